This design comes from an exercise in tuning for small area on the open sky130 flow, not from production work. At most, simulation tests tie the RTL to the original design; equivalence was not proved. The runs stand in the order in which they began. Some may have run side by side, so a run need not build on the results above it, and the first need not be the original design. The series may have gaps, and a smaller design here may also do less where the tests do not look. Function not checked in run 1: the RTL went through the layout flow alone.

<file path="flow/run.sh">
#!/bin/bash
# synth_recipe.tcl (not shown) runs the flow's synth.tcl, then flattens the netlist and writes it again
# the make line also repeats each setting of config.mk as NAME=value (left out here)
make -C /OpenROAD-flow-scripts/flow DESIGN_CONFIG=/design/flow/config.mk WORK_HOME=/design/flow/orfs CLKGATE_MAP_FILE= SYNTH_SCRIPT=/design/flow/synth_recipe.tcl finish
</file>
<file path="flow/design.v">
module input_port(clk,rst,Data_Request_Switching,Data_Request_Routing,input_flit,Credit_out,output_flit);
	input clk,rst,Data_Request_Switching,Data_Request_Routing;
	input [31:0] input_flit;
	output reg Credit_out;
	output reg[31:0] output_flit;
	wire Data_Request;
	reg[191:0] Virtual_buffer;
	reg[191:0] vb;
	always @(negedge clk)
	begin
		vb = Virtual_buffer;
		if(rst) begin
			vb = 192'h000000000000000000000000000000000000000000000000;
			Credit_out <= 1'b0;
		end
		else begin
		if(Data_Request==1'b1) begin
			vb = vb >> 32;
			Credit_out <= 1'b1;
		end
		if(vb[31:30]==2'b00)
			vb[31:0] = input_flit;
		else if(vb[63:62]==2'b00)
			vb[63:32] = input_flit;
		else if(vb[95:94]==2'b00)
			vb[95:64] = input_flit;
		else if(vb[127:126]==2'b00)
			vb[127:96] = input_flit;
		else if(vb[159:158]==2'b00)
			vb[159:128] = input_flit;
		else if(vb[191:190]==2'b00)
			vb[191:160] = input_flit;
		end
		Virtual_buffer <= vb;
		output_flit <= vb[31:0];
	end	
	assign Data_Request = Data_Request_Switching & Data_Request_Routing;
endmodule
module routing_logic(clk,rst,Type_headerL,Type_headerN,Type_headerS,Type_headerE,Type_headerW,XDestinationL,YDestinationL,XDestinationN,YDestinationN,XDestinationS,YDestinationS,XDestinationE,YDestinationE,XDestinationW,YDestinationW,MoveUpL,MoveDownL,MoveRightL,MoveLeftL,MoveDownN,MoveRightN,MoveLeftN,MoveCoreN,MoveUpS,MoveRightS,MoveLeftS,MoveCoreS,MoveUpE,MoveDownE,MoveLeftE,MoveCoreE,MoveUpW,MoveDownW,MoveRightW,MoveCoreW,Data_requestL,Data_requestN,Data_requestS,Data_requestE,Data_requestW);
        input clk,rst;
		input[1:0] Type_headerL,Type_headerN,Type_headerS,Type_headerE,Type_headerW;
		input[1:0] XDestinationL,YDestinationL;
		input[1:0] XDestinationN,YDestinationN;
		input[1:0] XDestinationS,YDestinationS;
		input[1:0] XDestinationE,YDestinationE;
		input[1:0] XDestinationW,YDestinationW;
		output reg MoveUpL,MoveDownL,MoveRightL,MoveLeftL;
		output reg MoveDownN,MoveRightN,MoveLeftN,MoveCoreN;
		output reg MoveUpS,MoveRightS,MoveLeftS,MoveCoreS;
		output reg MoveUpE,MoveDownE,MoveLeftE,MoveCoreE;
		output reg MoveUpW,MoveDownW,MoveRightW,MoveCoreW;
        output reg Data_requestL,Data_requestN,Data_requestS,Data_requestE,Data_requestW;
		reg[2:0] XdiffL,YdiffL,XdiffN,YdiffN,XdiffS,YdiffS,XdiffE,YdiffE,XdiffW,YdiffW;
		wire[1:0] XPresent=2'b01,YPresent=2'b01;
		parameter IDLEL = 0, MoveNorthL = 1, MoveSouthL = 2, MoveEastL = 3, MoveWestL =4;
		parameter IDLEN = 5, MoveSouthN = 6, MoveEastN = 7, MoveWestN =8, MoveLocalN =9;
		parameter IDLES = 10, MoveNorthS = 11,  MoveEastS = 12, MoveWestS =13, MoveLocalS =14;
		parameter IDLEE = 15, MoveNorthE = 16, MoveSouthE = 17, MoveWestE =18, MoveLocalE =19;
		parameter IDLEW = 20, MoveNorthW = 21, MoveSouthW = 22, MoveEastW = 23, MoveLocalW =24;
		reg[2:0] state_signalL,next_stateL;  
		reg[3:0] state_signalN,next_stateN;  
		reg[3:0] state_signalS,next_stateS;  
		reg[4:0] state_signalE,next_stateE;  
		reg[4:0] state_signalW,next_stateW;  
		always @(state_signalL,Type_headerL,XdiffL,YdiffL)
		begin
		next_stateL = IDLEL;
		case(state_signalL)
		IDLEL: begin
			if(Type_headerL== 2'b01) begin
				if($signed(XdiffL) < 0)
					next_stateL = MoveWestL;
				else if($signed(XdiffL) > 0)
					next_stateL = MoveEastL;
				else begin
					if($signed(YdiffL) < 0)
						next_stateL = MoveNorthL;
					else if($signed(YdiffL) >0)
						next_stateL = MoveSouthL;
					else
						next_stateL = IDLEL;
				end
			end
			else
				next_stateL = IDLEL;			
		end
		MoveNorthL: begin
			if(Type_headerL== 2'b01) begin
				if($signed(XdiffL) < 0)
					next_stateL = MoveWestL;
				else if($signed(XdiffL) > 0)
					next_stateL = MoveEastL;
				else begin
					if($signed(YdiffL) < 0)
						next_stateL = MoveNorthL;
					else if($signed(YdiffL) >0)
						next_stateL = MoveSouthL;
					else
						next_stateL = IDLEL;
				end
			end
			else if(Type_headerL== 2'b10||Type_headerL== 2'b11)
				next_stateL = MoveNorthL;
			else
				next_stateL = IDLEL;
		end
		MoveSouthL: begin
			if(Type_headerL== 2'b01) begin
				if($signed(XdiffL) < 0)
					next_stateL = MoveWestL;
				else if($signed(XdiffL) > 0)
					next_stateL = MoveEastL;
				else begin
					if($signed(YdiffL) < 0)
						next_stateL = MoveNorthL;
					else if($signed(YdiffL) >0)
						next_stateL = MoveSouthL;
					else
						next_stateL = IDLEL;
				end
			end
			else if(Type_headerL== 2'b10 || Type_headerL== 2'b11)
				next_stateL = MoveSouthL;
			else
				next_stateL = IDLEL;
		end
		MoveEastL: begin
			if(Type_headerL== 2'b01) begin
				if($signed(XdiffL) < 0)
					next_stateL = MoveWestL;
				else if($signed(XdiffL) > 0)
					next_stateL = MoveEastL;
				else begin
					if($signed(YdiffL) < 0)
						next_stateL = MoveNorthL;
					else if($signed(YdiffL) >0)
						next_stateL = MoveSouthL;
					else
						next_stateL = IDLEL;
				end
			end
			else if(Type_headerL== 2'b10 || Type_headerL== 2'b11)
				next_stateL = MoveEastL;
			else
				next_stateL = IDLEL;
		end
		MoveWestL: begin
			if(Type_headerL== 2'b01) begin
				if($signed(XdiffL) < 0)
					next_stateL = MoveWestL;
				else if($signed(XdiffL) > 0)
					next_stateL = MoveEastL;
				else begin
					if($signed(YdiffL) < 0)
						next_stateL = MoveNorthL;
					else if($signed(YdiffL) >0)
						next_stateL = MoveSouthL;
					else
						next_stateL = IDLEL;
				end
			end
			else if(Type_headerL== 2'b10 || Type_headerL== 2'b11)
				next_stateL = MoveWestL;
			else
				next_stateL = IDLEL;
		end
		endcase
		end
		always @(state_signalN,Type_headerN,XdiffN,YdiffN)
		begin
		next_stateN = IDLEN;
		case(state_signalN)
		IDLEN :begin
			if(Type_headerN== 2'b01) begin
				if($signed(XdiffN) < 0)
					next_stateN = MoveWestN;
				else if($signed(XdiffN) > 0)
					next_stateN = MoveEastN;
				else begin
					if($signed(YdiffN) < 0)
						next_stateN = IDLEN;  
					else if($signed(YdiffN) > 0)
						next_stateN = MoveSouthN;
					else
						next_stateN = MoveLocalN;
				end
			end
			else
				next_stateN = IDLEN;			
		end
		MoveSouthN: begin
			if(Type_headerN== 2'b01) begin
				if($signed(XdiffN) < 0)
					next_stateN = MoveWestN;
				else if($signed(XdiffN) > 0)
					next_stateN = MoveEastN;
				else begin
					if($signed(YdiffN) < 0)
						next_stateN = IDLEN;  
					else if($signed(YdiffN) > 0)
						next_stateN = MoveSouthN;
					else
						next_stateN = MoveLocalN;
				end
			end
			else if(Type_headerN== 2'b10 || Type_headerN== 2'b11)
				next_stateN = MoveSouthN;
			else
				next_stateN = IDLEN;
		end
		MoveEastN: begin
			if(Type_headerN== 2'b01) begin
				if($signed(XdiffN) < 0)
					next_stateN = MoveWestN;
				else if($signed(XdiffN) > 0)
					next_stateN = MoveEastN;
				else begin
					if($signed(YdiffN) < 0)
						next_stateN = IDLEN;  
					else if($signed(YdiffN) > 0)
						next_stateN = MoveSouthN;
					else
						next_stateN = MoveLocalN;
				end
			end
			else if(Type_headerN== 2'b10 || Type_headerN== 2'b11)
				next_stateN = MoveEastN;
			else
				next_stateN = IDLEN;
		end
		MoveWestN: begin
			if(Type_headerN== 2'b01) begin
				if($signed(XdiffN) < 0)
					next_stateN = MoveWestN;
				else if($signed(XdiffN) > 0)
					next_stateN = MoveEastN;
				else begin
					if($signed(YdiffN) < 0)
						next_stateN = IDLEN;  
					else if($signed(YdiffN) > 0)
						next_stateN = MoveSouthN;
					else
						next_stateN = MoveLocalN;
				end
			end
			else if(Type_headerN== 2'b10 || Type_headerN== 2'b11)
				next_stateN = MoveWestN;
			else
				next_stateN = IDLEN;
		end
		MoveLocalN: begin
			if(Type_headerN== 2'b01) begin
				if($signed(XdiffN) < 0)
					next_stateN = MoveWestN;
				else if($signed(XdiffN) > 0)
					next_stateN = MoveEastN;
				else begin
					if($signed(YdiffN) < 0)
						next_stateN = IDLEN;  
					else if($signed(YdiffN) > 0)
						next_stateN = MoveSouthN;
					else
						next_stateN = MoveLocalN;
				end
			end
			else if(Type_headerN== 2'b10 || Type_headerN== 2'b11)
				next_stateN = MoveLocalN;
			else
				next_stateN = IDLEN;
		end
		endcase
		end
		always @(state_signalS,Type_headerS,XdiffS,YdiffS)
		begin
		next_stateS = IDLES;
		case(state_signalS)
		IDLES :begin
			if(Type_headerS== 2'b01) begin
				if($signed(XdiffS) < 0)
					next_stateS = MoveWestS;
				else if($signed(XdiffS) > 0)
					next_stateS = MoveEastS;
				else begin
					if($signed(YdiffS) < 0)
						next_stateS = MoveNorthS;
					else if($signed(YdiffS) > 0)
						next_stateS = IDLES;  
					else
						next_stateS = MoveLocalS;
				end
			end
			else
				next_stateS = IDLES;			
		end
		MoveNorthS: begin
			if(Type_headerS== 2'b01) begin
				if($signed(XdiffS) < 0)
					next_stateS = MoveWestS;
				else if($signed(XdiffS) > 0)
					next_stateS = MoveEastS;
				else begin
					if($signed(YdiffS) < 0)
						next_stateS = MoveNorthS;
					else if($signed(YdiffS) > 0)
						next_stateS = IDLES;  
					else
						next_stateS = MoveLocalS;
				end
			end
			else if(Type_headerS== 2'b10 || Type_headerS== 2'b11)
				next_stateS = MoveNorthS;
			else
				next_stateS = IDLES;
		end
		MoveEastS: begin
			if(Type_headerS== 2'b01) begin
				if($signed(XdiffS) < 0)
					next_stateS = MoveWestS;
				else if($signed(XdiffS) > 0)
					next_stateS = MoveEastS;
				else begin
					if($signed(YdiffS) < 0)
						next_stateS = MoveNorthS;
					else if($signed(YdiffS) > 0)
						next_stateS = IDLES;  
					else
						next_stateS = MoveLocalS;
				end
			end
			else if(Type_headerS== 2'b10|| Type_headerS== 2'b11)
				next_stateS = MoveEastS;
			else
				next_stateS = IDLES;
		end
		MoveWestS: begin
			if(Type_headerS== 2'b01) begin
				if($signed(XdiffS) < 0)
					next_stateS = MoveWestS;
				else if($signed(XdiffS) > 0)
					next_stateS = MoveEastS;
				else begin
					if($signed(YdiffS) < 0)
						next_stateS = MoveNorthS;
					else if($signed(YdiffS) > 0)
						next_stateS = IDLES;  
					else
						next_stateS = MoveLocalS;
				end
			end
			else if(Type_headerS== 2'b10|| Type_headerS== 2'b11)
				next_stateS = MoveWestS;
			else
				next_stateS = IDLES;
		end
		MoveLocalS: begin
			if(Type_headerS== 2'b01) begin
				if($signed(XdiffS) < 0)
					next_stateS = MoveWestS;
				else if($signed(XdiffS) > 0)
					next_stateS = MoveEastS;
				else begin
					if($signed(YdiffS) < 0)
						next_stateS = MoveNorthS;
					else if($signed(YdiffS) > 0)
						next_stateS = IDLES;  
					else
						next_stateS = MoveLocalS;
				end
			end
			else if(Type_headerS== 2'b10|| Type_headerS== 2'b11)
				next_stateS = MoveLocalS;
			else
				next_stateS = IDLES;
		end
		endcase
	end
		always @(state_signalE,Type_headerE,XdiffE,YdiffE)
		begin
		next_stateE = IDLEE;
		case(state_signalE)
		IDLEE :begin
			if(Type_headerE== 2'b01) begin
				if($signed(XdiffE) < 0)
					next_stateE = MoveWestE;
				else if($signed(XdiffE) > 0)
					next_stateE = IDLEE;  
				else begin
					if($signed(YdiffE) < 0)
						next_stateE = MoveNorthE;
					else if($signed(YdiffE) > 0)
						next_stateE = MoveSouthE;
					else
						next_stateE = MoveLocalE;
				end
			end
			else
				next_stateE = IDLEE;			
		end
		MoveNorthE: begin
			if(Type_headerE== 2'b01) begin
				if($signed(XdiffE) < 0)
					next_stateE = MoveWestE;
				else if($signed(XdiffE) > 0)
					next_stateE = IDLEE;  
				else begin
					if($signed(YdiffE) < 0)
						next_stateE = MoveNorthE;
					else if($signed(YdiffE) > 0)
						next_stateE = MoveSouthE;
					else
						next_stateE = MoveLocalE;
				end
			end
			else if(Type_headerE== 2'b10 || Type_headerE== 2'b11)
				next_stateE = MoveNorthE;
			else
				next_stateE = IDLEE;
		end
		MoveSouthE: begin
			if(Type_headerE== 2'b01) begin
				if($signed(XdiffE) < 0)
					next_stateE = MoveWestE;
				else if($signed(XdiffE) > 0)
					next_stateE = IDLEE;  
				else begin
					if($signed(YdiffE) < 0)
						next_stateE = MoveNorthE;
					else if($signed(YdiffE) > 0)
						next_stateE = MoveSouthE;
					else
						next_stateE = MoveLocalE;
				end
			end
			else if(Type_headerE== 2'b10 || Type_headerE== 2'b11)
				next_stateE = MoveSouthE;
			else
				next_stateE = IDLEE;
		end
		MoveWestE: begin
			if(Type_headerE== 2'b01) begin
				if($signed(XdiffE) < 0)
					next_stateE = MoveWestE;
				else if($signed(XdiffE) > 0)
					next_stateE = IDLEE;  
				else begin
					if($signed(YdiffE) < 0)
						next_stateE = MoveNorthE;
					else if($signed(YdiffE) > 0)
						next_stateE = MoveSouthE;
					else
						next_stateE = MoveLocalE;
				end
			end
			else if(Type_headerE== 2'b10 || Type_headerE== 2'b11)
				next_stateE = MoveWestE;
			else
				next_stateE = IDLEE;
		end
		MoveLocalE: begin
			if(Type_headerE== 2'b01) begin
				if($signed(XdiffE) < 0)
					next_stateE = MoveWestE;
				else if($signed(XdiffE) > 0)
					next_stateE = IDLEE;  
				else begin
					if($signed(YdiffE) < 0)
						next_stateE = MoveNorthE;
					else if($signed(YdiffE) > 0)
						next_stateE = MoveSouthE;
					else
						next_stateE = MoveLocalE;
				end
			end
			else if(Type_headerE== 2'b10 || Type_headerE== 2'b11)
				next_stateE = MoveLocalE;
			else
				next_stateE = IDLEE;
		end
		endcase
	end
		always @(state_signalW,Type_headerW,XdiffW,YdiffW)
		begin
		next_stateW = IDLEW;
		case(state_signalW)
		IDLEW :begin
			if(Type_headerW== 2'b01) begin
				if($signed(XdiffW) < 0)
					next_stateW = IDLEW;  
				else if($signed(XdiffW) > 0)
					next_stateW = MoveEastW;
				else begin
					if($signed(YdiffW) < 0)
						next_stateW = MoveNorthW;
					else if($signed(YdiffW) > 0)
						next_stateW = MoveSouthW;
					else
						next_stateW = MoveLocalW;
				end
			end
			else
				next_stateW = IDLEW;			
		end
		MoveNorthW: begin
			if(Type_headerW== 2'b01) begin
				if($signed(XdiffW) < 0)
					next_stateW = IDLEW;  
				else if($signed(XdiffW) > 0)
					next_stateW = MoveEastW;
				else begin
					if($signed(YdiffW) < 0)
						next_stateW = MoveNorthW;
					else if($signed(YdiffW) > 0)
						next_stateW = MoveSouthW;
					else
						next_stateW = MoveLocalW;
				end
			end
			else if(Type_headerW== 2'b10 || Type_headerW== 2'b11)
				next_stateW = MoveNorthW;
			else
				next_stateW = IDLEW;
		end
		MoveSouthW: begin
			if(Type_headerW== 2'b01) begin
				if($signed(XdiffW) < 0)
					next_stateW = IDLEW;  
				else if($signed(XdiffW) > 0)
					next_stateW = MoveEastW;
				else begin
					if($signed(YdiffW) < 0)
						next_stateW = MoveNorthW;
					else if($signed(YdiffW) > 0)
						next_stateW = MoveSouthW;
					else
						next_stateW = MoveLocalW;
				end
			end
			else if(Type_headerW== 2'b10 || Type_headerW== 2'b11)
				next_stateW = MoveSouthW;
			else
				next_stateW = IDLEW;
		end
		MoveEastW: begin
			if(Type_headerW== 2'b01) begin
				if($signed(XdiffW) < 0)
					next_stateW = IDLEW;  
				else if($signed(XdiffW) > 0)
					next_stateW = MoveEastW;
				else begin
					if($signed(YdiffW) < 0)
						next_stateW = MoveNorthW;
					else if($signed(YdiffW) > 0)
						next_stateW = MoveSouthW;
					else
						next_stateW = MoveLocalW;
				end
			end
			else if(Type_headerW== 2'b10 || Type_headerW== 2'b11)
				next_stateW = MoveEastW;
			else
				next_stateW = IDLEW;
		end
		MoveLocalW: begin
			if(Type_headerW== 2'b01) begin
				if($signed(XdiffW) < 0)
					next_stateW = IDLEW;  
				else if($signed(XdiffW) > 0)
					next_stateW = MoveEastW;
				else begin
					if($signed(YdiffW) < 0)
						next_stateW = MoveNorthW;
					else if($signed(YdiffW) > 0)
						next_stateW = MoveSouthW;
					else
						next_stateW = MoveLocalW;
				end
			end
			else if(Type_headerW== 2'b10 || Type_headerW== 2'b11)
				next_stateW = MoveLocalW;
			else
				next_stateW = IDLEW;
		end
		endcase
	end
		always @(posedge clk)
		begin
			if(rst) begin
			state_signalL <= IDLEL;
			state_signalN <= IDLEN;
			state_signalS <= IDLES;
			state_signalE <= IDLEE;
			state_signalW <= IDLEW;
			end
			else begin
			state_signalL <= next_stateL;
			state_signalN <= next_stateN;
			state_signalS <= next_stateS;
			state_signalE <= next_stateE;
			state_signalW <= next_stateW;
			end
		end
		always @(state_signalL)
		begin
		MoveDownL <= 0;
		MoveLeftL <= 0;
		MoveRightL <= 0;
		MoveUpL <= 0;
			case(state_signalL)
			IDLEL : begin
				MoveDownL<=1'b0;
				MoveUpL<=1'b0;
				MoveRightL<=1'b0;
				MoveLeftL<=1'b0; 
			end
			MoveNorthL :begin
				MoveDownL<=1'b0;
				MoveUpL<=1'b1;
				MoveRightL<=1'b0;
				MoveLeftL<=1'b0; 
			end
			MoveSouthL :begin
				MoveDownL<=1'b1;
				MoveUpL<=1'b0;
				MoveRightL<=1'b0;
				MoveLeftL<=1'b0; 
			end
			MoveEastL :begin
				MoveDownL<=1'b0;
				MoveUpL<=1'b0;
				MoveRightL<=1'b1;
				MoveLeftL<=1'b0; 
			end
			MoveWestL :begin	
				MoveDownL<=1'b0;
				MoveUpL<=1'b0;
				MoveRightL<=1'b0;
				MoveLeftL<=1'b1; 
			end
			endcase
		end
		always @(state_signalN)
		begin
		MoveCoreN <= 0;
		MoveDownN <= 0;
		MoveLeftN <= 0;
		MoveRightN <= 0;
			case(state_signalN)
			IDLEN : begin
				MoveCoreN <= 1'b0;	
				MoveDownN<=1'b0;
				MoveRightN<=1'b0;
				MoveLeftN<=1'b0; 
			end
			MoveSouthN :begin
				MoveCoreN <= 1'b0;	
				MoveDownN<=1'b1;
				MoveRightN<=1'b0;
				MoveLeftN<=1'b0; 
			end
			MoveEastN :begin
				MoveCoreN <= 1'b0;	
				MoveDownN<=1'b0;
				MoveRightN<=1'b1;
				MoveLeftN<=1'b0; 
			end
			MoveWestN :begin
				MoveCoreN <= 1'b0;	
				MoveDownN<=1'b0;
				MoveRightN<=1'b0;
				MoveLeftN<=1'b1; 
			end
			MoveLocalN :begin
				MoveCoreN <= 1'b1;	
				MoveDownN<=1'b0;
				MoveRightN<=1'b0;
				MoveLeftN<=1'b0; 
			end
			endcase
		end
		always @(state_signalS)
		begin
		MoveCoreS <= 0;
		MoveLeftS <= 0;
		MoveRightS <= 0;
		MoveUpS <= 0;
			case(state_signalS)
			IDLES : begin
				MoveCoreS <= 1'b0;	
				MoveUpS<=1'b0;
				MoveRightS<=1'b0;
				MoveLeftS<=1'b0; 
			end
			MoveNorthS :begin
				MoveCoreS <= 1'b0;	
				MoveUpS<=1'b1;
				MoveRightS<=1'b0;
				MoveLeftS<=1'b0; 
			end
			MoveEastS :begin
				MoveCoreS <= 1'b0;	
				MoveUpS<=1'b0;
				MoveRightS<=1'b1;
				MoveLeftS<=1'b0; 
			end
			MoveWestS :begin
				MoveCoreS <= 1'b0;	
				MoveUpS<=1'b0;
				MoveRightS<=1'b0;
				MoveLeftS<=1'b1; 
			end
			MoveLocalS :begin
				MoveCoreS <= 1'b1;	
				MoveUpS<=1'b0;
				MoveRightS<=1'b0;
				MoveLeftS<=1'b0; 
			end
			endcase
		end
		always @(state_signalE)
		begin
		MoveCoreE <= 0;
		MoveDownE <= 0;
		MoveLeftE <= 0;
		MoveUpE <= 0;
			case(state_signalE)
			IDLEE : begin
				MoveCoreE <= 1'b0;	
				MoveDownE<=1'b0;
				MoveUpE<=1'b0;
				MoveLeftE<=1'b0; 
			end
			MoveNorthE :begin
				MoveCoreE <= 1'b0;	
				MoveDownE<=1'b0;
				MoveUpE<=1'b1;
				MoveLeftE<=1'b0; 
			end
			MoveSouthE :begin
				MoveCoreE <= 1'b0;	
				MoveDownE<=1'b1;
				MoveUpE<=1'b0;
				MoveLeftE<=1'b0; 
			end
			MoveWestE :begin
				MoveCoreE <= 1'b0;	
				MoveDownE<=1'b0;
				MoveUpE<=1'b0;
				MoveLeftE<=1'b1; 
			end
			MoveLocalE :begin
				MoveCoreE <= 1'b1;	
				MoveDownE<=1'b0;
				MoveUpE<=1'b0;
				MoveLeftE<=1'b0; 
			end
			endcase
		end
		always @(state_signalW)
		begin
		MoveCoreW <= 0;
		MoveDownW <= 0;
		MoveRightW <= 0;
		MoveUpW <= 0;
			case(state_signalW)
			IDLEW : begin
				MoveCoreW <= 1'b0;	
				MoveDownW<=1'b0;
				MoveUpW<=1'b0;
				MoveRightW<=1'b0;
			end
			MoveNorthW :begin
				MoveCoreW <= 1'b0;	
				MoveDownW<=1'b0;
				MoveUpW<=1'b1;
				MoveRightW<=1'b0;
			end
			MoveSouthW :begin
				MoveCoreW <= 1'b0;	
				MoveDownW<=1'b1;
				MoveUpW<=1'b0;
				MoveRightW<=1'b0;
			end
			MoveEastW :begin
				MoveCoreW <= 1'b0;	
				MoveDownW<=1'b0;
				MoveUpW<=1'b0;
				MoveRightW<=1'b1;
			end
			MoveLocalW :begin
				MoveCoreW <= 1'b1;	
				MoveDownW<=1'b0;
				MoveUpW<=1'b0;
				MoveRightW<=1'b0;
			end
			endcase
		end
		always @(XDestinationL,YDestinationL,XDestinationN,YDestinationN,XDestinationS,YDestinationS,XDestinationE,YDestinationE,XDestinationW,YDestinationW)
		begin
			XdiffL <= XDestinationL - XPresent;
			YdiffL <= YDestinationL - YPresent;
			XdiffN <= XDestinationN - XPresent;
			YdiffN <= YDestinationN - YPresent;
			XdiffS <= XDestinationS - XPresent;
			YdiffS <= YDestinationS - YPresent;
			XdiffE <= XDestinationE - XPresent;
			YdiffE <= YDestinationE - YPresent;
			XdiffW <= XDestinationW - XPresent;
			YdiffW <= YDestinationW - YPresent;
		end
		always @(negedge clk)
		begin
			if(Type_headerL== 2'b11)
				Data_requestL<=1'b0;
			else
				Data_requestL<=1'b1;
			if(Type_headerN== 2'b11)
				Data_requestN<=1'b0;
			else
				Data_requestN<=1'b1;
			if(Type_headerS== 2'b11)
				Data_requestS<=1'b0;
			else
				Data_requestS<=1'b1;
			if(Type_headerE== 2'b11)
				Data_requestE<=1'b0;
			else
				Data_requestE<=1'b1;
			if(Type_headerW== 2'b11)
				Data_requestW<=1'b0;
			else
				Data_requestW<=1'b1;
		end
 endmodule
module Switch_Allocator(clk,rst,credit_inL,credit_inN,credit_inS,credit_inE,credit_inW,MoveUpL,MoveDownL,MoveRightL,MoveLeftL,MoveCoreN,MoveDownN,MoveRightN,MoveLeftN,MoveCoreS,MoveUpS,MoveRightS,MoveLeftS,MoveCoreE,MoveUpE,MoveDownE,MoveLeftE,MoveCoreW,MoveUpW,MoveDownW,MoveRightW,NSEWtoL,LSEWtoN,LNEWtoS,LNSWtoE,LNSEtoW,Data_RequestL,Data_RequestN,Data_RequestS,Data_RequestE,Data_RequestW);
	input clk,rst;
	input credit_inL,credit_inN,credit_inS,credit_inE,credit_inW;
	input MoveUpL,MoveDownL,MoveRightL,MoveLeftL;
	input MoveCoreN,MoveDownN,MoveRightN,MoveLeftN;
	input MoveCoreS,MoveUpS,MoveRightS,MoveLeftS;
	input MoveCoreE,MoveUpE,MoveDownE,MoveLeftE;
	input MoveCoreW,MoveUpW,MoveDownW,MoveRightW;
	output reg[3:0] NSEWtoL;
	output reg[3:0] LSEWtoN;
	output reg[3:0] LNEWtoS;
	output reg[3:0] LNSWtoE;
	output reg[3:0] LNSEtoW;
	output reg Data_RequestL,Data_RequestN,Data_RequestS,Data_RequestE,Data_RequestW;	
	reg Data_RequestLN, Data_RequestLS, Data_RequestLE,  Data_RequestLW;
	reg Data_RequestNL, Data_RequestNS, Data_RequestNE, Data_RequestNW;
	reg Data_RequestSL, Data_RequestSN, Data_RequestSE,Data_RequestSW;
	reg Data_RequestEL,Data_RequestEN, Data_RequestES, Data_RequestEW;
	reg Data_RequestWL,Data_RequestWN, Data_RequestWS,Data_RequestWE;
	integer countL,countN,countS,countE,countW;
	parameter IDLELocal=0,LocalN=1, LocalS=2, LocalE =3,LocalW = 4; 
	parameter IDLEUP=5,UpCore = 6, UpS=7, UpE = 8,UpW = 9; 
	parameter IDLEDN=10,DNCore = 11, DNN=12, DNE = 13,DNW = 14;
	parameter IDLER=15,RCore = 16, RN=17, RS = 18,RW = 19;
	parameter IDLEL=20,LCore = 21, LN=22, LS = 23,LE = 24;
	reg[2:0] state_signalL, next_stateL;  
	reg[3:0] state_signalUp, next_stateUP;  
	reg[3:0] state_signalDN, next_stateDN;  
	reg[4:0] state_signalRight, next_stateRight;  
	reg[4:0] state_signalLeft, next_stateLeft;  
	always @(state_signalL,MoveCoreN,MoveCoreS,MoveCoreE,MoveCoreW,countL)
	begin
		next_stateL = IDLELocal;
	case(state_signalL)
	IDLELocal: begin
		if(countL>1) begin
			if(MoveCoreN==1'b1 )
				next_stateL = LocalN;
			else if(MoveCoreS==1'b1 )
				next_stateL = LocalS;
			else if(MoveCoreE==1'b1 )
				next_stateL = LocalE;
			else if(MoveCoreW==1'b1 )
				next_stateL = LocalW;
			else
				next_stateL = IDLELocal;
		end
		else
			next_stateL = IDLELocal;
	end
	LocalN: begin
		if(countL>1) begin
			if(MoveCoreN==1'b1 )
				next_stateL = LocalN;
			else if(MoveCoreS==1'b1 )
				next_stateL = LocalS;
			else if(MoveCoreE==1'b1 )
				next_stateL = LocalE;
			else if(MoveCoreW==1'b1 )
				next_stateL = LocalW;
			else
				next_stateL = IDLELocal;
		end
		else
			next_stateL = IDLELocal;
	end
	LocalS: begin
		if(countL>1) begin
			if(MoveCoreS==1'b1 )
				next_stateL = LocalS;
			else if(MoveCoreN==1'b1 )
				next_stateL = LocalN;
			else if(MoveCoreE==1'b1 )
				next_stateL = LocalE;
			else if(MoveCoreW==1'b1 )
				next_stateL = LocalW;
			else
				next_stateL = IDLELocal;
		end
		else
			next_stateL = IDLELocal;
	end
	LocalE: begin
		if(countL>1) begin
			if(MoveCoreE==1'b1 )
				next_stateL = LocalE;
			else if(MoveCoreN==1'b1 )
				next_stateL = LocalN;
			else if(MoveCoreS==1'b1 )
				next_stateL = LocalS;
			else if(MoveCoreW==1'b1 )
				next_stateL = LocalW;
			else 
				next_stateL = IDLELocal;
		end
		else
			next_stateL = IDLELocal;
	end
	LocalW: begin
		if(countL>1) begin
			if(MoveCoreW==1'b1 )
				next_stateL = LocalW;
			else if(MoveCoreN==1'b1 )
				next_stateL = LocalN;
			else if(MoveCoreS==1'b1 )
				next_stateL = LocalS;
			else if(MoveCoreE==1'b1 )
				next_stateL = LocalE; 
			else
				next_stateL = IDLELocal;
		end
		else
			next_stateL = IDLELocal;
	end
	endcase
	end
	always @(state_signalUp,MoveUpL,MoveUpS,MoveUpE,MoveUpW,countN)
	begin
		next_stateUP = IDLEUP;
	case(state_signalUp)
	IDLEUP: begin
		if(countN>1) begin
			if(MoveUpL==1'b1 )
				next_stateUP = UpCore;
			else if(MoveUpS==1'b1 )
				next_stateUP = UpS;
			else if(MoveUpE==1'b1 )
				next_stateUP = UpE;
			else if(MoveUpW==1'b1 )
				next_stateUP = UpW;
			else
				next_stateUP = IDLEUP;
		end
		else
			next_stateUP = IDLEUP;
	end
	UpCore: begin
		if(countN>1) begin
			if(MoveUpL==1'b1 )
				next_stateUP = UpCore;
			else if(MoveUpS==1'b1 )
				next_stateUP = UpS;
			else if(MoveUpE==1'b1 )
				next_stateUP = UpE;
			else if(MoveUpW==1'b1 )
				next_stateUP = UpW; 
			else
				next_stateUP = IDLEUP;
		end
		else
			next_stateUP = IDLEUP;
	end
	UpS: begin
		if(countN>1) begin
			if(MoveUpS==1'b1 )
				next_stateUP = UpS;
			else if(MoveUpL==1'b1 )
				next_stateUP = UpCore;
			else if(MoveUpE==1'b1 )
				next_stateUP = UpE;
			else if(MoveUpW==1'b1 )
				next_stateUP = UpW;
			else
				next_stateUP = IDLEUP;
		end
		else
			next_stateUP = IDLEUP;
	end
	UpE: begin
		if(countN>1) begin
			if(MoveUpE==1'b1 )
				next_stateUP = UpE;
			else if(MoveUpL==1'b1 )
				next_stateUP = UpCore;
			else if(MoveUpS==1'b1 )
				next_stateUP = UpS;
			else if(MoveUpW==1'b1 )
				next_stateUP = UpW;
			else
				next_stateUP = IDLEUP;
		end
		else
			next_stateUP = IDLEUP;
	end
	UpW: begin
		if(countN>1) begin
			if(MoveUpW==1'b1 )
				next_stateUP = UpW;
			else if(MoveUpL==1'b1 )
				next_stateUP = UpCore;
			else if(MoveUpS==1'b1 )
				next_stateUP = UpS;
			else if(MoveUpE==1'b1 )
				next_stateUP = UpE; 
			else
				next_stateUP = IDLEUP;
		end
		else
			next_stateUP = IDLEUP;
	end
	endcase
	end
	always @(state_signalDN,MoveDownL,MoveDownN,MoveDownE,MoveDownW,countS)
	begin
		next_stateDN = IDLEDN;
	case(state_signalDN)
	IDLEDN: begin
		if(countS>1) begin
			if(MoveDownL==1'b1)
				next_stateDN = DNCore;
			else if(MoveDownN==1'b1)
				next_stateDN = DNN;
			else if(MoveDownE==1'b1)
				next_stateDN = DNE;
			else if(MoveDownW==1'b1)
				next_stateDN = DNW;
			else
				next_stateDN = IDLEDN;
		end
		else
			next_stateDN = IDLEDN;
	end
	DNCore: begin
		if(countS>1) begin
			if(MoveDownL==1'b1)
				next_stateDN = DNCore;
			else if(MoveDownN==1'b1)
				next_stateDN = DNN;
			else if(MoveDownE==1'b1)
				next_stateDN = DNE;
			else if(MoveDownW==1'b1)
				next_stateDN = DNW;
			else
				next_stateDN = IDLEDN;
		end
		else
			next_stateDN = IDLEDN;
	end
	DNN: begin
		if(countS>1) begin
			if(MoveDownN==1'b1)
				next_stateDN = DNN;
			else if(MoveDownL==1'b1)
				next_stateDN = DNCore;
			else if(MoveDownE==1'b1)
				next_stateDN = DNE;
			else if(MoveDownW==1'b1)
				next_stateDN = DNW;
			else
				next_stateDN = IDLEDN;
		end
		else
			next_stateDN = IDLEDN;
	end
	DNE: begin
		if(countS>1) begin
			if(MoveDownE==1'b1)
				next_stateDN = DNE;
			else if(MoveDownL==1'b1)
				next_stateDN = DNCore;
			else if(MoveDownN==1'b1)
				next_stateDN = DNN; 
			else if(MoveDownW==1'b1)
				next_stateDN = DNW;
			else
				next_stateDN = IDLEDN;
		end
		else
			next_stateDN = IDLEDN;
	end
	DNW: begin
		if(countS>1) begin
			if(MoveDownW==1'b1)
				next_stateDN = DNW;
			else if(MoveDownL==1'b1)
				next_stateDN = DNCore;
			else if(MoveDownN==1'b1)
				next_stateDN = DNN;
			else if(MoveDownE==1'b1)
				next_stateDN = DNE; 
			else
				next_stateDN = IDLEDN;
		end
		else
			next_stateDN = IDLEDN;
	end
	endcase
	end
	always @(state_signalRight,MoveRightL,MoveRightN,MoveRightS,MoveRightW,countE)
	begin
		next_stateRight = IDLER;
	case(state_signalRight)
		IDLER: begin
			if(countE>1) begin
				if(MoveRightL==1'b1 )
					next_stateRight = RCore;
				else if(MoveRightN==1'b1 )
					next_stateRight = RN;
				else if(MoveRightS==1'b1 )
					next_stateRight = RS;
				else if(MoveRightW==1'b1 )
					next_stateRight = RW;
				else
					next_stateRight = IDLER;
			end
			else
				next_stateRight = IDLER;
		end
		RCore:begin
			if(countE>1) begin
				if(MoveRightL==1'b1 )
					next_stateRight = RCore;
				else if(MoveRightN==1'b1 )
					next_stateRight = RN;
				else if(MoveRightS==1'b1 )
					next_stateRight = RS;
				else if(MoveRightW==1'b1 )
					next_stateRight = RW;
				else
					next_stateRight = IDLER;
			end
			else
				next_stateRight = IDLER;
		end
		RN: begin
			if(countE>1) begin
				if(MoveRightN==1'b1 )
					next_stateRight = RN;
				else if(MoveRightL==1'b1 )
					next_stateRight = RCore;
				else if(MoveRightS==1'b1 )
					next_stateRight = RS;
				else if(MoveRightW==1'b1 )
					next_stateRight = RW;
				else
					next_stateRight = IDLER;
			end
			else
				next_stateRight = IDLER;
		end
		RS: begin
			if(countE>1) begin
				if(MoveRightS==1'b1 )
					next_stateRight = RS;
				else if(MoveRightL==1'b1 )
					next_stateRight = RCore;
				else if(MoveRightN==1'b1 )
					next_stateRight = RN;
				else if(MoveRightW==1'b1 )
					next_stateRight = RW; 
				else
					next_stateRight = IDLER;
			end
			else
				next_stateRight = IDLER;
		end
		RW: begin
			if(countE>1) begin
				if(MoveRightW==1'b1 )
					next_stateRight = RW;
				else if(MoveRightL==1'b1 )
					next_stateRight = RCore;
				else if(MoveRightN==1'b1 )
					next_stateRight = RN;
				else if(MoveRightS==1'b1 )
					next_stateRight = RS;
				else
					next_stateRight = IDLER;
			end
			else
				next_stateRight = IDLER;
		end
	endcase
	end
	always @(state_signalLeft,MoveLeftL,MoveLeftN,MoveLeftS,MoveLeftE,countW)
	begin
		next_stateLeft = IDLEL;
	case(state_signalLeft)
	IDLEL: begin
		if(countW>1) begin
			if(MoveLeftL==1'b1 )
				next_stateLeft = LCore;
			else if(MoveLeftN==1'b1 )
				next_stateLeft = LN;
			else if(MoveLeftS==1'b1 )
				next_stateLeft = LS;
			else if(MoveLeftE==1'b1 )
				next_stateLeft = LE;
			else
					next_stateLeft = IDLEL;	
		end
		else
			next_stateLeft = IDLEL;
	end
	LCore: begin
		if(countW>1) begin
			if(MoveLeftL==1'b1 )
				next_stateLeft = LCore;
			else if(MoveLeftN==1'b1 )
				next_stateLeft = LN;
			else if(MoveLeftS==1'b1 )
				next_stateLeft = LS;
			else if(MoveLeftE==1'b1 )
				next_stateLeft = LE;
			else
					next_stateLeft = IDLEL;	
		end
		else
			next_stateLeft = IDLEL;
	end
	LN: begin
		if(countW>1) begin
			if(MoveLeftN==1'b1 )
				next_stateLeft = LN;
			else if(MoveLeftL==1'b1 )
				next_stateLeft = LCore;
			else if(MoveLeftS==1'b1 )
				next_stateLeft = LS;
			else if(MoveLeftE==1'b1 )
				next_stateLeft = LE;
			else
				next_stateLeft = IDLEL;	
		end
		else
			next_stateLeft = IDLEL;
	end
	LS: begin
		if(countW>1) begin
			if(MoveLeftS==1'b1 )
				next_stateLeft = LS;
			else if(MoveLeftL==1'b1 )
				next_stateLeft = LCore;
			else if(MoveLeftN==1'b1 )
				next_stateLeft = LN;
			else if(MoveLeftE==1'b1 )
				next_stateLeft = LE;
			else
					next_stateLeft = IDLEL;	
		end
		else
			next_stateLeft = IDLEL;
	end
	LE: begin
		if(countW>1) begin
			if(MoveLeftE==1'b1 )
				next_stateLeft = LE;
			else if(MoveLeftL==1'b1 )
				next_stateLeft = LCore;
			else if(MoveLeftN==1'b1 )
				next_stateLeft = LN;
			else if(MoveLeftS==1'b1 )
				next_stateLeft = LS;
			else
					next_stateLeft = IDLEL;	
		end
		else
			next_stateLeft = IDLEL;
	end
	endcase
	end
	always @(negedge clk)
	if(rst) begin
		state_signalL <= IDLELocal;
		state_signalUp <= IDLEUP;
		state_signalDN <= IDLEDN;
		state_signalRight <= IDLER;
		state_signalLeft <= IDLEL;
		countL <= 6; countN <= 6; countS <= 6; countE <= 6; countW <= 6;
	end
	else begin
		state_signalL <= next_stateL;
		state_signalUp <= next_stateUP;
		state_signalDN <= next_stateDN;
		state_signalRight <= next_stateRight;
		state_signalLeft <= next_stateLeft;
		if(next_stateL==IDLELocal) begin
			if(credit_inL==1'b1)
				countL <= countL+1;
		end
		else begin
			if(credit_inL!=1'b1)
				countL <= countL-1;
		end
		if(next_stateUP==IDLEUP) begin
			if(credit_inN==1'b1)
				countN <= countN+1;
		end
		else begin
			if(credit_inN!=1'b1)
				countN <= countN-1;
		end
		if(next_stateDN==IDLEDN) begin
			if(credit_inS==1'b1)
				countS <= countS+1;
		end
		else begin
			if(credit_inS!=1'b1)
				countS <= countS-1;
		end
		if(next_stateRight==IDLER) begin
			if(credit_inE==1'b1)
				countE <= countE+1;
		end
		else begin
			if(credit_inE!=1'b1)
				countE <= countE-1;
		end
		if(next_stateLeft==IDLEL) begin
			if(credit_inW==1'b1)
				countW <= countW+1;
		end
		else begin
			if(credit_inW!=1'b1)
				countW <= countW-1;
		end
	end
	always @(state_signalL)
	begin
		Data_RequestLE <= 0;
		Data_RequestLN <= 0;
		Data_RequestLS <= 0;
		Data_RequestLW <= 0;
		NSEWtoL <= 0;
	case(state_signalL)
		IDLELocal: begin
			Data_RequestLN <= 1'b0;
			Data_RequestLS <= 1'b0;
			Data_RequestLE <= 1'b0;
			Data_RequestLW <= 1'b0;
			NSEWtoL <= 4'b0000;
		end
		LocalN: begin
			Data_RequestLN <=1'b1;
			Data_RequestLS <= 1'b0;
			Data_RequestLE <= 1'b0;
			Data_RequestLW <= 1'b0;
			NSEWtoL <= 4'b1000;
		end
		LocalS: begin
			Data_RequestLN <=1'b0;
			Data_RequestLS <= 1'b1;
			Data_RequestLE <= 1'b0;
			Data_RequestLW <= 1'b0;
			NSEWtoL <= 4'b0100;
		end
		LocalE: begin
			Data_RequestLN <=1'b0;
			Data_RequestLS <= 1'b0;
			Data_RequestLE <= 1'b1;
			Data_RequestLW <= 1'b0;
			NSEWtoL <= 4'b0010;
		end
		LocalW: begin
			Data_RequestLN <=1'b0;
			Data_RequestLS <= 1'b0;
			Data_RequestLE <= 1'b1;
			Data_RequestLW <= 1'b1;
			NSEWtoL <= 4'b0001;
		end
	endcase
	end
	always @(state_signalUp)
	begin
		Data_RequestNE <= 0;
		Data_RequestNL <= 0;
		Data_RequestNS <= 0;
		Data_RequestNW <= 0;
		LSEWtoN <= 0;
	case(state_signalUp)
		IDLEUP: begin
			Data_RequestNL <=1'b0; 
			Data_RequestNS <=1'b0; 
			Data_RequestNE <=1'b0; 
			Data_RequestNW <=1'b0; 
			LSEWtoN <= 4'b0000;
		end
		UpCore:begin
			Data_RequestNL <=1'b1; 
			Data_RequestNS <=1'b0; 
			Data_RequestNE <=1'b0; 
			Data_RequestNW <=1'b0;
			LSEWtoN <= 4'b1000;
		end
		UpS: begin
			Data_RequestNL <=1'b0; 
			Data_RequestNS <=1'b1; 
			Data_RequestNE <=1'b0; 
			Data_RequestNW <=1'b0;
			LSEWtoN <= 4'b0100;
		end
		UpE: begin
			Data_RequestNL <=1'b0; 
			Data_RequestNS <=1'b0; 
			Data_RequestNE <=1'b1; 
			Data_RequestNW <=1'b0;
			LSEWtoN <= 4'b0010;
		end
		UpW: begin
			Data_RequestNL <=1'b0; 
			Data_RequestNS <=1'b0; 
			Data_RequestNE <=1'b0; 
			Data_RequestNW <=1'b1;
			LSEWtoN <= 4'b0001;
		end
	endcase
	end
	always @(state_signalDN)
	begin
		Data_RequestSE <= 0;
		Data_RequestSL <= 0;
		Data_RequestSN <= 0;
		Data_RequestSW <= 0;
		LNEWtoS <= 0;
	case(state_signalDN)
	IDLEDN: begin
		Data_RequestSL <=1'b0; 
		Data_RequestSN <=1'b0; 
		Data_RequestSE <=1'b0; 
		Data_RequestSW <=1'b0;
		LNEWtoS <= 4'b0000;
	end
	DNCore: begin
		Data_RequestSL <=1'b1; 
		Data_RequestSN <=1'b0; 
		Data_RequestSE <=1'b0; 
		Data_RequestSW <=1'b0;
		LNEWtoS <= 4'b1000;
	end
	DNN: begin
		Data_RequestSL <=1'b0; 
		Data_RequestSN <=1'b1; 
		Data_RequestSE <=1'b0; 
		Data_RequestSW <=1'b0;
		LNEWtoS <= 4'b0100;
	end
	DNE: begin
		Data_RequestSL <=1'b0; 
		Data_RequestSN <=1'b0; 
		Data_RequestSE <=1'b1; 
		Data_RequestSW <=1'b0;
		LNEWtoS <= 4'b0010;
	end
	DNW: begin
		Data_RequestSL <=1'b0; 
		Data_RequestSN <=1'b0; 
		Data_RequestSE <=1'b0; 
		Data_RequestSW <=1'b1;
		LNEWtoS <= 4'b0001;
	end
	endcase
	end
	always @(state_signalRight)
	begin
		Data_RequestEL <= 0;
		Data_RequestEN <= 0;
		Data_RequestES <= 0;
		Data_RequestEW <= 0;
		LNSWtoE <= 0;
	case(state_signalRight)
		IDLER: begin
			Data_RequestEL <=1'b0; 
			Data_RequestEN <=1'b0; 
			Data_RequestES <=1'b0; 
			Data_RequestEW <=1'b0;
			LNSWtoE <= 4'b0000;
		end
		RCore: begin
			Data_RequestEL <=1'b1; 
			Data_RequestEN <=1'b0; 
			Data_RequestES <=1'b0; 
			Data_RequestEW <=1'b0;
			LNSWtoE <= 4'b1000;
		end
		RN: begin
			Data_RequestEL <=1'b0; 
			Data_RequestEN <=1'b1; 
			Data_RequestES <=1'b0; 
			Data_RequestEW <=1'b0;
			LNSWtoE <= 4'b0100;
		end
		RS: begin
			Data_RequestEL <=1'b0; 
			Data_RequestEN <=1'b0; 
			Data_RequestES <=1'b1; 
			Data_RequestEW <=1'b0;
			LNSWtoE <= 4'b0010;
		end
		RW: begin
			Data_RequestEL <=1'b0; 
			Data_RequestEN <=1'b0; 
			Data_RequestES <=1'b0; 
			Data_RequestEW <=1'b1;
			LNSWtoE <= 4'b0001;
		end
	endcase
	end
	always @(state_signalLeft)
	begin
		Data_RequestWE <= 0;
		Data_RequestWL <= 0;
		Data_RequestWN <= 0;
		Data_RequestWS <= 0;
		LNSEtoW <= 0;
	case(state_signalLeft)
		IDLEL: begin
			Data_RequestWL <=1'b0; 
			Data_RequestWN <=1'b0; 
			Data_RequestWS <=1'b0; 
			Data_RequestWE <=1'b0;
			LNSEtoW <= 4'b0000;
		end
		LCore: begin
			Data_RequestWL <=1'b1; 
			Data_RequestWN <=1'b0; 
			Data_RequestWS <=1'b0; 
			Data_RequestWE <=1'b0;
			LNSEtoW <= 4'b1000;
		end
		LN: begin
			Data_RequestWL <=1'b0; 
			Data_RequestWN <=1'b1; 
			Data_RequestWS <=1'b0; 
			Data_RequestWE <=1'b0;
			LNSEtoW <= 4'b0100;
		end
		LS: begin
			Data_RequestWL <=1'b0; 
			Data_RequestWN <=1'b0; 
			Data_RequestWS <=1'b1; 
			Data_RequestWE <=1'b0;
			LNSEtoW <= 4'b0010;
		end
		LE: begin
			Data_RequestWL <=1'b0; 
			Data_RequestWN <=1'b0; 
			Data_RequestWS <=1'b0; 
			Data_RequestWE <=1'b1;
			LNSEtoW <= 4'b0001;
		end
	endcase
	end
	always @(Data_RequestLN,Data_RequestLS,Data_RequestLE ,Data_RequestLW,Data_RequestNL,Data_RequestNS,Data_RequestNE,Data_RequestNW,Data_RequestSL,Data_RequestSN,Data_RequestSE,Data_RequestSW,Data_RequestEL,Data_RequestEN,Data_RequestES,Data_RequestEW,Data_RequestWL,Data_RequestWN,Data_RequestWS,Data_RequestWE)
	begin
		Data_RequestL <= Data_RequestNL | Data_RequestSL | Data_RequestEL | Data_RequestWL;
		Data_RequestN <= Data_RequestLN | Data_RequestSN | Data_RequestEN | Data_RequestWN;
		Data_RequestS <= Data_RequestLS | Data_RequestNS | Data_RequestES | Data_RequestWS;
		Data_RequestE <= Data_RequestLE | Data_RequestNE | Data_RequestSE | Data_RequestWE;
		Data_RequestW <= Data_RequestLW | Data_RequestNW | Data_RequestSW | Data_RequestEW;
	end
	endmodule
module delay_element(clk,Input_flit,Output_flit);
	input clk;
	input[31:0] Input_flit;
	output reg[31:0] Output_flit;
	reg[31:0] temp;
	always@(posedge clk)
	begin
		temp <= Input_flit;
	end
	always@(negedge clk)
	begin
		Output_flit <= temp;
	end
endmodule
module crossbar_switch(clk,rst,Local_Input,North_Input,South_Input,East_Input,West_Input,NSEWtoL,LSEWtoN,LNEWtoS,LNSWtoE,LNSEtoW,Local_output,North_output,South_output,East_output,West_output);
        input clk,rst;
		input[31:0] Local_Input,North_Input,South_Input,East_Input,West_Input;
		input[3:0] NSEWtoL;
		input[3:0] LSEWtoN;
		input[3:0] LNEWtoS;
		input[3:0] LNSWtoE;
		input[3:0] LNSEtoW;
		output reg[31:0] Local_output,North_output,South_output,East_output,West_output;
		reg[31:0] Local_output_temp,North_output_temp,South_output_temp,East_output_temp,West_output_temp;
		reg[31:0] temp1,temp2,temp3,temp4,temp5;
		always @(posedge clk)
		begin
		if (NSEWtoL==4'b1000) 
			Local_output_temp <= North_Input;
		else if (NSEWtoL==4'b0100) 
			Local_output_temp <= South_Input;
		else if (NSEWtoL==4'b0010) 
			Local_output_temp <= East_Input;
		else if (NSEWtoL==4'b0001) 
			Local_output_temp <= West_Input;
		else
			Local_output_temp <= 32'h00000000;
		if (LSEWtoN==4'b1000) 
			North_output_temp<=Local_Input;
		else if (LSEWtoN==4'b0100) 
			North_output_temp<=South_Input;
		else if (LSEWtoN==4'b0010) 
			North_output_temp<=East_Input;
		else if (LSEWtoN==4'b0001) 
			North_output_temp<=West_Input;
		else 
			North_output_temp<=32'h00000000;
		if (LNEWtoS==4'b1000) 
			South_output_temp<=Local_Input;
		else if (LNEWtoS==4'b0100) 
			South_output_temp<=North_Input;
		else if (LNEWtoS==4'b0010) 
			South_output_temp<=East_Input;
		else if (LNEWtoS==4'b0001) 
			South_output_temp<=West_Input;
		else 
			South_output_temp<=32'h00000000;
		if (LNSWtoE==4'b1000) 
			East_output_temp<=Local_Input;
		else if (LNSWtoE==4'b0100) 
			East_output_temp<=North_Input;
		else if (LNSWtoE==4'b0010) 
			East_output_temp<=South_Input;
		else if (LNSWtoE==4'b0001) 
			East_output_temp<=West_Input;
		else 
			East_output_temp<=32'h00000000;
		if (LNSEtoW==4'b1000) 
			West_output_temp<=Local_Input;
		else if (LNSEtoW==4'b0100) 
			West_output_temp<=North_Input;
		else if (LNSEtoW==4'b0010) 
			West_output_temp<=South_Input;
		else if (LNSEtoW==4'b0001) 
			West_output_temp<=East_Input;
		else 
			West_output_temp<=32'h00000000;
		end
		always @(posedge clk)
		begin
			if(rst) begin
				temp1 <= 32'h00000000; temp2 <= 32'h00000000; temp3 <= 32'h00000000; temp4 <= 32'h00000000; temp5 <= 32'h00000000;
				Local_output <= 32'h00000000; North_output <= 32'h00000000; South_output <= 32'h00000000; East_output <= 32'h00000000; West_output <= 32'h00000000;
			end
			else begin
			if(Local_output_temp[31:30] == 2'b01)begin
				temp1 <= Local_output_temp;
				Local_output <= temp1;
			end
			else begin
				Local_output <= Local_output_temp;
				temp1 <= 32'h00000000;
			end
			if(North_output_temp[31:30] == 2'b01)begin
				temp2 <= North_output_temp;
				North_output <= temp2;
			end
			else begin
				North_output <= North_output_temp;
				temp2 <= 32'h00000000;
			end
			if(South_output_temp[31:30] == 2'b01)begin
				temp3 <= South_output_temp;
				South_output <= temp3;
			end
			else begin
				South_output <= South_output_temp;
				temp3 <= 32'h00000000;
			end
			if(East_output_temp[31:30] == 2'b01)begin
				temp4 <= East_output_temp;
				East_output <= temp4;
			end
			else begin
				East_output <= East_output_temp;
				temp4 <= 32'h00000000;
			end
			if(West_output_temp[31:30] == 2'b01)begin
				temp5 <= West_output_temp;
				West_output <= temp5;
			end
			else begin
				West_output <= West_output_temp;
				temp5 <= 32'h00000000;
			end
		end
		end
endmodule
module router(clk,rst,input_flit_Local,input_flit_North, input_flit_South, input_flit_East,input_flit_West,credit_inL,credit_inN,credit_inS,credit_inE,credit_inW,Credit_outL,Credit_outN,Credit_outS,Credit_outE,Credit_outW,Local_output,North_output,South_output,East_output,West_output);
	input clk;
	input rst;
	input[31:0] input_flit_Local, input_flit_North, input_flit_South, input_flit_East,input_flit_West;
	input credit_inL,credit_inN,credit_inS,credit_inE,credit_inW;
	output Credit_outL,Credit_outN,Credit_outS,Credit_outE,Credit_outW;
	output[31:0] Local_output,North_output,South_output,East_output,West_output;
	wire[31:0] output_flitL,output_flitN,output_flitS,output_flitE,output_flitW;
	wire[31:0] Output_flitL_delayed,Output_flitN_delayed,Output_flitS_delayed,Output_flitE_delayed,Output_flitW_delayed;
	wire Data_RequestL,Data_RequestN,Data_RequestS,Data_RequestE,Data_RequestW;
	wire MoveUpL,MoveDownL,MoveRightL,MoveLeftL,MoveDownN,MoveRightN,MoveLeftN,MoveCoreN,MoveUpS,MoveRightS,MoveLeftS,MoveCoreS,MoveUpE,MoveDownE,MoveLeftE,MoveCoreE,MoveUpW,MoveDownW,MoveRightW,MoveCoreW;
	wire[3:0] NSEWtoL,LSEWtoN,LNEWtoS,LNSWtoE,LNSEtoW;
	wire Data_requestLR,Data_requestNR,Data_requestSR,Data_requestER,Data_requestWR;
	input_port input_portL(clk,rst,Data_RequestL,Data_requestLR,input_flit_Local,Credit_outL,output_flitL);
	input_port input_portN(clk,rst,Data_RequestN,Data_requestNR,input_flit_North,Credit_outN,output_flitN);
	input_port input_portS(clk,rst,Data_RequestS,Data_requestSR,input_flit_South,Credit_outS,output_flitS);
	input_port input_portE(clk,rst,Data_RequestE,Data_requestER,input_flit_East,Credit_outE,output_flitE);
	input_port input_portW(clk,rst,Data_RequestW,Data_requestWR,input_flit_West,Credit_outW,output_flitW);
	routing_logic routing_logic_1(clk,rst,output_flitL[31:30],output_flitN[31:30],output_flitS[31:30],output_flitE[31:30],output_flitW[31:30],output_flitL[23:22],output_flitL[21:20],output_flitN[23:22],output_flitN[21:20],output_flitS[23:22],output_flitS[21:20],output_flitE[23:22],output_flitE[21:20],output_flitW[23:22],output_flitW[21:20],MoveUpL,MoveDownL,MoveRightL,MoveLeftL,MoveDownN,MoveRightN,MoveLeftN,MoveCoreN,MoveUpS,MoveRightS,MoveLeftS,MoveCoreS,MoveUpE,MoveDownE,MoveLeftE,MoveCoreE,MoveUpW,MoveDownW,MoveRightW,MoveCoreW,Data_requestLR,Data_requestNR,Data_requestSR,Data_requestER,Data_requestWR);
	Switch_Allocator Switch_Allocator_1(clk,rst,credit_inL,credit_inN,credit_inS,credit_inE,credit_inW,MoveUpL,MoveDownL,MoveRightL,MoveLeftL,MoveCoreN,MoveDownN,MoveRightN,MoveLeftN,MoveCoreS,MoveUpS,MoveRightS,MoveLeftS,MoveCoreE,MoveUpE,MoveDownE,MoveLeftE,MoveCoreW,MoveUpW,MoveDownW,MoveRightW,NSEWtoL,LSEWtoN,LNEWtoS,LNSWtoE,LNSEtoW,Data_RequestL,Data_RequestN,Data_RequestS,Data_RequestE,Data_RequestW);
	delay_element delay_element1(clk,output_flitL,Output_flitL_delayed);
	delay_element delay_element2(clk,output_flitN,Output_flitN_delayed);
	delay_element delay_element3(clk,output_flitS,Output_flitS_delayed);
	delay_element delay_element4(clk,output_flitE,Output_flitE_delayed);
	delay_element delay_element5(clk,output_flitW,Output_flitW_delayed);
	crossbar_switch crossbar_switch_1(clk,rst,Output_flitL_delayed,Output_flitN_delayed,Output_flitS_delayed,Output_flitE_delayed,Output_flitW_delayed,NSEWtoL,LSEWtoN,LNEWtoS,LNSWtoE,LNSEtoW,Local_output,North_output,South_output,East_output,West_output);
endmodule
</file>
<file path="flow/config.mk">
export PLATFORM = sky130hd
export DESIGN_NAME = router
export DESIGN_NICKNAME = router
export VERILOG_FILES = /design/flow/design.v
export SDC_FILE = /design/flow/constraint.sdc
export NUM_CORES = 4
export LEC_CHECK = 0
export CAP_MARGIN = 20
export CORE_MARGIN = 2
export CORE_UTILIZATION = 40
export SLEW_MARGIN = 20
</file>
<file path="flow/constraint.sdc">
create_clock -name core_clock -period 10.0 [get_ports {clk}]
set_input_delay 2.0000 -clock core_clock [delete_from_list [all_inputs] [get_ports {clk}]]
set_output_delay 2.0000 -clock core_clock [all_outputs]
set_load 0.01 [all_outputs]
</file>
==> results_dict.tcl, run 1 <==
set metrics [dict create \
    status "timing/DRC/antenna clean" \
    grt_setup_unrepaired "false" \
    r2r_slack_ns 1.58 \
    fin_setup_tns_ns 0 \
    cp_common_cell "or3_1" \
    clockRootBuffer "clkbuf_16" \
    grt.total_usage 0.255 \
    die_w_um 444 \
    drt_iter0_markers 6835 \
    vias_per_cell 5.53 \
    synth_cell_type_count 95 \
    clk_latency_ns 0.87 \
    crit_arrival_ns 4.54 \
    synth.most_common_cell "nand2_1" \
    ys_seq_area_frac 0.508 \
    syn_avg_cell_area_um2 8.41 \
    clockBufferDepth 3 \
    hpwl_um 166000 \
    end_kind "register" \
    timing.hold.worst_endpoint "crossbar_switch_1.West_output[23]$_SDFF_PP0_" \
    rows 161 \
    post_cts_resized 0 \
    min_path_cells 2 \
    cts.sinks 1966 \
    cp_cell_sequence "clkdlybuf4s50_1 -> or4_1 -> nor3_1 -> nand2b_1 -> or3_1 -> or3_1 -> o22ai_1 -> mux2_2" \
    dr.pass1.iters 8 \
    crit_fanout 5 \
    reg2reg_to "Switch_Allocator_1.countS[10]$_SDFFE_NP0P_" \
    min_from "crossbar_switch_1.temp5[23]$_SDFF_PP0_" \
    cts_tree "done" \
    final_max_slew_viol_count 0 \
    hold_class "reg2reg" \
    drv_cap 0 \
    fin_nets 10609 \
    layout-drive-gt1-share 0.0571 \
    worst-setup-path-type "in2reg" \
    synth_enable_flop_cells 0 \
    ioPinCount 332 \
    path_clk_slew_ns 0.06 \
    antenna_found_initial 27 \
    start_util 0.402 \
    drcViolationCount 0 \
    grt_pass1_wl_um 401000 \
    slowest_stage "or4_1" \
    reg2reg_from "routing_logic_1.state_signalE[4]$_SDFF_PP0_" \
    cts_setup_buffers 0 \
    yosysTopAreaCellShare 0.508 \
    synth_commonest_cells "nand2_1 (2,235), dfxtp_1 (1,966), nor2_1 (1,103)" \
    ys_ff_latch 1966 \
    first_global_vias 69635 \
    critical_path.top_delay_family "simple AND/OR/NAND/NOR gates" \
    cts_hold_buffers 0 \
    place_congestion 0.939 \
    core_area_um2 192000 \
    worstMarginPinSlew_ns 1.20 \
    hold_violations 0 \
    portBuffers 331 \
    via_count 72693 \
    antenna_left 0 \
    setup_viol 0 \
    yosys-top-cells-area "dfxtp_1 (51%), nand2_1 (11%), a311oi_1 (8.5%)" \
    synth_top_area_cell "dfxtp_1" \
    max_stage_delay_ns 0.47 \
    async_flop_share 0 \
    grt_start_max_net_pins 213 \
    ys_warn_count 5 \
    overflow 0 \
    area_growth_pct 22.4 \
    dieArea_um2 197000 \
    reg2regPathDepth 8 \
    wl_per_cell_um 19.9 \
    htree_num_levels 4 \
    crit_required_ns 5.69 \
    cts_buffers 211 \
    synth_ff_type "dfxtp_1" \
    cp_num_buf_inv 1 \
    wl_um 261000 \
    fin_skew_ns 0.0747 \
    syn_inst 9202 \
    slew_headroom 0.200 \
    syn-cell-area_um2 77400 \
    die_y_um 444 \
    startpoint_type "input port" \
]
logic make-up after synthesis:
family,after synthesis,share of synthesized area
simple gates,4327,0.241
other cells,1,0.0000484
mux,233,0.0308
xor+xnor,88,0.00996
buf+inv,800,0.0401
flops,1966,0.508
fa+ha+maj,16,0.00255
compound gates,1771,0.168
worst max-delay path by stage:
stage | depth (start not counted) | endpoint | slack, ns | from
floorplan | 8 | Switch_Allocator_1.countS[31]$_SDFFE_NP0P_ | 0.77 | credit_inS
detailed placement | 8 | Switch_Allocator_1.countS[21]$_SDFFE_NP0P_ | 0.38 | credit_inS
global route | 9 | Switch_Allocator_1.countS[31]$_SDFFE_NP0P_ | 1.03 | credit_inS
finish | 8 | Switch_Allocator_1.countS[21]$_SDFFE_NP0P_ | 1.15 | credit_inS
CTS | 1 | Credit_outE | 1.15 | input_portE.Credit_out$_SDFFE_NP0P_
global placement | 8 | Switch_Allocator_1.countS[21]$_SDFFE_NP0P_ | 0.40 | credit_inS
per-stage QoR:
stage                     setup slack (ns)  hold slack (ns)   util  instance area [um2]  instances
after floorplan                      0.774            0.393      -                77400       9206
after global placement               0.395            0.424  0.428                82300      11431
after detailed placement             0.381            0.424  0.428                82400      11433
after CTS                             1.15            0.429  0.492                94700      13138
after global routing                  1.03            0.438  0.493                94800      13142
final                                 1.15            0.430  0.493                94800      13149
flip-flops by register name, indices dropped and copies added, names as in the netlist, 160 cells and up:
signal                      cells
input_portE.Virtual_buffer    160
input_portL.Virtual_buffer    160
input_portN.Virtual_buffer    161
input_portS.Virtual_buffer    160
input_portW.Virtual_buffer    161
cell usage in the layout, fill, tap and decap left out, types with 142 or more instances in the layout:
cell,instances
nand2_1,2230
dfxtp_1,1963
inv_1,1382
nor2_1,1099
a311oi_1,751
a21oi_1,431
clkdlybuf4s50_1,330
nand3_1,226
clkbuf_16,219
mux2i_1,190
and2_1,142
tightest hold or removal path, cell delays in order (launching register included):
cell	delay, ns
dfxtp_1	0.30
nand2_1	0.05
a21oi_1	0.05
layer usage:
layer,GRT usage,share of wire,vias to the layer above
met2,0.386,0.44,2726
met4,0.129,0.042,8
li1,-,-,34634
met5,0,0.00021,-
met1,0.335,0.44,34810
met3,0.0658,0.076,515
cell type report:
class | instances | area (um2)
Antenna cell | 11 | 27.5
Clock buffer | 265 | 5860
Clock inverter | 1441 | 6460
Fill cell | 18326 | 97600
Inverter | 59 | 221
Multi-Input combinational cell | 6440 | 35400
Sequential cell | 1966 | 39400
Tap cell | 2526 | 3160
Timing Repair Buffer | 441 | 4300
Power of run 1 is not shown: the default activity estimate is doubtful for this run.
==> run 2, diff against run 1 <==
==> flow/design.v (replaced) <==
module input_port(clk,rst,sw,input_flit,head,Credit_out);
	input clk,rst,sw;
	input [31:0] input_flit;
	output [31:0] head;
	output reg Credit_out;
	reg [191:0] mem;
	reg [5:0] rd;    
	reg [5:0] wp;    
	reg [2:0] n;     
	reg req_r;       
	wire shift = sw & req_r;
	wire adv   = shift & (n != 3'd0);
	wire [2:0] n1 = n - {2'b00,adv};
	wire full1 = (n1 == 3'd6);
	wire acc   = ~full1 & (input_flit[31:30] != 2'b00);
	always @(posedge clk) begin
		req_r <= (head[31:30] != 2'b11);
		if (rst) begin
			rd <= 6'b000001;
			wp <= 6'b000001;
			n <= 3'd0;
			Credit_out <= 1'b0;
		end else begin
			if (shift) Credit_out <= 1'b1;
			if (adv) rd <= {rd[4:0],rd[5]};
			if (acc) wp <= {wp[4:0],wp[5]};
			n <= n1 + {2'b00,acc};
		end
	end
	genvar j;
	generate for (j = 0; j < 6; j = j + 1) begin : slot
		always @(posedge clk)
			if (wp[j] & ~full1)
				mem[32*j +: 32] <= input_flit;
	end endgenerate
	assign head = ({32{rd[0]}} & mem[31:0])    | ({32{rd[1]}} & mem[63:32])  |
	              ({32{rd[2]}} & mem[95:64])   | ({32{rd[3]}} & mem[127:96]) |
	              ({32{rd[4]}} & mem[159:128]) | ({32{rd[5]}} & mem[191:160]);
endmodule
module routing_logic(clk,rst_d,type_h,xdest,ydest,want);
	parameter P = 0;
	input clk,rst_d;
	input [1:0] type_h,xdest,ydest;
	output [4:0] want;
	reg [4:0] st;
	wire xw = (xdest == 2'd0);
	wire xe = xdest[1];
	wire yn = (ydest == 2'd0);
	wire ys = ydest[1];
	wire [4:0] dir = xw ? 5'b10000 : xe ? 5'b01000 : yn ? 5'b00010 : ys ? 5'b00100 : 5'b00001;
	wire [4:0] tgt = dir & ~(5'b00001 << P);
	assign want = rst_d ? 5'b00000 :
	              (type_h == 2'b01) ? tgt :
	              type_h[1] ? st : 5'b00000;
	always @(posedge clk)
		st <= want;
endmodule
module Switch_Allocator(clk,rst,credit_in,req,grant,grant_next);
	input clk,rst,credit_in;
	input [3:0] req;
	output reg [3:0] grant;
	output [3:0] grant_next;
	reg [31:0] count;
	wire cnt_ok = ~count[31] & (|count[30:1]);
	wire keep = |(grant & req);
	wire [3:0] first = {req[3] & ~|req[2:0], req[2] & ~|req[1:0], req[1] & ~req[0], req[0]};
	assign grant_next = (rst | ~cnt_ok) ? 4'b0000 : keep ? grant : first;
	wire idle_next = ~|grant_next;
	wire dn = ~idle_next & ~credit_in;
	wire [31:0] t;
	assign t[0] = ~(idle_next ^ credit_in);
	genvar i;
	generate for (i = 1; i < 32; i = i + 1) begin : chain
		assign t[i] = t[i-1] & (count[i-1] ^ dn);
	end endgenerate
	always @(posedge clk) begin
		grant <= grant_next;
		if (rst)
			count <= 32'd6;
		else
			count <= count ^ t;
	end
endmodule
module delay_element(clk,rst,sel_flit,out_flit);
	input clk,rst;
	input [31:0] sel_flit;
	output reg [31:0] out_flit;
	reg [30:0] held;    
	wire hd = (sel_flit[31:30] == 2'b01) & ~rst;
	wire nh = (sel_flit[31:30] != 2'b01) & ~rst;
	always @(posedge clk) begin
		held <= {31{hd}} & sel_flit[30:0];
		out_flit <= ({32{hd}} & {1'b0,held}) | ({32{nh}} & sel_flit);
	end
endmodule
module crossbar_switch(clk,sel,h0,h1,h2,h3,sel_flit);
	input clk;
	input [3:0] sel;
	input [31:0] h0,h1,h2,h3;
	output reg [31:0] sel_flit;
	always @(posedge clk)
		sel_flit <= ({32{sel[0]}} & h0) | ({32{sel[1]}} & h1) | ({32{sel[2]}} & h2) | ({32{sel[3]}} & h3);
endmodule
module router(clk,rst,input_flit_Local,input_flit_North, input_flit_South, input_flit_East,input_flit_West,credit_inL,credit_inN,credit_inS,credit_inE,credit_inW,Credit_outL,Credit_outN,Credit_outS,Credit_outE,Credit_outW,Local_output,North_output,South_output,East_output,West_output);
	input clk;
	input rst;
	input[31:0] input_flit_Local, input_flit_North, input_flit_South, input_flit_East,input_flit_West;
	input credit_inL,credit_inN,credit_inS,credit_inE,credit_inW;
	output Credit_outL,Credit_outN,Credit_outS,Credit_outE,Credit_outW;
	output[31:0] Local_output,North_output,South_output,East_output,West_output;
	wire [31:0] hL,hN,hS,hE,hW;              
	wire [4:0] wL,wN,wS,wE,wW;               
	wire [3:0] gL,gN,gS,gE,gW;               
	wire [3:0] gnL,gnN,gnS,gnE,gnW;          
	wire [31:0] zL,zN,zS,zE,zW;              
	reg rst_d;
	always @(posedge clk) rst_d <= rst;
	wire swL = gN[0] | gS[0] | gE[0] | gW[0];
	wire swN = gL[0] | gS[1] | gE[1] | gW[1];
	wire swS = gL[1] | gN[1] | gE[2] | gW[2];
	wire swE = gL[2] | gN[2] | gS[2] | gW[3] | gL[3];   
	wire swW = gL[3] | gN[3] | gS[3] | gE[3];
	input_port input_portL(clk,rst,swL,input_flit_Local,hL,Credit_outL);
	input_port input_portN(clk,rst,swN,input_flit_North,hN,Credit_outN);
	input_port input_portS(clk,rst,swS,input_flit_South,hS,Credit_outS);
	input_port input_portE(clk,rst,swE,input_flit_East,hE,Credit_outE);
	input_port input_portW(clk,rst,swW,input_flit_West,hW,Credit_outW);
	routing_logic #(0) routing_L(clk,rst_d,hL[31:30],hL[23:22],hL[21:20],wL);
	routing_logic #(1) routing_N(clk,rst_d,hN[31:30],hN[23:22],hN[21:20],wN);
	routing_logic #(2) routing_S(clk,rst_d,hS[31:30],hS[23:22],hS[21:20],wS);
	routing_logic #(3) routing_E(clk,rst_d,hE[31:30],hE[23:22],hE[21:20],wE);
	routing_logic #(4) routing_W(clk,rst_d,hW[31:30],hW[23:22],hW[21:20],wW);
	Switch_Allocator sa_L(clk,rst,credit_inL,{wW[0],wE[0],wS[0],wN[0]},gL,gnL);
	Switch_Allocator sa_N(clk,rst,credit_inN,{wW[1],wE[1],wS[1],wL[1]},gN,gnN);
	Switch_Allocator sa_S(clk,rst,credit_inS,{wW[2],wE[2],wN[2],wL[2]},gS,gnS);
	Switch_Allocator sa_E(clk,rst,credit_inE,{wW[3],wS[3],wN[3],wL[3]},gE,gnE);
	Switch_Allocator sa_W(clk,rst,credit_inW,{wE[4],wS[4],wN[4],wL[4]},gW,gnW);
	crossbar_switch xb_L(clk,gnL,hN,hS,hE,hW,zL);
	crossbar_switch xb_N(clk,gnN,hL,hS,hE,hW,zN);
	crossbar_switch xb_S(clk,gnS,hL,hN,hE,hW,zS);
	crossbar_switch xb_E(clk,gnE,hL,hN,hS,hW,zE);
	crossbar_switch xb_W(clk,gnW,hL,hN,hS,hE,zW);
	delay_element out_L(clk,rst,zL,Local_output);
	delay_element out_N(clk,rst,zN,North_output);
	delay_element out_S(clk,rst,zS,South_output);
	delay_element out_E(clk,rst,zE,East_output);
	delay_element out_W(clk,rst,zW,West_output);
endmodule
==> results_dict.tcl, run 2 <==
set metrics [dict create \
    area_growth_pct 18.8 \
    synth_enable_flop_cells 960 \
    worstMarginPinSlew_ns 1.28 \
    cts.sinks 1721 \
    synth_commonest_cells "edfxtp_1 (960), dfxtp_1 (761), a22oi_1 (472)" \
    setup_viol 0 \
    grt_pass1_wl_um 282000 \
    grt_setup_unrepaired "false" \
    post_cts_resized 0 \
    place_congestion 0.979 \
    drt_iter0_markers 5326 \
    synth_cell_type_count 82 \
    fin_nets 5396 \
    fin_skew_ns 0.0630 \
    drcViolationCount 0 \
    die_y_um 404 \
    hold_violations 0 \
    layout-drive-gt1-share 0.0898 \
    critical_path.top_delay_family "simple AND/OR/NAND/NOR gates" \
    instances_no_fill 7437 \
    hold_class "reg2reg" \
    rows 146 \
    crit_arrival_ns 8.43 \
    ys_ff_latch 1721 \
    period_needed_ns 7.71 \
    grt.total_usage 0.236 \
    synth_ff_type "edfxtp_1" \
    synth_top_area_cell "edfxtp_1" \
    path_clk_slew_ns 0.07 \
    slew_headroom 0.149 \
    core_area_um2 159000 \
    ys_warn_count 10 \
    yosys-top-cells-area "edfxtp_1 (45%), dfxtp_1 (24%), a22oi_1 (5.5%)" \
    dp_cells 7090 \
    cts_setup_buffers 0 \
    ioPinCount 332 \
    wl_um 197000 \
    final_max_slew_viol_count 0 \
    drv_cap 0 \
    layout_common_cells "edfxtp_1 (960), dfxtp_1 (747), a22oi_1 (472)" \
    clockRootBuffer "clkbuf_16" \
    hpwl_um 134000 \
    via_count 42951 \
    fmax_ghz 0.130 \
    wl_per_cell_um 26.5 \
    async_flop_share 0 \
    cts_buffers 176 \
    cp_cell_sequence "buf_4 -> a22oi_1 -> and3_1 -> nor4_2 -> a32o_1 -> a211oi_2 -> mux2_2 -> inv_1 -> or4_1 -> ha_1 -> nand4b_1 -> a221o_1 -> a2111o_1 -> nor3_2 -> and2b_1 -> nand2_1 -> or3_1 -> a21oi_1" \
    vias_per_cell 5.78 \
    clk_latency_ns 0.85 \
    dr.pass1.iters 8 \
    portBuffers 331 \
    crit_fanout 33 \
    holdWs_ns 0.432 \
    first_global_vias 40257 \
    post-route-period-util 0.771 \
    dieArea_um2 163000 \
    syn-cell-area_um2 64100 \
    cts_hold_buffers 0 \
    cp_num_buf_inv 2 \
    ys_seq_area_frac 0.688 \
    worst-setup-path-type "reg2reg" \
    final_common_cell "edfxtp_1" \
    htree_num_levels 4 \
    overflow 0 \
    fin_setup_tns_ns 0 \
    end_kind "register" \
    syn_avg_cell_area_um2 13.1 \
    crit_required_ns 10.73 \
    die_w_um 404 \
    clockBufferDepth 3 \
    grt_start_max_net_pins 90 \
    startpoint_type "register" \
    status "timing/DRC/antenna clean" \
    antenna_left 0 \
    yosysTopAreaCellShare 0.450 \
    antenna_found_initial 29 \
    synth.most_common_cell "edfxtp_1" \
    cts_tree "done" \
    slowest_stage "dfxtp_1" \
    syn_inst 4886 \
    start_util 0.404 \
    max_stage_delay_ns 0.90 \
]
-- run 2: cell count changes after synthesis, sizes merged, moves of 125 or more --
cell    change
edfxtp    +960
a22o      +125
dfxtp    -1205
nand2    -1989
a22oi     +394
nor2      -797
clkbuf    -381
mux2i     -131
a21oi     -360
a311oi    -749
-- run 2: worst paths after layout --
check | slack, ns | cells after the start | to | start
min reg2reg | 0.43 | 1 | out_E.held[5]$_DFF_P_ | xb_E.sel_flit[5]$_DFF_P_
min | 0.43 | 1 | out_E.held[5]$_DFF_P_ | xb_E.sel_flit[5]$_DFF_P_
max reg2reg | 2.29 | 18 | sa_L.count[31]$_SDFF_PP0_ | input_portS.rd[2]$_SDFFE_PP0P_
max | 2.29 | 18 | sa_L.count[31]$_SDFF_PP0_ | input_portS.rd[2]$_SDFFE_PP0P_
-- run 2: worst reg2reg max path, cell delays in order (launching register included) --
cell      delay [ns]
dfxtp_1         0.90
buf_4           0.46
a22oi_1         0.17
and3_1          0.34
nor4_2          0.38
a32o_1          0.42
a211oi_2        0.18
mux2_2          0.82
inv_1           0.15
or4_1           0.68
ha_1            0.57
nand4b_1        0.34
a221o_1         0.43
a2111o_1        0.44
nor3_2          0.37
and2b_1         0.27
nand2_1         0.15
or3_1           0.36
a21oi_1         0.15
-- run 2: cell families (layout without fill, tap and decap cells) --
| logic type | Yosys count | in the layout | share of synthesized area |
|---|---|---|---|
| muxes | 69 | 69 | 0.0113 |
| other | 0 | 9 | 0 |
| AOI/OAI and AO/OA | 1215 | 1215 | 0.145 |
| and+or+nand+nor | 1241 | 1241 | 0.100 |
| DFF | 1721 | 1721 | 0.688 |
| buffers and inverters | 431 | 901 | 0.0257 |
| xor gates and xnor gates | 184 | 184 | 0.0252 |
| adders and majority gates | 25 | 25 | 0.00488 |
-- run 2: area by class of cell --
cell class,count,area [um2]
antenna,9,22.5
clock buffer,252,5090
clock inverter,78,1050
timing repair buffer,450,4260
sequential,1721,44100
multi-input combinational,2734,18600
fill,13800,82600
inverter,121,454
tap,2072,2590
-- run 2: metal layers --
layer,share of wire,global-route usage,up-vias
li1,-,-,19184
met1,0.43,0.333,21499
met3,0.096,0.0628,322
met2,0.44,0.346,1916
met5,0.0010,0,-
met4,0.039,0.0928,30
-- run 2: metrics by stage --
step           area (um2)  setup WS [ns]   util
2_1_floorplan       64100           3.80      -
6_report            76100           2.29  0.479
3_3_place_gp        69800           2.17  0.440
4_1_cts             76000           2.32  0.479
3_5_place_dp        69800           2.07  0.440
5_1_grt             76100           1.77  0.479
Power of run 2 is not shown: the default activity estimate is doubtful for this run.
==> run 3, diff against run 2 <==
==> flow/flow/run.sh (new file) <==
#!/bin/bash
# Layout flow: the standard ORFS flow, with an area-oriented ABC mapping,
# CTS without dummy loads and with smaller clock buffers, and single-drive
# port buffers.  Every tool's output is in orfs/logs; make's output in flow.log.
set -euo pipefail
here=$(pwd)
rm -rf "$here/scripts_area"
cp -r "$FLOW_HOME/scripts" "$here/scripts_area"
cp "$here/flow/abc_area.script" "$here/scripts_area/abc_area.script"
bash standard.sh \
  SCRIPTS_DIR="$here/scripts_area" \
  ABC_AREA=1 \
  BUFFER_PORTS_ARGS="-buffer_cell sky130_fd_sc_hd__buf_1" \
  CTS_ARGS="-sink_clustering_enable -repair_clock_nets -dont_use_dummy_load -buf_list sky130_fd_sc_hd__clkbuf_8 -sink_clustering_size 16 -sink_clustering_max_diameter 60" \
  finish > "$here/flow.log" 2>&1
==> flow/flow/abc_area.script (new file) <==
strash
&get -n
&st
&dch
&nf -a
&put
==> flow/standard.sh (new file) <==
#!/bin/bash
# synth_recipe.tcl (not shown) runs the flow's synth.tcl, then flattens the netlist and writes it again
# the make line also repeats each setting of config.mk as NAME=value (left out here)
make -C /OpenROAD-flow-scripts/flow DESIGN_CONFIG=/design/flow/config.mk WORK_HOME=/design/flow/orfs CLKGATE_MAP_FILE= SYNTH_SCRIPT=/design/flow/synth_recipe.tcl "${@:-finish}"
removed: flow/run.sh
==> results_dict.tcl, run 3 <==
set metrics [dict create \
    status "timing/DRC/antenna clean" \
    worst-setup-path-type "reg2reg" \
    dr.pass1.iters 11 \
    area_growth_pct 10.8 \
    vias_per_cell 5.92 \
    hold_violations 0 \
    core_area_um2 154000 \
    layout-drive-gt1-share 0.0585 \
    end_kind "register" \
    crit_required_ns 10.69 \
    grt_setup_unrepaired "false" \
    rows 144 \
    drv_cap 0 \
    fmax_ghz 0.112 \
    ioPinCount 332 \
    ys_seq_area_frac 0.715 \
    clk_latency_ns 0.97 \
    portBuffers 331 \
    yosys-top-cells-area "edfxtp_1 (47%), dfxtp_1 (25%), a222oi_1 (7.0%)" \
    start_util 0.402 \
    grt_start_max_net_pins 77 \
    synth_ff_type "edfxtp_1" \
    reg2reg_from "input_portL.rd[0]$_SDFFE_PP1P_" \
    cts_setup_buffers 0 \
    wl_um 193000 \
    crit_arrival_ns 9.65 \
    die_y_um 397 \
    fillerInstances 13884 \
    yosysTopAreaCellShare 0.468 \
    path_clk_slew_ns 0.10 \
    antenna_left 0 \
    wl_per_cell_um 27.9 \
    ys_warn_count 10 \
    dieArea_um2 157000 \
    cts.sinks 1721 \
    cts_buffers 139 \
    syn_inst 4309 \
    min_from "out_W.held[10]$_DFF_P_" \
    period_needed_ns 8.96 \
    slew_headroom 0.167 \
    fin_nets 5069 \
    synth.most_common_cell "edfxtp_1" \
    die_w_um 397 \
    crit_fanout 50 \
    via_count 41020 \
    first_global_vias 38461 \
    syn_avg_cell_area_um2 14.3 \
    fin_setup_tns_ns 0 \
    grt.total_usage 0.239 \
    final_max_slew_viol_count 0 \
    synth_top_area_cell "edfxtp_1" \
    async_flop_share 0 \
    post_cts_resized 0 \
    synth_enable_flop_cells 960 \
    hold_class "reg2reg" \
    setup_viol 0 \
    synth_cell_type_count 59 \
    fin_skew_ns 0.177 \
    clockRootBuffer "clkbuf_8" \
    post-route-period-util 0.896 \
    drt_iter0_markers 5489 \
    clockBufferDepth 3 \
    worstSetupStartpoint "input_portL.rd[0]$_SDFFE_PP1P_" \
    antenna_found_initial 50 \
    startpoint_type "register" \
    drcViolationCount 0 \
    htree_num_levels 4 \
    overflow 0 \
    worstMarginPinSlew_ns 1.24 \
    cts_tree "done" \
    cts_hold_buffers 0 \
    synth_commonest_cells "edfxtp_1 (960), dfxtp_1 (761), a222oi_1 (433)" \
    ys_ff_latch 1721 \
    grt_pass1_wl_um 274000 \
    final_common_cell "edfxtp_1" \
    place_congestion 0.974 \
    hpwl_um 130000 \
    layout_common_cells "edfxtp_1 (960), dfxtp_1 (739), a222oi_1 (433)" \
    syn-cell-area_um2 61600 \
]
==> run 3: changes by cell type after synthesis, moves of 88 or more <==
| cell | previous run | this run |
|---|---|---|
| nand3_1 | 126 | 16 |
| inv_1 | 117 | 0 |
| and2_1 | 190 | 0 |
| a222oi_1 | 1 | 433 |
| clkbuf_1 | 260 | 0 |
| o22ai_1 | 89 | 1 |
| clkinv_1 | 0 | 101 |
| and2_0 | 28 | 223 |
| a22oi_1 | 472 | 14 |
==> run 3: area by class of cell <==
type                    count  area [um2]  share of cell area
diodes                     14        35.0            0.000513
well taps                2044        2560              0.0374
flip-flops and latches   1721       44100               0.645
repair buffers            427        1970              0.0288
clock buffers             139        1910              0.0280
multi-input cells        2487       17400               0.254
inverters                 101         379             0.00555
==> run 3: kinds of logic (layout without fill, tap and decap cells) <==
| group | count (synthesis) | in the layout | share of synthesized area |
|---|---|---|---|
| adder cells (fa/ha/maj) | 25 | 25 | 0.00507 |
| AND/OR/NAND/NOR | 1197 | 1197 | 0.102 |
| other | 0 | 14 | 0 |
| XOR/XNOR | 197 | 197 | 0.0280 |
| buffers and inverters | 101 | 667 | 0.00615 |
| multiplexers | 50 | 50 | 0.00828 |
| flip-flops | 1721 | 1721 | 0.715 |
| AO/OA/AOI/OAI | 1018 | 1018 | 0.135 |
==> run 3: through the flow <==
step	hold slack (ns)	area (um2)	cells	setup WS (ns)	util
6_report	0.420	68300	6933	1.04	0.445
5_1_grt	0.438	68300	6924	0.129	0.445
3_5_place_dp	0.434	66400	6780	1.19	0.432
4_1_cts	0.428	68300	6919	1.17	0.445
2_1_floorplan	0.412	61600	4309	1.06	-
3_3_place_gp	0.433	66300	6779	1.31	0.432
==> run 3: critical path: stages (launching register included) <==
cell and delay (ns):
dfxtp_2 0.58, a222oi_1 0.50, nand4_1 0.49, a31oi_1 0.58
nor3b_1 0.11, nor4_1 0.72, mux2i_1 0.26, buf_4 0.26
nor2_2 0.06, or4_1 0.53, ha_2 0.53, xnor2_1 0.27
nor4bb_1 0.73, nand4b_1 0.24, nor4_1 0.91, nand4_1 0.46
nor4_1 0.70, a21boi_0 0.55, and3_1 0.24, nor3_1 0.05
==> run 3: path summary, 6_finish.rpt <==
kind / endpoint / slack [ns] / cells past startpoint
hold / removal: out_W.out_flit[10]$_DFF_P_ / 0.42 / 1
setup reg to reg: sa_E.count[31]$_SDFF_PP0_ / 1.04 / 19
hold reg to reg: out_W.out_flit[10]$_DFF_P_ / 0.42 / 1
setup / recovery: sa_E.count[31]$_SDFF_PP0_ / 1.04 / 19
==> run 3: per-layer routing <==
layer / wire (um) / GRT usage / vias to the layer above
met5: 276 / 0 / -
met4: 8770 / 0.105 / 40
met3: 19200 / 0.0597 / 389
met2: 87700 / 0.371 / 2015
met1: 77400 / 0.317 / 20323
li1: - / - / 18253
Power of run 3 is not shown: the default activity estimate is doubtful for this run.
==> run 4, diff against run 3 <==
--- a/flow/design.v
+++ b/flow/design.v
@@ -51,7 +51,7 @@
 	wire [4:0] tgt = dir & ~(5'b00001 << P);
 	assign want = rst_d ? 5'b00000 :
 	              (type_h == 2'b01) ? tgt :
-	              type_h[1] ? st : 5'b00000;
+	              type_h[1] ? (st & ~(5'b00001 << P)) : 5'b00000;    
 	always @(posedge clk)
 		st <= want;
 endmodule
==> flow/flow/abc_area.script (replaced) <==
strash
&get -n
&st
&dch -x
&nf -a -R 1000 -p -C 32
&put
strash
&get -n
&st
&dch -x
&nf -a -R 1000 -p -C 32
&put
==> results_dict.tcl, run 4 <==
set metrics [dict create \
    antenna_left 0 \
    period_needed_ns 9.02 \
    die_w_um 391 \
    reg2regPathDepth 45 \
    grt_setup_unrepaired "false" \
    synth_ff_type "edfxtp_1" \
    max_stage_delay_ns 0.64 \
    dieArea_um2 153000 \
    drv_cap 0 \
    cp_common_cell "nand2_1" \
    final_common_cell "edfxtp_1" \
    post_cts_resized 0 \
    path_clk_slew_ns 0.10 \
    synth_cell_type_count 39 \
    synth_top_family_by_area "compound AO/OA/AOI/OAI gates" \
    ys_seq_area_frac 0.736 \
    layout-drive-gt1-share 0.0696 \
    place_congestion 0.958 \
    drt_iter0_markers 6043 \
    yosysTopAreaCellShare 0.482 \
    worst-setup-path-type "reg2reg" \
    fin_skew_ns 0.139 \
    worstSetupStartpoint "input_portE.rd[0]$_SDFFE_PP1P_" \
    cts_hold_buffers 0 \
    startpoint_type "register" \
    reg2reg_to "sa_N.count[31]$_SDFF_PP0_" \
    holdWs_ns 0.424 \
    grt_start_max_net_pins 65 \
    start_util 0.404 \
    crit_arrival_ns 9.85 \
    grt.total_usage 0.233 \
    async_flop_share 0 \
    cts_buffers 139 \
    dr.pass1.iters 14 \
    yosys-top-cells-area "edfxtp_1 (48%), dfxtp_1 (25%), a222oi_1 (5.8%)" \
    dp_cells 6500 \
    synthXorXnorAreaFrac 0.0435 \
    synthAdderAreaFrac 0.00522 \
    fin_nets 4905 \
    first_global_vias 36144 \
    status "timing/DRC/antenna clean" \
    grt_pass1_wl_um 258000 \
    synth_commonest_cells "edfxtp_1 (960), dfxtp_1 (761), nor2_1 (361)" \
    reg2reg_from "input_portE.rd[0]$_SDFFE_PP1P_" \
    crit_required_ns 10.83 \
    cts_tree "done" \
    clockBufferDepth 3 \
    instances_no_fill 6657 \
    post-route-period-util 0.902 \
    vias_per_cell 5.86 \
    end_kind "register" \
    syn-cell-area_um2 59900 \
    via_count 39037 \
    cts.sinks 1721 \
    synth_enable_flop_cells 960 \
    r2r_slack_ns 0.98 \
    synth_compound_area_frac 0.130 \
    antenna_found_initial 39 \
    hold_class "reg2reg" \
    synth_top_area_cell "edfxtp_1" \
    wl_per_cell_um 27.5 \
    layout_common_cells "edfxtp_1 (960), dfxtp_1 (751), nor2_1 (356)" \
    core_area_um2 148000 \
    portBuffers 331 \
    syn_avg_cell_area_um2 14.6 \
    syn_inst 4098 \
    hold_violations 0 \
    worstMarginPinSlew_ns 1.29 \
    crit_fanout 30 \
    slew_headroom 0.133 \
    ys_ff_latch 1721 \
    final_max_slew_viol_count 0 \
    slowest_stage "or4_1" \
    place_area_um2 64800 \
    overflow 0 \
    synth.area.mux_share 0.000836 \
    hpwl_um 122000 \
    ys_warn_count 10 \
    synth.most_common_cell "edfxtp_1" \
    clockRootBuffer "clkbuf_8" \
    cts_setup_buffers 0 \
    final_area_um2 66800 \
    rows 141 \
    wl_um 183000 \
    fmax_ghz 0.111 \
    area_growth_pct 11.6 \
    setup_viol 0 \
    drcViolationCount 0 \
    die_y_um 391 \
    htree_num_levels 4 \
    fin_setup_tns_ns 0 \
    synth-simple-area-share 0.0803 \
    clk_latency_ns 0.95 \
    crit_end "sa_N.count[31]$_SDFF_PP0_" \
    ioPinCount 332 \
]
run 4: area by class of cell:
cell class              instances  area, um2
fillers                     13236      81400
flip-flops and latches       1721      44100
multi-input cells            2313      15800
well taps                    1930       2410
repair buffers                474       2310
clock buffers                 139       1910
inverters                      64        240
diodes                         16       40.0
run 4: cells by family (layout without fill, tap and decap cells):
group,after synthesis,count (layout)
muxes,5,5
xor gates and xnor gates,297,297
and+or+nand+nor,1056,1056
DFF,1721,1721
buffers and inverters,64,677
AOI/OAI and AO/OA,930,930
adders and majority gates,25,25
other,0,16
run 4: worst min-delay path by stage:
stage / depth (start not counted) / endpoint / startpoint
after floorplan: 2 / out_E.out_flit[31]$_DFF_P_ / xb_E.sel_flit[31]$_DFF_P_
after global placement: 1 / out_E.out_flit[3]$_DFF_P_ / out_E.held[3]$_DFF_P_
after detailed placement: 1 / out_S.out_flit[8]$_DFF_P_ / out_S.held[8]$_DFF_P_
after CTS: 1 / out_N.out_flit[7]$_DFF_P_ / out_N.held[7]$_DFF_P_
after global routing: 1 / out_N.out_flit[7]$_DFF_P_ / out_N.held[7]$_DFF_P_
final: 1 / out_N.out_flit[7]$_DFF_P_ / out_N.held[7]$_DFF_P_
run 4: metrics by stage:
step,worst slack (ns),utilization
after floorplan,0.00787,-
after global placement,0.787,0.437
after detailed placement,0.639,0.437
after CTS,0.716,0.450
after global routing,0.0188,0.451
final,0.980,0.451
run 4: metal layers:
layer,share of wire,track usage,vias to the layer above,routed length [um]
met4,0.041,0.0902,34,7430
met5,0.0013,0,-,230
met3,0.11,0.0679,407,19300
met2,0.45,0.361,2046,82400
li1,-,-,17300,-
met1,0.40,0.310,19250,73700
run 4: critical path, delay by kind of cell (launching register included):
family / cells / cell delay [ns]
DFF: 1 / 0.48
xor gates and xnor gates: 1 / 0.18
and+or+nand+nor: 32 / 5.76
AOI/OAI and AO/OA: 7 / 1.37
buffers and inverters: 4 / 0.92
adders and majority gates: 1 / 0.25
Power of run 4 is not shown: the default activity estimate is doubtful for this run.
==> run 5, diff against run 4 <==
--- a/flow/design.v
+++ b/flow/design.v
@@ -4,8 +4,9 @@
 	output [31:0] head;
 	output reg Credit_out;
 	reg [191:0] mem;
-	reg [5:0] rd;    
-	reg [5:0] wp;    
+	reg [2:0] rp, wq;
+	wire [5:0] rd = {rp[2] & ~rp[1], rp[1] & ~rp[0], rp[2] & rp[0], rp[1] & ~rp[2], rp[0] & ~rp[1], ~rp[2] & ~rp[0]};
+	wire [5:0] wp = {wq[2] & ~wq[1], wq[1] & ~wq[0], wq[2] & wq[0], wq[1] & ~wq[2], wq[0] & ~wq[1], ~wq[2] & ~wq[0]};
 	reg [2:0] n;     
 	reg req_r;       
 	wire shift = sw & req_r;
@@ -16,14 +17,14 @@
 	always @(posedge clk) begin
 		req_r <= (head[31:30] != 2'b11);
 		if (rst) begin
-			rd <= 6'b000001;
-			wp <= 6'b000001;
+			rp <= 3'b000;
+			wq <= 3'b000;
 			n <= 3'd0;
 			Credit_out <= 1'b0;
 		end else begin
 			if (shift) Credit_out <= 1'b1;
-			if (adv) rd <= {rd[4:0],rd[5]};
-			if (acc) wp <= {wp[4:0],wp[5]};
+			if (adv) rp <= {rp[1:0],~rp[2]};
+			if (acc) wq <= {wq[1:0],~wq[2]};
 			n <= n1 + {2'b00,acc};
 		end
 	end
==> results_dict.tcl, run 5 <==
set metrics [dict create \
    synth_enable_flop_cells 960 \
    clk_latency_ns 0.91 \
    rows 141 \
    yosys-top-cells-area "edfxtp_1 (49%), dfxtp_1 (25%), a222oi_1 (6.6%)" \
    synth_top_area_cell "edfxtp_1" \
    crit_required_ns 10.72 \
    start_util 0.402 \
    synth_cell_type_count 39 \
    startpoint_type "register" \
    drt_iter0_markers 5791 \
    worstMarginPinSlew_ns 1.20 \
    period_needed_ns 9.15 \
    final_max_slew_viol_count 0 \
    die_y_um 389 \
    overflow 0 \
    clockBufferDepth 3 \
    portBuffers 331 \
    ys_warn_count 10 \
    hold_violations 0 \
    fin_nets 4818 \
    dieArea_um2 151000 \
    post-route-period-util 0.915 \
    wl_per_cell_um 27.4 \
    reg2reg_to "sa_W.count[31]$_SDFF_PP0_" \
    cp_common_cell "nor2_1" \
    grt_setup_unrepaired "false" \
    reg2regPathDepth 42 \
    ys_seq_area_frac 0.734 \
    cts.sinks 1691 \
    crit_arrival_ns 9.87 \
    synth_ff_type "edfxtp_1" \
    slew_headroom 0.202 \
    antenna_left 0 \
    layout_common_cells "edfxtp_1 (960), dfxtp_1 (731), a222oi_1 (393)" \
    grt_start_max_net_pins 84 \
    cts_hold_buffers 0 \
    r2r_slack_ns 0.85 \
    syn_inst 4027 \
    max_stage_delay_ns 0.58 \
    min_path_cells 1 \
    ys_ff_latch 1691 \
    path_clk_slew_ns 0.10 \
    hold_class "reg2reg" \
    final_common_cell "edfxtp_1" \
    grt_pass1_wl_um 256000 \
    place_congestion 0.918 \
    fillerInstances 13105 \
    synth.most_common_cell "edfxtp_1" \
    end_kind "register" \
    antenna_found_initial 50 \
    first_global_vias 36316 \
    min_from "xb_S.sel_flit[2]$_DFF_P_" \
    clockRootBuffer "clkbuf_8" \
    die_w_um 389 \
    via_count 38361 \
    grt.total_usage 0.232 \
    fmax_ghz 0.109 \
    fin_setup_tns_ns 0 \
    seq_area_um2 43500 \
    wl_um 180000 \
    ioPinCount 332 \
    htree_num_levels 4 \
    vias_per_cell 5.84 \
    hpwl_um 120000 \
    dr.pass1.iters 14 \
    syn_avg_cell_area_um2 14.7 \
    drv_cap 0 \
    core_area_um2 147000 \
    worst-setup-path-type "reg2reg" \
    drcViolationCount 0 \
    yosysTopAreaCellShare 0.487 \
    fin_skew_ns 0.102 \
    slowest_stage "or4_1" \
    layout-drive-gt1-share 0.0763 \
    multi_input_area_um2 16000 \
    syn-cell-area_um2 59200 \
    cts_tree "done" \
    crit_fanout 30 \
    async_flop_share 0 \
    status "timing/DRC/antenna clean" \
    cts_buffers 137 \
    area_growth_pct 12.0 \
    reg2reg_from "input_portS.rp[2]$_SDFFE_PP0P_" \
    timing.hold.worst_endpoint "out_S.held[2]$_DFF_P_" \
    synth_commonest_cells "edfxtp_1 (960), dfxtp_1 (731), a222oi_1 (393)" \
    setup_viol 0 \
]
-- run 5: cell count changes after synthesis, sizes merged, moves of 31 or more --
cell / delta
nand2: +43
nor3: -44
a222oi: +47
a22oi: -60
o221ai: -59
nor2: -35
a221o: +31
-- run 5: worst max path at each step --
stage	slack, ns	cells past startpoint	end	startpoint
finish	0.85	42	sa_W.count[31]$_SDFF_PP0_	input_portS.rp[2]$_SDFFE_PP0P_
detailed placement	0.70	45	sa_N.count[31]$_SDFF_PP0_	input_portW.rp[0]$_SDFFE_PP0P_
global placement	0.87	45	sa_N.count[31]$_SDFF_PP0_	input_portW.rp[0]$_SDFFE_PP0P_
global route	0.01	42	sa_W.count[31]$_SDFF_PP0_	input_portS.rp[2]$_SDFFE_PP0P_
CTS	0.62	39	sa_S.count[31]$_SDFF_PP0_	input_portW.rp[0]$_SDFFE_PP0P_
floorplan	-0.03	41	sa_W.count[31]$_SDFF_PP0_	input_portL.rp[0]$_SDFFE_PP0P_
-- run 5: final cells by class --
type	instances	area share
Clock buffer	137	0.0284
Inverter	56	0.00317
Antenna cell	17	0.000642
Timing Repair Buffer	460	0.0343
Sequential cell	1691	0.656
Tap cell	1930	0.0364
Multi-Input combinational cell	2280	0.241
-- run 5: what timing repair did --
action / 4_1_cts / 5_1_grt
endpoints found under the setup margin: 0 / 16
buffers inserted: 0 / 4
resized for setup: 0 / 15
-- run 5: worst max-delay path, delay by kind of cell (launching register included) --
kind	cells	cell delay, ns
AO/OA/AOI/OAI	6	1.39
XOR/XNOR	1	0.18
adder cells (fa/ha/maj)	1	0.22
buffers and inverters	2	0.47
flip-flops	1	0.38
AND/OR/NAND/NOR	32	6.35
-- run 5: metal layers --
layer  vias up  GRT usage  wire (um)  share of wire
li1      17002          -          -              -
met1     18827      0.310      72500           0.40
met2      2108      0.353      79900           0.44
met3       390     0.0705      19800           0.11
met4        34     0.0917       7370          0.041
met5         -          0        218         0.0012
-- run 5: logic make-up (layout without fill, tap and decap cells) --
logic type,Yosys count,in the layout,share of synthesized area
and+or+nand+nor,1039,1039,0.0803
xor gates and xnor gates,303,303,0.0448
AOI/OAI and AO/OA,889,889,0.128
DFF,1691,1691,0.734
other,0,17,0
buffers and inverters,56,653,0.00355
muxes,24,24,0.00406
adders and majority gates,25,25,0.00528
-- run 5: metrics by stage --
step	setup WS, ns	cells	utilization	cell area (um2)	hold slack [ns]
detailed placement	0.699	6410	0.436	64200	0.432
global route	0.0141	6558	0.450	66300	0.421
floorplan	-0.0348	4027	-	59300	0.412
finish	0.854	6571	0.450	66300	0.399
global placement	0.873	6408	0.436	64200	0.431
CTS	0.620	6547	0.449	66100	0.408
Power of run 5 is not shown: the default activity estimate is doubtful for this run.
==> run 6, diff against run 5 <==
--- a/flow/design.v
+++ b/flow/design.v
@@ -7,25 +7,26 @@
 	reg [2:0] rp, wq;
 	wire [5:0] rd = {rp[2] & ~rp[1], rp[1] & ~rp[0], rp[2] & rp[0], rp[1] & ~rp[2], rp[0] & ~rp[1], ~rp[2] & ~rp[0]};
 	wire [5:0] wp = {wq[2] & ~wq[1], wq[1] & ~wq[0], wq[2] & wq[0], wq[1] & ~wq[2], wq[0] & ~wq[1], ~wq[2] & ~wq[0]};
-	reg [2:0] n;     
+	reg full;        
 	reg req_r;       
 	wire shift = sw & req_r;
-	wire adv   = shift & (n != 3'd0);
-	wire [2:0] n1 = n - {2'b00,adv};
-	wire full1 = (n1 == 3'd6);
+	wire empty = (rp == wq) & ~full;
+	wire adv   = shift & ~empty;
+	wire full1 = full & ~adv;
 	wire acc   = ~full1 & (input_flit[31:30] != 2'b00);
+	wire [2:0] wq_inc = {wq[1:0],~wq[2]};
 	always @(posedge clk) begin
 		req_r <= (head[31:30] != 2'b11);
 		if (rst) begin
 			rp <= 3'b000;
 			wq <= 3'b000;
-			n <= 3'd0;
+			full <= 1'b0;
 			Credit_out <= 1'b0;
 		end else begin
 			if (shift) Credit_out <= 1'b1;
 			if (adv) rp <= {rp[1:0],~rp[2]};
 			if (acc) wq <= {wq[1:0],~wq[2]};
-			n <= n1 + {2'b00,acc};
+			full <= full ? (~adv | acc) : (acc & ~adv & (wq_inc == rp));
 		end
 	end
 	genvar j;
--- a/flow/flow/run.sh
+++ b/flow/flow/run.sh
@@ -11,5 +11,5 @@
   SCRIPTS_DIR="$here/scripts_area" \
   ABC_AREA=1 \
   BUFFER_PORTS_ARGS="-buffer_cell sky130_fd_sc_hd__buf_1" \
-  CTS_ARGS="-sink_clustering_enable -repair_clock_nets -dont_use_dummy_load -buf_list sky130_fd_sc_hd__clkbuf_8 -sink_clustering_size 16 -sink_clustering_max_diameter 60" \
+  CTS_ARGS="-sink_clustering_enable -repair_clock_nets -dont_use_dummy_load -buf_list sky130_fd_sc_hd__clkbuf_4 -sink_clustering_size 10 -sink_clustering_max_diameter 40" \
   finish > "$here/flow.log" 2>&1
--- a/flow/config.mk
+++ b/flow/config.mk
@@ -8,4 +8,5 @@
 export CAP_MARGIN = 20
 export CORE_MARGIN = 2
 export CORE_UTILIZATION = 40
+export PLACE_DENSITY = 0.85
 export SLEW_MARGIN = 20
==> results_dict.tcl, run 6 <==
set metrics [dict create \
    slew_headroom 0.138 \
    clockBufferDepth 3 \
    crit_required_ns 11.05 \
    layout-drive-gt1-share 0.0952 \
    synth_cell_type_count 44 \
    worst-setup-path-type "reg2reg" \
    clk_latency_ns 1.25 \
    dr.pass1.iters 20 \
    die_y_um 388 \
    synthXorXnorAreaFrac 0.0471 \
    startpoint_type "register" \
    core_area_um2 146000 \
    synth.area.mux_share 0.00340 \
    layout_common_cells "edfxtp_1 (960), dfxtp_1 (712), a222oi_1 (438)" \
    synth-simple-area-share 0.0821 \
    cts_tree "done" \
    synth_top_family_by_area "compound AO/OA/AOI/OAI gates" \
    first_global_vias 38066 \
    final_max_slew_viol_count 0 \
    drcViolationCount 0 \
    syn_inst 4026 \
    cts.sinks 1681 \
    crit_arrival_ns 10.40 \
    min_path_cells 1 \
    reg2regPathDepth 39 \
    overflow 0 \
    place_congestion 1.00 \
    max_stage_delay_ns 0.84 \
    vias_per_cell 6.09 \
    grt_setup_unrepaired "true" \
    ys_ff_latch 1681 \
    area_growth_pct 11.7 \
    post-route-util 0.451 \
    yosysTopAreaCellShare 0.489 \
    drt_iter0_markers 8457 \
    via_count 40472 \
    yosys-top-cells-area "edfxtp_1 (49%), dfxtp_1 (25%), a222oi_1 (7.4%)" \
    drv_cap 0 \
    dieArea_um2 150000 \
    setup_viol 0 \
    fin_setup_tns_ns 0 \
    r2r_slack_ns 0.65 \
    synth.most_common_cell "edfxtp_1" \
    start_util 0.404 \
    syn_avg_cell_area_um2 14.6 \
    synth_compound_area_frac 0.128 \
    worstMarginPinSlew_ns 1.29 \
    async_flop_share 0 \
    cts_buffers 198 \
    die_w_um 388 \
    final_common_cell "edfxtp_1" \
    hold_class "reg2reg" \
    ys_warn_count 10 \
    synth_top_area_cell "edfxtp_1" \
    htree_num_levels 4 \
    rows 140 \
    fin_skew_ns 0.198 \
    cp_common_cell "nand2_1" \
    synth_ff_type "edfxtp_1" \
    clockRootBuffer "clkbuf_4" \
    end_kind "register" \
    status "timing/DRC/antenna clean" \
    synthAdderAreaFrac 0.00106 \
    fmax_ghz 0.107 \
    crit_fanout 30 \
    hpwl_um 123000 \
    portBuffers 331 \
    grt_start_max_net_pins 63 \
    antenna_found_initial 71 \
    synth_enable_flop_cells 960 \
    synth_commonest_cells "edfxtp_1 (960), dfxtp_1 (721), a222oi_1 (438)" \
    grt.total_usage 0.232 \
    grt_pass1_wl_um 257000 \
    post-route-period-util 0.935 \
    fin_nets 4871 \
    wl_per_cell_um 27.4 \
    cts_hold_buffers 0 \
    path_clk_slew_ns 0.12 \
    period_needed_ns 9.35 \
    slowest_stage "a221oi_1" \
    hold_violations 0 \
    wl_um 182000 \
    antenna_left 0 \
    holdWs_ns 0.391 \
    ys_seq_area_frac 0.735 \
    ioPinCount 332 \
    syn-cell-area_um2 58900 \
]
[run 6: cell types whose count changed after synthesis, moves of 10 or more]
cell      previous run  this run
a211oi_1            16        27
a21oi_1             46        61
a221oi_1            32        19
a222oi_1           393       438
a22oi_1             34         9
and2_0             171       181
dfxtp_1            731       721
ha_1                25         5
nand2_1            357       411
nor2b_1             36        21
o21ai_0            134       112
o221ai_1            21         0
xor2_1             143       158
[run 6: path summary, 6_finish.rpt]
path / to / startpoint
worst max-delay path: sa_L.count[31]$_SDFF_PP0_ / input_portN.rp[1]$_SDFFE_PP0P_
worst min-delay path: out_N.out_flit[6]$_DFF_P_ / out_N.held[6]$_DFF_P_
worst max register to register: sa_L.count[31]$_SDFF_PP0_ / input_portN.rp[1]$_SDFFE_PP0P_
worst min register to register: out_N.out_flit[6]$_DFF_P_ / out_N.held[6]$_DFF_P_
[run 6: critical path, delay by kind of cell (launching register included)]
family | cells | cell delay, ns
AND/OR/NAND/NOR | 27 | 5.63
AO/OA/AOI/OAI | 8 | 2.34
flip-flops | 1 | 0.43
buffers and inverters | 2 | 0.36
adder cells (fa/ha/maj) | 1 | 0.25
XOR/XNOR | 1 | 0.18
[run 6: area by class of cell]
cell class | count | area (um2)
Multi-Input combinational cell | 2296 | 16000
Tap cell | 1917 | 2400
Timing Repair Buffer | 470 | 2300
Fill cell | 12449 | 80100
Clock buffer | 198 | 1490
Antenna cell | 37 | 92.6
Sequential cell | 1681 | 43300
Inverter | 52 | 203
[run 6: metal layers]
layer  track usage  vias up  share of wire
met5             0        -         0.0011
met4        0.0953       32          0.045
met3         0.104      585           0.17
met2         0.347     3299           0.44
met1         0.291    19305           0.35
li1              -    17251              -
[run 6: logic make-up after synthesis]
logic type	after synthesis
multiplexers	20
AO/OA/AOI/OAI	880
buffers and inverters	52
XOR/XNOR	317
AND/OR/NAND/NOR	1071
adder cells (fa/ha/maj)	5
flip-flops	1681
[run 6: stage by stage]
stage,area (um2),worst slack (ns),instances
3_5_place_dp,63900,0.310,6397
2_1_floorplan,59000,0.0128,4026
4_1_cts,65400,0.265,6595
5_1_grt,65800,-0.0652,6634
3_3_place_gp,63900,0.592,6397
6_report,65800,0.649,6651
[run 6: timing repair]
item | CTS | global route
setup endpoints to repair | 0 | 25
hold endpoints to repair | 0 | 0
buffers inserted | 0 | 14
gates resized for setup | 0 | 40
Power of run 6 is not shown: the default activity estimate is doubtful for this run.
==> run 7, diff against run 6 <==
--- a/flow/config.mk
+++ b/flow/config.mk
@@ -8,5 +8,4 @@
 export CAP_MARGIN = 20
 export CORE_MARGIN = 2
 export CORE_UTILIZATION = 40
-export PLACE_DENSITY = 0.85
 export SLEW_MARGIN = 20
==> results_dict.tcl, run 7 <==
set metrics [dict create \
    fin_setup_tns_ns 0 \
    core_area_um2 146000 \
    synth_commonest_cells "edfxtp_1 (960), dfxtp_1 (721), a222oi_1 (438)" \
    synth.most_common_cell "edfxtp_1" \
    r2r_slack_ns 0.94 \
    grt_setup_unrepaired "false" \
    status "timing/DRC/antenna clean" \
    grt.total_usage 0.233 \
    drt_iter0_markers 6147 \
    first_global_vias 36749 \
    portBuffers 331 \
    start_util 0.404 \
    path_clk_slew_ns 0.10 \
    crit_fanout 30 \
    cp_common_cell "nand2_1" \
    clk_latency_ns 1.33 \
    final_common_cell "edfxtp_1" \
    synth_cell_type_count 44 \
    synth_enable_flop_cells 960 \
    htree_num_levels 4 \
    ys_seq_area_frac 0.735 \
    vias_per_cell 5.87 \
    reg2regPathDepth 44 \
    max_stage_delay_ns 0.61 \
    wl_per_cell_um 27.1 \
    crit_required_ns 11.10 \
    fmax_ghz 0.110 \
    period_needed_ns 9.06 \
    cts_buffers 223 \
    die_w_um 388 \
    syn_avg_cell_area_um2 14.6 \
    min_path_cells 1 \
    place_congestion 0.931 \
    slowest_stage "or4_1" \
    synth_top_area_cell "edfxtp_1" \
    syn_inst 4026 \
    dr.pass1.iters 30 \
    syn-cell-area_um2 58900 \
    final_max_slew_viol_count 0 \
    antenna_left 0 \
    worst-setup-path-type "reg2reg" \
    antenna_found_initial 57 \
    clockRootBuffer "clkbuf_4" \
    reg2reg_to "sa_S.count[31]$_SDFF_PP0_" \
    ioPinCount 332 \
    rows 140 \
    cts_tree "done" \
    timing.hold.worst_endpoint "out_N.held[23]$_DFF_P_" \
    post-route-period-util 0.906 \
    drcViolationCount 0 \
    area_growth_pct 12.1 \
    overflow 0 \
    worstMarginPinSlew_ns 1.11 \
    drv_cap 0 \
    synth_ff_type "edfxtp_1" \
    grt_pass1_wl_um 256000 \
    wl_um 181000 \
    fin_nets 4897 \
    min_from "xb_N.sel_flit[23]$_DFF_P_" \
    cts_hold_buffers 0 \
    grt_start_max_net_pins 63 \
    end_kind "register" \
    cts.sinks 1681 \
    layout_common_cells "edfxtp_1 (960), dfxtp_1 (718), a222oi_1 (438)" \
    worstSetupStartpoint "input_portL.rp[0]$_SDFFE_PP0P_" \
    ys_ff_latch 1681 \
    ys_warn_count 10 \
    hold_violations 0 \
    reg2reg_from "input_portL.rp[0]$_SDFFE_PP0P_" \
    yosys-top-cells-area "edfxtp_1 (49%), dfxtp_1 (25%), a222oi_1 (7.4%)" \
    hpwl_um 120000 \
    slew_headroom 0.261 \
    yosysTopAreaCellShare 0.489 \
    crit_arrival_ns 10.17 \
    clockBufferDepth 3 \
    die_y_um 388 \
    via_count 39023 \
    startpoint_type "register" \
    async_flop_share 0 \
    dieArea_um2 150000 \
    fin_skew_ns 0.224 \
    setup_viol 0 \
    hold_class "reg2reg" \
    layout-drive-gt1-share 0.0991 \
]
-- run 7: cells by family (layout without fill, tap and decap cells) --
kind of cell	count (synthesis)	in the layout	synth area share
DFF	1681	1681	0.735
and+or+nand+nor	1071	1071	0.0821
AOI/OAI and AO/OA	880	880	0.128
xor gates and xnor gates	317	317	0.0471
buffers and inverters	52	749	0.00331
muxes	20	20	0.00340
adders and majority gates	5	5	0.00106
other	0	11	0
-- run 7: layout make-up --
| class | count | area [um2] |
|---|---|---|
| diodes | 11 | 27.5 |
| inverters | 52 | 195 |
| fillers | 13166 | 79900 |
| well taps | 1917 | 2400 |
| multi-input cells | 2293 | 16000 |
| repair buffers | 474 | 2400 |
| clock buffers | 223 | 1670 |
| flip-flops and latches | 1681 | 43300 |
-- run 7: layer usage --
layer	up-vias	GRT usage	part of all wire
li1	17289	-	-
met1	18998	0.307	0.40
met2	2219	0.351	0.44
met3	461	0.0757	0.12
met4	56	0.0991	0.042
met5	-	0	0.0021
-- run 7: through the flow --
step                setup WS, ns  hold WS [ns]  utilization  cell area [um2]  std cells
global route             0.00920         0.389        0.452            66000       6646
detailed placement         0.656         0.434        0.440            64200       6416
floorplan                 0.0128         0.412            -            59000       4026
global placement           0.875         0.429        0.439            64100       6411
finish                     0.935         0.379        0.452            66000       6651
CTS                        0.523         0.378        0.451            65900       6639
-- run 7: what timing repair did --
item,4_1_cts,5_1_grt
gates resized for setup,0,27
buffers inserted,0,1
endpoints found under the setup margin,0,18
-- run 7: worst max-delay path by stage --
stage,endpoint,cells past startpoint
after global routing,sa_E.count[31]$_SDFF_PP0_,42
after detailed placement,sa_L.count[31]$_SDFF_PP0_,41
after global placement,sa_L.count[31]$_SDFF_PP0_,39
final,sa_S.count[31]$_SDFF_PP0_,44
after CTS,sa_L.count[31]$_SDFF_PP0_,39
after floorplan,sa_L.count[31]$_SDFF_PP0_,40
-- run 7: worst max-delay path, delay by kind of cell, from the launching register on --
family,cells,cell delay [ns]
multiplexers,1,0.22
AND/OR/NAND/NOR,32,5.50
XOR/XNOR,1,0.18
adder cells (fa/ha/maj),1,0.23
flip-flops,1,0.43
buffers and inverters,5,1.10
AO/OA/AOI/OAI,4,1.23
Power of run 7 is not shown: the default activity estimate is doubtful for this run.
==> run 8, diff against run 7 <==
--- a/flow/flow/run.sh
+++ b/flow/flow/run.sh
@@ -11,5 +11,5 @@
   SCRIPTS_DIR="$here/scripts_area" \
   ABC_AREA=1 \
   BUFFER_PORTS_ARGS="-buffer_cell sky130_fd_sc_hd__buf_1" \
-  CTS_ARGS="-sink_clustering_enable -repair_clock_nets -dont_use_dummy_load -buf_list sky130_fd_sc_hd__clkbuf_4 -sink_clustering_size 10 -sink_clustering_max_diameter 40" \
+  CTS_ARGS="-sink_clustering_enable -repair_clock_nets -dont_use_dummy_load -buf_list sky130_fd_sc_hd__clkbuf_8 -sink_clustering_size 16 -sink_clustering_max_diameter 60" \
   finish > "$here/flow.log" 2>&1
--- a/flow/config.mk
+++ b/flow/config.mk
@@ -8,4 +8,5 @@
 export CAP_MARGIN = 20
 export CORE_MARGIN = 2
 export CORE_UTILIZATION = 40
+export PLACE_DENSITY = 0.7
 export SLEW_MARGIN = 20
==> results_dict.tcl, run 8 <==
set metrics [dict create \
    synth_commonest_cells "edfxtp_1 (960), dfxtp_1 (721), a222oi_1 (438)" \
    layout-drive-gt1-share 0.0801 \
    end_kind "register" \
    syn_inst 4026 \
    crit_fanout 31 \
    grt_util_met1 0.300 \
    hpwl_um 120000 \
    htree_num_levels 4 \
    synth_cell_type_count 44 \
    clk_latency_ns 0.93 \
    final_area_um2 66100 \
    grt_setup_unrepaired "false" \
    die_y_um 388 \
    wl_per_cell_um 27.0 \
    first_global_vias 36426 \
    ioPinCount 332 \
    drt_iter0_markers 7236 \
    clockBufferDepth 3 \
    place_congestion 0.977 \
    cts_tree "done" \
    rows 140 \
    final_common_cell "edfxtp_1" \
    crit_required_ns 10.75 \
    cts.sinks 1681 \
    hold_violations 0 \
    via_count 38996 \
    grt.total_usage 0.227 \
    dr.pass1.iters 17 \
    yosys-top-cells-area "edfxtp_1 (49%), dfxtp_1 (25%), a222oi_1 (7.4%)" \
    fin_setup_tns_ns 0 \
    layout_common_cells "edfxtp_1 (960), dfxtp_1 (715), a222oi_1 (438)" \
    core_area_um2 146000 \
    cp_common_cell "nand2_1" \
    wl_um 178000 \
    synth_top_area_cell "edfxtp_1" \
    use_met2 0.332 \
    syn-cell-area_um2 58900 \
    dieArea_um2 150000 \
    fin_skew_ns 0.152 \
    crit_arrival_ns 9.80 \
    use_met3 0.0841 \
    antenna_found_initial 56 \
    start_util 0.404 \
    status "timing/DRC/antenna clean" \
    setup_ws_ns 0.948 \
    startpoint_type "register" \
    place_area_um2 64000 \
    setup_viol 0 \
    cts_hold_buffers 0 \
    drcViolationCount 0 \
    max_stage_delay_ns 0.63 \
    final_max_slew_viol_count 0 \
    critical_path.top_delay_family "simple AND/OR/NAND/NOR gates" \
    syn_avg_cell_area_um2 14.6 \
    synth.most_common_cell "edfxtp_1" \
    portBuffers 331 \
    synth_enable_flop_cells 960 \
    area_growth_pct 12.2 \
    slowest_stage "nor2_2" \
    post-route-period-util 0.905 \
    grt_busiest_layer "met2" \
    ys_seq_area_frac 0.735 \
    cp_num_buf_inv 3 \
    cts_buffers 134 \
    die_w_um 388 \
    vias_per_cell 5.94 \
    worstMarginPinSlew_ns 1.20 \
    drv_cap 0 \
    grt_pass1_wl_um 251000 \
    async_flop_share 0 \
    hold_class "reg2reg" \
    period_needed_ns 9.05 \
    ys_ff_latch 1681 \
    fin_nets 4808 \
    grt_start_max_net_pins 84 \
    overflow 0 \
    worst-setup-path-type "reg2reg" \
    synth_ff_type "edfxtp_1" \
    yosysTopAreaCellShare 0.489 \
    slew_headroom 0.200 \
    ys_warn_count 10 \
    fmax_ghz 0.110 \
    dpl_worst_slack_ns 0.461 \
    path_clk_slew_ns 0.10 \
    antenna_left 0 \
    clockRootBuffer "clkbuf_8" \
]
run 8: cell families after synthesis:
family	Yosys count	synth area share
mux	20	0.00340
simple gates	1071	0.0821
flops	1681	0.735
xor+xnor	317	0.0471
compound gates	880	0.128
buf+inv	52	0.00331
fa+ha+maj	5	0.00106
run 8: path summary, 6_finish.rpt:
check | start | cells after the start | end | slack, ns
min reg2reg | xb_S.sel_flit[27]$_DFF_P_ | 1 | out_S.held[27]$_DFF_P_ | 0.42
max | input_portS.rp[0]$_SDFFE_PP0P_ | 43 | sa_W.count[31]$_SDFF_PP0_ | 0.95
min | xb_S.sel_flit[27]$_DFF_P_ | 1 | out_S.held[27]$_DFF_P_ | 0.42
max reg2reg | input_portS.rp[0]$_SDFFE_PP0P_ | 43 | sa_W.count[31]$_SDFF_PP0_ | 0.95
run 8: per-stage QoR:
stage          instances  hold WS (ns)   util
3_3_place_gp        6402         0.431  0.438
4_1_cts             6538         0.403  0.451
3_5_place_dp        6404         0.434  0.438
2_1_floorplan       4026         0.412      -
6_report            6564         0.424  0.453
5_1_grt             6554         0.443  0.453
run 8: cell type report:
class,instances,area [um2]
inverters,52,206
multi-input cells,2294,16000
clock buffers,134,1840
fillers,12821,79800
well taps,1917,2400
repair buffers,473,2380
diodes,13,32.5
flip-flops and latches,1681,43300
run 8: layer usage:
| metal | part of all wire | vias up |
|---|---|---|
| met3 | 0.14 | 457 |
| met5 | 0.0018 | - |
| met4 | 0.051 | 50 |
| met1 | 0.38 | 18967 |
| met2 | 0.43 | 2493 |
| li1 | - | 17029 |
run 8: repair_timing:
item	in CTS	in global routing
resized for setup	0	30
buffers inserted	0	7
endpoints found under the setup margin	0	15
Power of run 8 is not shown: the default activity estimate is doubtful for this run.

[static timing again, ports no longer ideal]
The results above use ideal ports. As a check the final layouts listed here were re-extracted and re-timed, cells and wires unchanged.
Step 1, drivers: a clkbuf_16 drives clk and a buf_2 each remaining input, both assumed.
Step 2, shift: input delay + t, output delay - t, t = (earliest + latest rising clock arrival at the registers) / 2. This alone moves slack from input paths to output paths.
a / b / c = ideal ports / drivers / drivers and shift; a / b = the first two.
| run | t (ns) | setup WS [ns] | worst slew at a driven data input, ns | cell pins on the clock port's net |
|---|---|---|---|---|
| run 2 | 0.900 | 2.292 / 2.292 / 2.062 | 0.13 | 1 |
| run 3 | 0.949 | 1.037 / 1.037 / 1.037 | 0.18 | 1 |
| run 4 | 0.962 | 0.980 / 0.980 / 0.842 | 0.17 | 1 |
| run 5 | 0.940 | 0.854 / 0.854 / 0.854 | 0.19 | 1 |
| run 6 | 1.241 | 0.649 / 0.649 / 0.649 | 0.20 | 1 |
| run 7 | 1.292 | 0.935 / 0.935 / 0.935 | 0.16 | 1 |
| run 8 | 0.937 | 0.948 / 0.948 / 0.928 | 0.19 | 1 |
After both steps every run listed still meets setup and hold. The setup slack of run 2, which loses most, moves by 0.000 ns with the drivers and by -0.230 ns with both steps.
